This design comes from an exercise in tuning for small area and a short achievable clock period on the open sky130 flow, not from production work. Function was checked by simulation only, so behaviour that the tests miss may differ from the original. The runs stand in the order in which they began. Some may have run side by side, so a run need not build on the results above it, and the first need not be the original design. Some runs may be left out. An edit can pass the tests and still lose a function that they never use. The clock port is modelled as an ideal driver; clocking choices that lean on that would not hold on a real chip.

$ cat design.v
module lisnoc_fifo #(
   parameter W = 34
)(
   input              clk,
   input              rst,
   input  [W-1:0]     in_flit,
   input              push,       
   output             in_ready,
   output [W-1:0]     out_flit,
   output             out_valid,
   input              pop         
);
   reg [2:0]   wr, rd;
   reg [W-1:0] mem0, mem1, mem2, mem3;
   wire empty = (wr == rd);
   wire full  = (wr[1:0] == rd[1:0]) & (wr[2] != rd[2]);
   assign in_ready  = !full;
   assign out_valid = !empty;
   always @(posedge clk) begin
      if (rst) begin
         wr <= 3'd0;
         rd <= 3'd0;
      end else begin
         if (push) wr <= wr + 3'd1;
         if (pop)  rd <= rd + 3'd1;
      end
   end
   always @(posedge clk) begin
      if (!full && wr[1:0] == 2'd0) mem0 <= in_flit;
      if (!full && wr[1:0] == 2'd1) mem1 <= in_flit;
      if (!full && wr[1:0] == 2'd2) mem2 <= in_flit;
      if (!full && wr[1:0] == 2'd3) mem3 <= in_flit;
   end
   assign out_flit = rd[1] ? (rd[0] ? mem3 : mem2) : (rd[0] ? mem1 : mem0);
endmodule
module lisnoc_router_input_route (
   input             clk,
   input             rst,
   input      [33:0] fifo_flit,
   input             fifo_valid,
   output            fifo_pop,
   input             read,          
   output reg        active,
   output reg [4:0]  sel,
   output reg [33:0] switch_flit
);
   wire load = !active | read;
   wire hdr  = fifo_flit[32];       
   assign fifo_pop = fifo_valid & load;
   always @(posedge clk) begin
      if (rst) begin
         active <= 1'b0;
         sel    <= 5'd0;
      end else begin
         active <= fifo_valid | (active & !read);
         if (fifo_pop & hdr) sel <= fifo_flit[4:0];
      end
   end
   always @(posedge clk) begin
      if (load)
         switch_flit <= {fifo_flit[33:28],
                         hdr ? {5'd0, fifo_flit[27:5]} : fifo_flit[27:0]};
   end
endmodule
module lisnoc_router_arbiter_prio #(
   parameter [4:0] PRESENT = 5'b11111    
)(
   input              clk,
   input              rst,
   input  [4:0]       req,           
   input  [5*34-1:0]  flits,         
   input              full,          
   output [4:0]       grant,         
   output             push,          
   output [33:0]      flit_o
);
   reg  [4:0] mst;                  
   reg  [3:0] mem [0:4];            
   reg  [4:0] hi;                   
   reg  [4:0] lock;                 
   wire [4:0] r = req & PRESENT;
   wire [33:0] f [0:4];
   wire [3:0]  q [0:4];             
   wire [3:0]  c [0:4];             
   genvar p, k;
   generate
      for (p = 0; p < 5; p = p + 1) begin : g_in
         assign f[p] = PRESENT[p] ? flits[p*34 +: 34] : 34'd0;
         assign q[p] = f[p][31] ? f[p][31:28] : 4'd0;
         assign c[p] = mst[p] ? mem[p] : q[p];
      end
   endgenerate
   wire [24:0] gt;
   wire [24:0] ahead;
   generate
      for (p = 0; p < 5; p = p + 1) begin : g_p
         for (k = 0; k < 5; k = k + 1) begin : g_q
            assign gt[k*5+p] = |(c[k] & ~c[p]);
            if (k < p)
               assign ahead[k*5+p] = hi[k] | !hi[p];
            else
               assign ahead[k*5+p] = hi[k] & !hi[p];
         end
      end
   endgenerate
   wire [4:0] wun;                  
   generate
      for (p = 0; p < 5; p = p + 1) begin : g_w
         wire [4:0] beaten;
         for (k = 0; k < 5; k = k + 1) begin : g_b
            if (k == p || !PRESENT[k] || !PRESENT[p])
               assign beaten[k] = 1'b0;
            else
               assign beaten[k] = r[k] & (gt[k*5+p] | (!gt[p*5+k] & ahead[k*5+p]));
         end
         assign wun[p] = r[p] & ~|beaten;
      end
   endgenerate
   wire locked = |lock;
   wire [4:0] w = locked ? lock : wun;
   assign grant = w;
   wire [4:0] take = w & r;
   assign push = !full & |take;
   wire [4:0] is_last, is_hdr;
   generate
      for (p = 0; p < 5; p = p + 1) begin : g_t
         assign is_last[p] = f[p][33];
         assign is_hdr[p]  = !f[p][33] & f[p][32];
      end
   endgenerate
   wire done  = !full & |(take & is_last);
   wire hxfer = !full & |(take & is_hdr);
   assign flit_o = ({34{w[0]}} & f[0]) | ({34{w[1]}} & f[1]) | ({34{w[2]}} & f[2]) |
                   ({34{w[3]}} & f[3]) | ({34{w[4]}} & f[4]);
   integer i;
   always @(posedge clk) begin
      if (rst) begin
         mst  <= 5'd0;
         hi   <= 5'd0;
         lock <= 5'd0;
         for (i = 0; i < 5; i = i + 1) mem[i] <= 4'd0;
      end else if (done) begin
         for (i = 0; i < 5; i = i + 1) begin
            if (r[i] & !w[i]) begin
               mst[i] <= 1'b1;
               mem[i] <= mst[i] ? {1'b1, mem[i][3:1]} : q[i];
            end else begin
               mst[i] <= 1'b0;
               mem[i] <= 4'd0;
            end
         end
         hi   <= {w[3] | w[2] | w[1] | w[0], w[2] | w[1] | w[0], w[1] | w[0], w[0], 1'b0};
         lock <= 5'd0;
      end else if (hxfer) begin
         lock <= w;
      end
   end
endmodule
module lisnoc_router #(
   parameter [4:0] PRESENT = 5'b11111
)(
   input              clk,
   input              rst,
   input  [5*34-1:0]  in_flit,
   input  [4:0]       in_valid,
   output [4:0]       in_ready,
   output [5*34-1:0]  out_flit,
   output [4:0]       out_valid,      
   input  [4:0]       out_ready       
);
   wire [5*34-1:0] sw_flit;
   wire [4:0]      sw_active;
   wire [4:0]      sw_sel [0:4];
   wire [4:0]      read;
   wire [4:0]      grant [0:4];      
   wire [4:0]      ofull;
   genvar p, o;
   generate
      for (p = 0; p < 5; p = p + 1) begin : inputs
         if (PRESENT[p]) begin : g
            wire [33:0] fflit;
            wire        fvalid, fpop, fready;
            lisnoc_fifo fifo (
               .clk(clk), .rst(rst),
               .in_flit(in_flit[p*34 +: 34]),
               .push(in_valid[p] & fready),
               .in_ready(fready),
               .out_flit(fflit), .out_valid(fvalid), .pop(fpop));
            assign in_ready[p] = fready;
            lisnoc_router_input_route route (
               .clk(clk), .rst(rst),
               .fifo_flit(fflit), .fifo_valid(fvalid), .fifo_pop(fpop),
               .read(read[p]),
               .active(sw_active[p]), .sel(sw_sel[p]),
               .switch_flit(sw_flit[p*34 +: 34]));
            assign read[p] = (grant[0][p] & !ofull[0]) | (grant[1][p] & !ofull[1]) |
                             (grant[2][p] & !ofull[2]) | (grant[3][p] & !ofull[3]) |
                             (grant[4][p] & !ofull[4]);
         end else begin : g
            assign in_ready[p]  = 1'b0;
            assign sw_active[p] = 1'b0;
            assign sw_sel[p]    = 5'd0;
            assign sw_flit[p*34 +: 34] = 34'd0;
            assign read[p] = 1'b0;
         end
      end
      for (o = 0; o < 5; o = o + 1) begin : outputs
         if (PRESENT[o]) begin : g
            wire [4:0]  req;
            for (p = 0; p < 5; p = p + 1) begin : r
               assign req[p] = sw_active[p] & sw_sel[p][o];
            end
            wire [33:0] aflit;
            wire        apush, aready;
            lisnoc_router_arbiter_prio #(.PRESENT(PRESENT)) arbiter (
               .clk(clk), .rst(rst),
               .req(req), .flits(sw_flit), .full(!aready),
               .grant(grant[o]), .push(apush), .flit_o(aflit));
            assign ofull[o] = !aready;
            lisnoc_fifo fifo (
               .clk(clk), .rst(rst),
               .in_flit(aflit), .push(apush), .in_ready(aready),
               .out_flit(out_flit[o*34 +: 34]), .out_valid(out_valid[o]),
               .pop(out_valid[o] & out_ready[o]));
         end else begin : g
            assign grant[o] = 5'd0;
            assign ofull[o] = 1'b1;
            assign out_flit[o*34 +: 34] = 34'd0;
            assign out_valid[o] = 1'b0;
         end
      end
   endgenerate
endmodule
module reset (
   input      clk,
   input      rst_n,
   output reg reset_globle
);
   always @(posedge clk or negedge rst_n) begin
      if (!rst_n) reset_globle <= 1'b1;
      else        reset_globle <= 1'b0;
   end
endmodule
module torus_mesh #(
   parameter flit_type_width = 2,
   parameter flit_data_width = 32,
   parameter vchannels = 1,
   parameter xdim = 3,
   parameter ydim = 3,
   parameter ph_prio_offset = 0,
   parameter ph_prio_width = 4,
   parameter nodes = xdim*ydim,
   parameter flit_width = flit_data_width + flit_type_width
)(
   input                          rst_n,
   input                          clk,
   input  [nodes*flit_width-1:0]  local_in_flit_i,
   input  [nodes*vchannels-1:0]   local_in_valid_i,
   output [nodes*vchannels-1:0]   local_in_ready_o,
   output [nodes*flit_width-1:0]  local_out_flit_o,
   output [nodes*vchannels-1:0]   local_out_valid_o,
   input  [nodes*vchannels-1:0]   local_out_ready_i
);
   wire rst;
   reset rs (.clk(clk), .rst_n(rst_n), .reset_globle(rst));
   wire [5*34-1:0] in_flit   [0:8];
   wire [4:0]      in_valid  [0:8];
   wire [4:0]      in_ready  [0:8];
   wire [5*34-1:0] out_flit  [0:8];
   wire [4:0]      out_valid [0:8];
   wire [4:0]      out_ready [0:8];
   genvar x, y;
   generate
      for (y = 0; y < 3; y = y + 1) begin : row
         for (x = 0; x < 3; x = x + 1) begin : col
            localparam integer n = x + 3*y;
            localparam [4:0] PRESENT = {1'b1, x > 0, y > 0, x < 2, y < 2};
            lisnoc_router #(.PRESENT(PRESENT)) u_router (
               .clk(clk), .rst(rst),
               .in_flit(in_flit[n]), .in_valid(in_valid[n]), .in_ready(in_ready[n]),
               .out_flit(out_flit[n]), .out_valid(out_valid[n]), .out_ready(out_ready[n]));
            if (y < 2) begin : gn
               assign in_flit[n][0*34 +: 34] = out_flit[n+3][2*34 +: 34];
               assign in_valid[n][0]         = out_valid[n+3][2];
               assign out_ready[n][0]        = in_ready[n+3][2];
            end else begin : gn
               assign in_flit[n][0*34 +: 34] = 34'd0;
               assign in_valid[n][0]         = 1'b0;
               assign out_ready[n][0]        = 1'b0;
            end
            if (x < 2) begin : ge
               assign in_flit[n][1*34 +: 34] = out_flit[n+1][3*34 +: 34];
               assign in_valid[n][1]         = out_valid[n+1][3];
               assign out_ready[n][1]        = in_ready[n+1][3];
            end else begin : ge
               assign in_flit[n][1*34 +: 34] = 34'd0;
               assign in_valid[n][1]         = 1'b0;
               assign out_ready[n][1]        = 1'b0;
            end
            if (y > 0) begin : gs
               assign in_flit[n][2*34 +: 34] = out_flit[n-3][0*34 +: 34];
               assign in_valid[n][2]         = out_valid[n-3][0];
               assign out_ready[n][2]        = in_ready[n-3][0];
            end else begin : gs
               assign in_flit[n][2*34 +: 34] = 34'd0;
               assign in_valid[n][2]         = 1'b0;
               assign out_ready[n][2]        = 1'b0;
            end
            if (x > 0) begin : gw
               assign in_flit[n][3*34 +: 34] = out_flit[n-1][1*34 +: 34];
               assign in_valid[n][3]         = out_valid[n-1][1];
               assign out_ready[n][3]        = in_ready[n-1][1];
            end else begin : gw
               assign in_flit[n][3*34 +: 34] = 34'd0;
               assign in_valid[n][3]         = 1'b0;
               assign out_ready[n][3]        = 1'b0;
            end
            assign in_flit[n][4*34 +: 34] = local_in_flit_i[n*34 +: 34];
            assign in_valid[n][4]         = local_in_valid_i[n];
            assign local_in_ready_o[n]    = in_ready[n][4];
            assign local_out_flit_o[n*34 +: 34] = out_flit[n][4*34 +: 34];
            assign local_out_valid_o[n]   = !rst & out_valid[n][4] & local_out_ready_i[n];
            assign out_ready[n][4]        = local_out_ready_i[n];
         end
      end
   endgenerate
endmodule
$ cat run.sh
#!/bin/bash
# synth_recipe.tcl (not shown) runs the flow's synth.tcl, then flattens the netlist and writes it again
# the make line also repeats each setting of config.mk as NAME=value (left out here)
make -C /OpenROAD-flow-scripts/flow DESIGN_CONFIG=/design/flow/config.mk WORK_HOME=/design/flow/orfs CLKGATE_MAP_FILE= SYNTH_SCRIPT=/design/flow/synth_recipe.tcl finish
$ cat config.mk
export PLATFORM = sky130hd
export DESIGN_NAME = torus_mesh
export DESIGN_NICKNAME = torus_mesh
export VERILOG_FILES = /design/flow/design.v
export SDC_FILE = /design/flow/constraint.sdc
export NUM_CORES = 8
export LEC_CHECK = 0
export CAP_MARGIN = 20
export CORE_MARGIN = 2
export CORE_UTILIZATION = 40
export SLEW_MARGIN = 20
$ cat constraint.sdc
create_clock -name core_clock -period 8.0 [get_ports {clk}]
set_input_delay 1.6000 -clock core_clock [delete_from_list [all_inputs] [get_ports {clk}]]
set_output_delay 1.6000 -clock core_clock [all_outputs]
set_load 0.01 [all_outputs]
==> results.yml, run 1 <==
worst_hold_path:
  hold_path_depth: 2
  hold_class: "reg -> reg"
drt:
  viasPerCell: 6.05
  drt_iter0_markers: 41298
  antenna_left: 0
  vias: 288572
  drc_errors: 0
  first_pass_iters: 20
  wire_per_inst_um: 32.3
  wirelength_mm: 1540
synth:
  ys_ff_latch: 11545
  ys_async_sr_fraction: 0.0000866
  syn-num-nets: 30505
  synth_ff_type: "edfxtp_1"
  synthCells: 29849
  synth-edff-count: 10098
  synth_top_area_share: 0.626
  synth_common_cells: "edfxtp_1 (10098), nand2_1 (2655), mux4_2 (2244)"
  seq_area_frac_synth: 0.685
  yosysMostFrequentCell: "edfxtp_1"
  synth_warnings: 31
  syn_area_per_cell_um2: 16.2
  ys_top_cells_by_area: "edfxtp_1 (63%), mux4_2 (10%), dfxtp_1 (6.0%)"
  ys_types: 118
  syn-cell-area_mm2: 0.485
  synth_top_area_cell: "edfxtp_1"
worst_setup_path:
  path_class: "reg -> reg"
  crit_arrival_ps: 6410
  ff2ff_setup_slack_ps: 2460
  cp_slowest_stage_delay_ps: 970
  critPathTopFamily: "compound AO/OA/AOI/OAI gates"
  path_max_fanout: 37
  crit_required_ps: 8870
  worstSetupStartpointType: "register"
  cp_slowest_cell: "edfxtp_1"
  cpMostUsedCell: "buf_4"
  path_buf_inv: 2
  cp-end-kind: "register"
  crit_path_cell_trace: "buf_4, and3b_1, a211oi_1, o41ai_1, o2111ai_1, o41ai_4, buf_4, a22o_1, a21o_1, or2_2"
  r2r_cells: 10
die:
  start_util: 0.401
  io_pins: 650
  num_rows: 404
  die_x_mm: 1.10
  die_h_mm: 1.10
  die_area_mm2: 1.22
  coreArea_mm2: 1.21
placement:
  portBuffers: 649
  place_area_mm2: 0.509
  hpwl_mm: 1050
  gp_congestion: 0.997
timing:
  rsz0062_at_grt: "no"
  fmax_mhz: 180
  min_period_over_period: 0.693
  finalHoldViolCount: 0
  setup-violations-final: 0
  setup_tns_ps: 0
  slew_headroom: 0.154
  tightest_slew_ps: 1270
  fin_worst_skew_ps: 103
  maxSlewViolCount: 0
  min_period_ps: 5540
status:
  outcome: "complete, no violations"
grt:
  met3_usage: 0.0520
  use_met2: 0.374
  grt.total_usage: 0.243
  grt_overflow_total: 0
  grt_pass1_vias: 278839
  grt_max_degree: 103
  grt.busiest_layer: "met2"
  antenna_found_initial: 121
  grt_pass1_wl_mm: 2140
  met1_usage: 0.336
clock_tree:
  cts_setup_buffers: 0
  clk_pin_slew_worst_paths_ps: 70
  ctsHtreeMaxLevel: 7
  clkLatencyLatePin_ps: 1330
  cts_root_buf: "clkbuf_16"
  cts-resized-gates: 0
  hold_buffers: 0
  clockBufferDepth: 6
  cts_tree: "built"
  cts-buffers-inserted: 1310
  numClockSinks: 11545
layout:
  fin_area_mm2: 0.551
  final_nets: 31239
  syn_to_final_growth_pct: 13.7
  layout-drive-gt1-share: 0.191
job:
  maxCapViolations: 0
-- worst max-delay path by stage --
stage                                                                  to  slack [ps]  depth (start not counted)
after floorplan           row[1].col[2].u_router.inputs[3].g.route.sel[4]        3860                         12
after global placement                               local_out_valid_o[4]        2300                          4
after detailed placement    row[1].col[1].u_router.inputs[1].g.fifo.rd[0]        2770                         11
after CTS                                           local_out_flit_o[146]        2340                          3
after global routing                                 local_out_valid_o[0]        2160                          6
final                                                            register        2460                         10
-- layout make-up --
type / instances / area, um^2
Timing Repair Buffer: 1332 / 11900
Multi-Input combinational cell: 15700 / 143000
Antenna cell: 61 / 153
Inverter: 694 / 2610
Sequential cell: 11545 / 332000
Clock buffer: 1668 / 35300
Fill cell: 103430 / 658000
Tap cell: 16037 / 20100
Clock inverter: 641 / 6360
-- metal layers --
layer / part of all wire / wire, um
met1: 0.41 / 636000
met2: 0.45 / 697000
met3: 0.084 / 129000
met4: 0.049 / 75500
met5: 0.00037 / 573
-- flip-flops by register name, indices dropped and copies added (netlist names), 102 cells and up --
name	cells
row.col.u_router.inputs.g.fifo.mem0	1122
row.col.u_router.inputs.g.fifo.mem1	1122
row.col.u_router.inputs.g.fifo.mem2	1122
row.col.u_router.inputs.g.fifo.mem3	1122
row.col.u_router.inputs.g.route.switch_flit	1122
row.col.u_router.outputs.g.fifo.mem0	1122
row.col.u_router.outputs.g.fifo.mem1	1122
row.col.u_router.outputs.g.fifo.mem2	1122
row.col.u_router.outputs.g.fifo.mem3	1122
row.col.u_router.outputs.g.arbiter.mem	500
row.col.u_router.outputs.g.arbiter.lock	165
row.col.u_router.inputs.g.route.sel	125
row.col.u_router.outputs.g.arbiter.mst	125
row.col.u_router.outputs.g.arbiter.hi	102
-- stage by stage --
stage	instances	worst slack [ps]	hold slack (ps)	utilization
6_report	47678	2460	445	0.456
5_1_grt	47619	2160	461	0.456
4_1_cts	47607	2340	443	0.456
3_5_place_dp	45298	2770	435	0.421
3_3_place_gp	45290	2300	427	0.421
2_1_floorplan	29849	3860	417	-
-- logic make-up after synthesis --
logic type               count (synthesis)  share of synthesized area
AO/OA/AOI/OAI                         4782                     0.0774
XOR/XNOR                               432                    0.00780
adder cells (fa/ha/maj)                330                    0.00852
buffers and inverters                 2604                     0.0212
flip-flops                           11545                      0.685
multiplexers                          3514                      0.133
other                                    1                 0.00000774
AND/OR/NAND/NOR                       6641                     0.0671
-- worst min-delay path, cell delays in order (launching register included) --
cell	delay, ps
dfxtp_1	320
inv_1	50
nor2_1	30
-- layout by cell type, fill, tap and decap left out, types with 132 or more instances in the layout --
| master | Yosys | final |
|---|---|---|
| clkinv_2 | 0 | 210 |
| a22o_1 | 134 | 134 |
| o211ai_1 | 458 | 458 |
| clkdlybuf4s50_1 | 0 | 649 |
| mux4_2 | 2244 | 2244 |
| clkbuf_16 | 0 | 1325 |
| o2111ai_1 | 144 | 144 |
| nor3_1 | 179 | 178 |
| ha_1 | 330 | 330 |
| mux2i_1 | 416 | 416 |
| mux2_2 | 851 | 851 |
| buf_4 | 38 | 654 |
| nand2_1 | 2655 | 2653 |
| clkinv_1 | 0 | 192 |
| a22oi_1 | 474 | 474 |
| and3b_1 | 262 | 262 |
| a211oi_1 | 415 | 415 |
| dfxtp_1 | 1446 | 1369 |
| a222oi_1 | 973 | 973 |
| o21ai_0 | 387 | 384 |
| nand3_1 | 381 | 374 |
| nand3b_1 | 286 | 286 |
| xnor2_1 | 258 | 258 |
| clkbuf_1 | 1346 | 260 |
| a21oi_1 | 594 | 593 |
| and2_1 | 628 | 612 |
| nor2b_1 | 306 | 303 |
| inv_1 | 694 | 689 |
| nand2b_1 | 133 | 132 |
| edfxtp_1 | 10098 | 10098 |
| xor2_1 | 174 | 174 |
| nor2_1 | 1211 | 1208 |
Power of run 1 is not shown: the default activity estimate is doubtful for this run.
==> run 2: changes to the inputs <==
==> design.v (replaced) <==
module lisnoc_fifo #(
   parameter W = 34
)(
   input              clk,
   input              rst,
   input  [W-1:0]     in_flit,
   input              push,       
   output             in_ready,
   output [W-1:0]     out_flit,
   output             out_valid,
   input              pop         
);
   reg [1:0]   wr;
   reg [3:0]   rd;                
   reg         ne, nf;            
   wire        full = !nf;
   reg [W-1:0] mem0, mem1, mem2, mem3;
   wire [1:0] rdb  = {rd[3] | rd[2], rd[3] | rd[1]};
   wire [1:0] diff = wr - rdb;
   wire one   = diff == 2'd1;
   wire three = diff == 2'd3;
   assign in_ready  = nf;
   assign out_valid = ne;
   always @(posedge clk) begin
      if (rst) begin
         wr   <= 2'd0;
         rd   <= 4'b0001;
         ne   <= 1'b0;
         nf   <= 1'b1;
      end else begin
         if (push) wr <= wr + 2'd1;
         if (pop)  rd <= {rd[2:0], rd[3]};
         ne   <= push | (ne & !(pop & one));
         nf   <= !((full & !pop) | (three & push & !pop));
      end
   end
   always @(posedge clk) begin
      if (!full && wr == 2'd0) mem0 <= in_flit;
      if (!full && wr == 2'd1) mem1 <= in_flit;
      if (!full && wr == 2'd2) mem2 <= in_flit;
      if (!full && wr == 2'd3) mem3 <= in_flit;
   end
   assign out_flit = ({W{rd[0]}} & mem0) | ({W{rd[1]}} & mem1) |
                     ({W{rd[2]}} & mem2) | ({W{rd[3]}} & mem3);
endmodule
module lisnoc_fifo_head #(
   parameter W = 34
)(
   input              clk,
   input              rst,
   input              rst_n,      
   input  [W-1:0]     in_flit,
   input              push,       
   output             in_ready,
   output [W-1:0]     out_flit,
   output             out_valid,
   input              out_ready   
);
   wire pop = out_ready & out_valid;
   reg [3:1]   occ_hi;
   reg         occ0;
   wire [3:0]  occ = {occ_hi, occ0};
   reg [W-1:0] e0, m0, m1, m2;
   reg [2:0]   cw, cr;
   assign in_ready  = !occ[3];
   assign out_valid = occ[0];
   assign out_flit  = e0;
   always @(posedge clk or negedge rst_n) begin
      if (!rst_n)             occ0 <= 1'b0;
      else if (rst)           occ0 <= 1'b0;
      else if (push & !pop)   occ0 <= 1'b1;
      else if (pop & !push)   occ0 <= occ[1];
   end
   always @(posedge clk) begin
      if (rst)                occ_hi <= 3'd0;
      else if (push & !pop)   occ_hi <= occ[2:0];
      else if (pop & !push)   occ_hi <= {1'b0, occ[3:2]};
   end
   wire cpush = push & (occ[1] | (occ[0] & !pop));
   wire cpop  = pop & occ[1];
   always @(posedge clk) begin
      if (rst) begin
         cw <= 3'b001;
         cr <= 3'b001;
      end else begin
         if (cpush) cw <= {cw[1:0], cw[2]};
         if (cpop)  cr <= {cr[1:0], cr[2]};
      end
   end
   wire [W-1:0] chead = ({W{cr[0]}} & m0) | ({W{cr[1]}} & m1) | ({W{cr[2]}} & m2);
   wire take_in = out_ready ? !occ[1] : !occ[0];
   wire [W-1:0] other = out_ready ? chead : e0;
   always @(posedge clk) begin
      if (rst)
         e0 <= {W{1'b0}};
      else
         e0 <= take_in ? in_flit : other;
   end
   wire cwe = !occ[3] | pop;
   always @(posedge clk) begin
      if (cwe & cw[0]) m0 <= in_flit;
      if (cwe & cw[1]) m1 <= in_flit;
      if (cwe & cw[2]) m2 <= in_flit;
   end
endmodule
module lisnoc_router #(
   parameter [4:0] PRESENT = 5'b11111
)(
   input              clk,
   input              rst,
   input              rst_n,
   input  [5*34-1:0]  in_flit,
   input  [4:0]       in_valid,
   output [4:0]       in_ready,
   output [5*34-1:0]  out_flit,
   output [4:0]       out_valid,      
   input  [4:0]       out_ready       
);
   wire [33:0] sw   [0:4];           
   wire [4:0]  active;
   wire [4:0]  sel  [0:4];
   wire [4:0]  mst;                  
   wire [4:0]  mid;                  
   wire [3:0]  c    [0:4];           
   wire [3:0]  cn   [0:4];           
   wire [4:0]  seln [0:4];           
   wire [4:0]  read;                 
   wire [4:0]  doneo;                
   wire [4:0]  onf;                  
   genvar p, o, k;
   generate
      for (p = 0; p < 5; p = p + 1) begin : inputs
         if (PRESENT[p]) begin : g
            wire [33:0] fflit;
            wire        fvalid, fready;
            wire        load = !active[p] | read[p];
            wire        hdr  = fflit[32];           
            lisnoc_fifo fifo (
               .clk(clk), .rst(rst),
               .in_flit(in_flit[p*34 +: 34]),
               .push(in_valid[p] & fready),
               .in_ready(fready),
               .out_flit(fflit), .out_valid(fvalid),
               .pop(fvalid & load));
            assign in_ready[p] = fready;
            reg [33:0] swr;
            always @(posedge clk) begin
               if (load)
                  swr <= {fflit[33:28], hdr ? {5'd0, fflit[27:5]} : fflit[27:0]};
            end
            assign sw[p] = swr;
            reg       act_r, mid_r, mst_r;
            reg [4:0] sel_r;
            reg [3:0] c_r;
            assign active[p] = act_r;
            assign sel[p]    = sel_r;
            assign mid[p]    = mid_r;
            assign mst[p]    = mst_r;
            assign c[p]      = c_r;
            wire xfer  = act_r & read[p];
            wire [4:0] sel_nx = (fvalid & load & hdr) ? fflit[4:0] : sel_r;
            assign seln[p] = rst ? 5'd0 : sel_nx;
            wire last  = swr[33];                   
            always @(posedge clk) begin
               if (rst) begin
                  act_r <= 1'b0;
                  sel_r <= 5'd0;
                  mid_r <= 1'b0;
                  mst_r <= 1'b0;
               end else begin
                  act_r <= fvalid | (act_r & !read[p]);
                  sel_r <= sel_nx;
                  if (xfer) mid_r <= !swr[33] & (swr[32] | mid_r);
                  if (xfer & last)
                     mst_r <= 1'b0;
                  else if (doneo[p])
                     mst_r <= 1'b1;
               end
            end
            wire [3:0] qh = fflit[31] ? fflit[31:28] : 4'd0;
            wire [3:0] c_nx = (load & (!mst_r | last)) ? qh :
                              (doneo[p] & mst_r) ? {1'b1, c_r[3:1]} : c_r;
            always @(posedge clk) c_r <= c_nx;
            assign cn[p] = c_nx;
         end else begin : g
            assign in_ready[p] = 1'b0;
            assign sw[p] = 34'd0;
            assign active[p] = 1'b0;
            assign sel[p]    = 5'd0;
            assign mid[p]    = 1'b0;
            assign mst[p]    = 1'b0;
            assign c[p]      = 4'd0;
            assign cn[p]     = 4'd0;
            assign seln[p]   = 5'd0;
         end
      end
      wire [24:0] gt;
      for (p = 0; p < 5; p = p + 1) begin : g_gt
         for (k = 0; k < 5; k = k + 1) begin : g_k
            if (k == p || !PRESENT[k] || !PRESENT[p]) begin : n
               assign gt[k*5+p] = 1'b0;
            end else begin : y
               reg gt_r;
               always @(posedge clk) gt_r <= |(cn[k] & ~cn[p]);
               assign gt[k*5+p] = gt_r;
            end
         end
      end
      wire [4:0]  hin    [0:4];
      wire [24:0] aheadn [0:4];
      for (o = 0; o < 5; o = o + 1) begin : g_hi
         for (p = 0; p < 5; p = p + 1) begin : g_p
            for (k = 0; k < 5; k = k + 1) begin : g_k
               if (k < p)
                  assign aheadn[o][k*5+p] = hin[o][k] | !hin[o][p];
               else
                  assign aheadn[o][k*5+p] = hin[o][k] & !hin[o][p];
            end
         end
      end
      wire [24:0] same, ahs;
      for (p = 0; p < 5; p = p + 1) begin : g_pair
         for (k = 0; k < 5; k = k + 1) begin : g_k
            if (k == p || !PRESENT[k] || !PRESENT[p]) begin : n
               assign same[k*5+p] = 1'b0;
               assign ahs[k*5+p]  = 1'b0;
            end else begin : y
               reg same_r, ahs_r;
               always @(posedge clk) begin
                  same_r <= |(seln[k] & seln[p]);
                  ahs_r  <= |(seln[p] & {aheadn[4][k*5+p], aheadn[3][k*5+p], aheadn[2][k*5+p],
                                         aheadn[1][k*5+p], aheadn[0][k*5+p]});
               end
               assign same[k*5+p] = same_r;
               assign ahs[k*5+p]  = ahs_r;
            end
         end
      end
      for (p = 0; p < 5; p = p + 1) begin : g_read
         if (PRESENT[p]) begin : g
            wire [4:0] beat, lockd, fin;
            for (k = 0; k < 5; k = k + 1) begin : g_k
               if (k == p || !PRESENT[k]) begin : n
                  assign beat[k]  = 1'b0;
                  assign lockd[k] = 1'b0;
                  assign fin[k]   = 1'b0;
               end else begin : y
                  wire sm = same[k*5+p];
                  assign beat[k]  = active[k] & sm & (gt[k*5+p] | (!gt[p*5+k] & ahs[k*5+p]));
                  assign lockd[k] = mid[k] & sm;
                  assign fin[k]   = active[k] & sm & read[k] & sw[k][33];
               end
            end
            wire nfsel = |(sel[p] & onf);
            assign read[p]  = nfsel & (mid[p] | (active[p] & ~|lockd & ~|beat));
            assign doneo[p] = active[p] & |fin;
         end else begin : g
            assign read[p]  = 1'b0;
            assign doneo[p] = 1'b0;
         end
      end
      for (o = 0; o < 5; o = o + 1) begin : outputs
         if (PRESENT[o]) begin : g
            wire [4:0] w, take;
            for (p = 0; p < 5; p = p + 1) begin : g_w
               assign w[p]    = read[p] & sel[p][o];
               assign take[p] = w[p] & active[p];
            end
            wire push = |take;
            wire done = |(take & {sw[4][33], sw[3][33], sw[2][33], sw[1][33], sw[0][33]});
            reg [4:0] hi_r;
            assign hin[o] = rst ? 5'd0 :
                            done ? {w[3] | w[2] | w[1] | w[0], w[2] | w[1] | w[0], w[1] | w[0], w[0], 1'b0} :
                            hi_r;
            always @(posedge clk) hi_r <= hin[o];
            wire [33:0] xbar = ({34{w[0]}} & sw[0]) | ({34{w[1]}} & sw[1]) | ({34{w[2]}} & sw[2]) |
                               ({34{w[3]}} & sw[3]) | ({34{w[4]}} & sw[4]);
            wire aready;
            assign onf[o] = aready;
            if (o == 4) begin : local_fifo
               lisnoc_fifo_head fifo (
                  .clk(clk), .rst(rst), .rst_n(rst_n),
                  .in_flit(xbar), .push(push), .in_ready(aready),
                  .out_flit(out_flit[o*34 +: 34]), .out_valid(out_valid[o]),
                  .out_ready(out_ready[o]));
            end else begin : link_fifo
               lisnoc_fifo fifo (
                  .clk(clk), .rst(rst),
                  .in_flit(xbar), .push(push), .in_ready(aready),
                  .out_flit(out_flit[o*34 +: 34]), .out_valid(out_valid[o]),
                  .pop(out_valid[o] & out_ready[o]));
            end
         end else begin : g
            assign hin[o] = 5'd0;
            assign onf[o] = 1'b0;
            assign out_flit[o*34 +: 34] = 34'd0;
            assign out_valid[o] = 1'b0;
         end
      end
   endgenerate
endmodule
module reset (
   input      clk,
   input      rst_n,
   output reg reset_globle
);
   always @(posedge clk or negedge rst_n) begin
      if (!rst_n) reset_globle <= 1'b1;
      else        reset_globle <= 1'b0;
   end
endmodule
module torus_mesh #(
   parameter flit_type_width = 2,
   parameter flit_data_width = 32,
   parameter vchannels = 1,
   parameter xdim = 3,
   parameter ydim = 3,
   parameter ph_prio_offset = 0,
   parameter ph_prio_width = 4,
   parameter nodes = xdim*ydim,
   parameter flit_width = flit_data_width + flit_type_width
)(
   input                          rst_n,
   input                          clk,
   input  [nodes*flit_width-1:0]  local_in_flit_i,
   input  [nodes*vchannels-1:0]   local_in_valid_i,
   output [nodes*vchannels-1:0]   local_in_ready_o,
   output [nodes*flit_width-1:0]  local_out_flit_o,
   output [nodes*vchannels-1:0]   local_out_valid_o,
   input  [nodes*vchannels-1:0]   local_out_ready_i
);
   wire rst;
   reset rs (.clk(clk), .rst_n(rst_n), .reset_globle(rst));
   wire [5*34-1:0] in_flit   [0:8];
   wire [4:0]      in_valid  [0:8];
   wire [4:0]      in_ready  [0:8];
   wire [5*34-1:0] out_flit  [0:8];
   wire [4:0]      out_valid [0:8];
   wire [4:0]      out_ready [0:8];
   genvar x, y;
   generate
      for (y = 0; y < 3; y = y + 1) begin : row
         for (x = 0; x < 3; x = x + 1) begin : col
            localparam integer n = x + 3*y;
            localparam [4:0] PRESENT = {1'b1, x > 0, y > 0, x < 2, y < 2};
            lisnoc_router #(.PRESENT(PRESENT)) u_router (
               .clk(clk), .rst(rst), .rst_n(rst_n),
               .in_flit(in_flit[n]), .in_valid(in_valid[n]), .in_ready(in_ready[n]),
               .out_flit(out_flit[n]), .out_valid(out_valid[n]), .out_ready(out_ready[n]));
            if (y < 2) begin : gn
               assign in_flit[n][0*34 +: 34] = out_flit[n+3][2*34 +: 34];
               assign in_valid[n][0]         = out_valid[n+3][2];
               assign out_ready[n][0]        = in_ready[n+3][2];
            end else begin : gn
               assign in_flit[n][0*34 +: 34] = 34'd0;
               assign in_valid[n][0]         = 1'b0;
               assign out_ready[n][0]        = 1'b0;
            end
            if (x < 2) begin : ge
               assign in_flit[n][1*34 +: 34] = out_flit[n+1][3*34 +: 34];
               assign in_valid[n][1]         = out_valid[n+1][3];
               assign out_ready[n][1]        = in_ready[n+1][3];
            end else begin : ge
               assign in_flit[n][1*34 +: 34] = 34'd0;
               assign in_valid[n][1]         = 1'b0;
               assign out_ready[n][1]        = 1'b0;
            end
            if (y > 0) begin : gs
               assign in_flit[n][2*34 +: 34] = out_flit[n-3][0*34 +: 34];
               assign in_valid[n][2]         = out_valid[n-3][0];
               assign out_ready[n][2]        = in_ready[n-3][0];
            end else begin : gs
               assign in_flit[n][2*34 +: 34] = 34'd0;
               assign in_valid[n][2]         = 1'b0;
               assign out_ready[n][2]        = 1'b0;
            end
            if (x > 0) begin : gw
               assign in_flit[n][3*34 +: 34] = out_flit[n-1][1*34 +: 34];
               assign in_valid[n][3]         = out_valid[n-1][1];
               assign out_ready[n][3]        = in_ready[n-1][1];
            end else begin : gw
               assign in_flit[n][3*34 +: 34] = 34'd0;
               assign in_valid[n][3]         = 1'b0;
               assign out_ready[n][3]        = 1'b0;
            end
            assign in_flit[n][4*34 +: 34] = local_in_flit_i[n*34 +: 34];
            assign in_valid[n][4]         = local_in_valid_i[n];
            assign local_in_ready_o[n]    = in_ready[n][4];
            assign local_out_flit_o[n*34 +: 34] = out_flit[n][4*34 +: 34];
            assign local_out_valid_o[n]   = out_valid[n][4] & local_out_ready_i[n];
            assign out_ready[n][4]        = local_out_ready_i[n];
         end
      end
   endgenerate
endmodule
==> flow/run.sh (new file) <==
#!/bin/bash
set -euo pipefail
cd "$(dirname "${BASH_SOURCE[0]}")/.."
bash standard.sh \
  "PRE_IO_PLACEMENT_TCL=$PWD/flow/io.tcl" \
  "POST_GLOBAL_PLACE_TCL=$PWD/flow/pinpath.tcl" \
  "CTS_ARGS=-sink_clustering_enable -repair_clock_nets -sink_clustering_size 20 -sink_clustering_max_diameter 50 -dont_use_dummy_load" \
  "BUFFER_PORTS_ARGS=-buffer_cell sky130_fd_sc_hd__buf_2" \
  finish > flow_make.log 2>&1
==> flow/io.tcl (new file) <==
# Sourced before place_pins (PRE_IO_PLACEMENT_TCL): keep each node's
# local_out_ready_i and local_out_valid_o pins next to each other, so the
# combinational path between them stays short.
for {set n 0} {$n < 9} {incr n} {
  set_io_pin_constraint -group -order \
    -pin_names [list "local_out_ready_i\[$n\]" "local_out_valid_o\[$n\]"]
}
==> flow/pinpath.tcl (new file) <==
# Sourced after global placement (POST_GLOBAL_PLACE_TCL). For each node n,
# the path local_out_ready_i[n] -> local_out_valid_o[n] is combinational
# (valid = not-empty and ready). io.tcl keeps those two pins together; this
# moves the cells on that path (the two port buffers and the gate joining
# them) next to the pins, and gives the input buffer's other loads (the
# output FIFO's pop logic) a buffer of their own, so that the input buffer
# drives only the joining gate and that buffer. Detailed placement
# legalizes the moved cells afterwards.
proc pinpath_driver {net} {
  foreach it [$net getITerms] {
    if {[$it isOutputSignal]} { return $it }
  }
  return ""
}
proc pinpath_move {inst x y} {
  set m [$inst getMaster]
  $inst setLocation [expr {$x - [$m getWidth] / 2}] [expr {$y - [$m getHeight] / 2}]
  $inst setPlacementStatus PLACED
}
set pinpath_block [ord::get_db_block]
set pinpath_core [$pinpath_block getCoreArea]
set pinpath_buf [[ord::get_db] findMaster sky130_fd_sc_hd__buf_4]
for {set n 0} {$n < 9} {incr n} {
  set po [$pinpath_block findBTerm "local_out_valid_o\[$n\]"]
  set pi [$pinpath_block findBTerm "local_out_ready_i\[$n\]"]
  if {$po eq "NULL" || $pi eq "NULL"} { continue }
  set bb [[lindex [$po getBPins] 0] getBBox]
  set x [expr {([$bb xMin] + [$bb xMax]) / 2}]
  set y [expr {([$bb yMin] + [$bb yMax]) / 2}]
  # a point inside the core, 10 um in from the pin
  set x [expr {max([$pinpath_core xMin] + 10000, min([$pinpath_core xMax] - 10000, $x))}]
  set y [expr {max([$pinpath_core yMin] + 10000, min([$pinpath_core yMax] - 10000, $y))}]
  # the input port buffer: the one cell on local_out_ready_i's net
  set inet [$pi getNet]
  set ibuf ""
  foreach it [$inet getITerms] { set ibuf [$it getInst] }
  if {$ibuf eq "" || [llength [$inet getITerms]] != 1} { continue }
  set ibufnet ""
  foreach it [$ibuf getITerms] { if {[$it isOutputSignal]} { set ibufnet [$it getNet] } }
  if {$ibufnet eq "" || $ibufnet eq "NULL"} { continue }
  # walk back from the output pin through single-input cells to the gate
  # fed by the input buffer
  set path {}
  set net [$po getNet]
  set gate ""
  for {set i 0} {$i < 8 && $gate eq ""} {incr i} {
    set d [pinpath_driver $net]
    if {$d eq ""} { break }
    set inst [$d getInst]
    lappend path $inst
    set ins {}
    foreach it [$inst getITerms] {
      if {[$it isInputSignal] && [$it getNet] ne "NULL"} { lappend ins $it }
    }
    foreach it $ins {
      if {[$it getNet] eq $ibufnet} { set gate $it }
    }
    if {[llength $ins] != 1} { break }
    set net [[lindex $ins 0] getNet]
  }
  if {$gate eq ""} { continue }
  foreach inst [concat $path [list $ibuf]] {
    puts "pinpath: node $n moves [$inst getName] ([[$inst getMaster] getName])"
    pinpath_move $inst $x $y
  }
  # start the port buffers at a useful size; repair may resize them later
  $ibuf swapMaster [[ord::get_db] findMaster sky130_fd_sc_hd__buf_8]
  [lindex $path 0] swapMaster [[ord::get_db] findMaster sky130_fd_sc_hd__buf_6]
  # On each net of the path (input buffer -> gate -> ... -> output buffer),
  # the loads off the path move to a new buffer of their own.
  set keep [list $gate]
  set nets [list $ibufnet]
  # path holds the cells from the output buffer back to the gate
  for {set i [expr {[llength $path] - 1}]} {$i > 0} {incr i -1} {
    set from [lindex $path $i]
    set to [lindex $path [expr {$i - 1}]]
    foreach it [$from getITerms] {
      if {[$it isOutputSignal]} {
        set pn [$it getNet]
        foreach jt [$to getITerms] {
          if {[$jt isInputSignal] && [$jt getNet] eq $pn} { lappend nets $pn; lappend keep $jt }
        }
      }
    }
  }
  set j 0
  foreach pn $nets kt $keep {
    set others {}
    foreach it [$pn getITerms] {
      if {[$it isInputSignal] && $it ne $kt} { lappend others $it }
    }
    if {[llength $others] == 0} { continue }
    set sb [odb::dbInst_create $pinpath_block $pinpath_buf "pinpath_split_${n}_$j"]
    set sn [odb::dbNet_create $pinpath_block "pinpath_split_net_${n}_$j"]
    foreach it $others { $it disconnect; $it connect $sn }
    [$sb findITerm A] connect $pn
    [$sb findITerm X] connect $sn
    pinpath_move $sb $x $y
    puts "pinpath: node $n splits [llength $others] loads of [$pn getName] to [$sb getName]"
    incr j
  }
}
==> standard.sh (new file) <==
#!/bin/bash
# synth_recipe.tcl (not shown) runs the flow's synth.tcl, then flattens the netlist and writes it again
# the make line also repeats each setting of config.mk as NAME=value (left out here)
make -C /OpenROAD-flow-scripts/flow DESIGN_CONFIG=/design/flow/config.mk WORK_HOME=/design/flow/orfs CLKGATE_MAP_FILE= SYNTH_SCRIPT=/design/flow/synth_recipe.tcl "${@:-finish}"
--- a/config.mk
+++ b/config.mk
@@ -7,5 +7,8 @@
 export LEC_CHECK = 0
 export CAP_MARGIN = 20
 export CORE_MARGIN = 2
-export CORE_UTILIZATION = 40
-export SLEW_MARGIN = 20
+export CORE_UTILIZATION = 65
+export CTS_CLUSTER_DIAMETER = 50
+export CTS_CLUSTER_SIZE = 20
+export SETUP_SLACK_MARGIN = 4.6
+export SLEW_MARGIN = 60
removed: run.sh
==> run 2 against run 1 <==
Against the previous run:
- synthesized cell count is 1.0% higher
- synthesized area shrank 8.4%
- routed wire length fell by 12%
- worst hold slack gained 6.9 ps
- register-to-register slack improved by 2100 ps
- clock-buffer cell count is 860 lower
- die area decreased by 44%
- setup slack gained 2000 ps
- via count shrank 0.53%
- highest routed layer unchanged
- clock skew rose by 15 ps
==> results.yml, run 2 <==
worst_setup_path:
  ff2ff_setup_slack_ps: 4560
  crit_arrival_ps: 1990
  cp-end-kind: "output port"
  crit_required_ps: 6400
  path_class: "reg -> out"
  r2r_end: "row[1].col[1].u_router.g_pair[1].g_k[3].y.ahs_r"
  critPathTopFamily: "flip-flops"
  crit_path_cell_trace: "nand2_8, inv_4, buf_6"
  path_max_fanout: 2
  worstSetupStartpointType: "register"
  cp_slowest_stage_delay_ps: 590
  r2r_cells: 12
  cp_slowest_cell: "dfrtp_4"
  path_buf_inv: 2
clock_tree:
  clockBufferDepth: 4
  clk_pin_slew_worst_paths_ps: 80
  cts_tree: "built"
  cts-buffers-inserted: 808
  numClockSinks: 11396
  ctsHtreeMaxLevel: 6
  clkLatencyLatePin_ps: 1230
  cts_root_buf: "clkbuf_16"
layout:
  fillers: 43055
  final_cell_mix: "edfxtp_1 (9792), nand2_1 (3585), a22oi_1 (2860), nor2_1 (1534), dfxtp_1 (1431)"
  fin_area_mm2: 0.488
  multi_input_area_mm2: 0.113
  final_nets: 31657
  final_common_cell: "edfxtp_1"
  seqCellArea_mm2: 0.327
  syn_to_final_growth_pct: 9.91
  layout-drive-gt1-share: 0.123
timing:
  maxSlewViolCount: 0
  rsz0062_at_grt: "yes"
  slew_headroom: 0.513
  holdWs_ps: 452
  setup_tns_ps: 0
  setup-violations-final: 0
  finalHoldViolCount: 0
  layout_setup_ws_ps: 4410
  fmax_mhz: 279
  min_period_ps: 3590
  fin_worst_skew_ps: 118
  min_period_over_period: 0.449
  tightest_slew_ps: 730
grt:
  grt.total_usage: 0.376
  met1_usage: 0.529
  grt_pass1_wl_mm: 1900
  antenna_found_initial: 95
  grt_pass1_vias: 268740
  grt_max_degree: 100
  grt_overflow_total: 0
  met3_usage: 0.0933
  grt.busiest_layer: "met2"
  use_met2: 0.562
synth:
  synth-edff-count: 9792
  synth_ff_type: "edfxtp_1"
  synth_top_area_share: 0.662
  seq_area_frac_synth: 0.735
  synth_top_area_cell: "edfxtp_1"
  ys_types: 113
  ys_async_sr_fraction: 0.000878
  syn-num-nets: 30791
  synthCells: 30162
  ys_ff_latch: 11396
  syn-cell-area_mm2: 0.444
  ys_top_cells_by_area: "edfxtp_1 (66%), dfxtp_1 (7.2%), a22oi_1 (4.9%)"
  synth_warnings: 13
  synth_common_cells: "edfxtp_1 (9792), nand2_1 (3607), a22oi_1 (2870)"
  yosysMostFrequentCell: "edfxtp_1"
  syn_area_per_cell_um2: 14.7
die:
  die_area_mm2: 0.690
  start_util: 0.652
  coreArea_mm2: 0.681
  die_x_um: 830
  die_h_um: 830
  io_pins: 650
  num_rows: 303
drt:
  drc_errors: 0
  antenna_left: 0
  vias: 287047
  wire_per_inst_um: 33.6
  viasPerCell: 7.16
  drt_iter0_markers: 48574
  wirelength_mm: 1350
  first_pass_iters: 29
placement:
  hpwl_mm: 915
  dpl_worst_slack_ps: 4000
  place_area_mm2: 0.463
  portBuffers: 649
status:
  outcome: "complete, no violations"
worst_hold_path:
  hold_class: "reg -> reg"
  hold_path_depth: 2
  min_to: "row[0].col[0].u_router.outputs[1].g.hi_r[0]"
  holdCritStartpoint: "row[0].col[0].u_router.outputs[1].g.hi_r[0]"
job:
  maxCapViolations: 0
[run 2: changes by cell type in the layout (fill, tap and decap cells not counted), moves of 355 or more]
cell             change
and2_1             -355
a22o_1             +744
buf_2              +754
clkdlybuf4s50_1    -649
mux2i_1            +537
clkbuf_16          -516
mux2_2             -818
a221oi_1           +718
mux4_2            -2244
nand2_1            +932
o211ai_1           -367
a22oi_1           +2386
a211oi_1           -376
[run 2: timing repair]
action / in CTS / in global routing
hold buffers: 0 / 0
setup buffers: 39 / 58
resized for setup: 279 / 204
gates cloned: 3 / 8
endpoints found under the setup margin: 302 / 197
endpoints found under the hold margin: 0 / 0
pin swaps: 20 / 47
[run 2: per-stage QoR]
| stage | utilization | std cells |
|---|---|---|
| 2_1_floorplan | - | 30162 |
| 3_3_place_gp | 0.671 | 38456 |
| 3_5_place_dp | 0.681 | 38996 |
| 4_1_cts | 0.713 | 39846 |
| 5_1_grt | 0.717 | 40043 |
| 6_report | 0.717 | 40088 |
[run 2: routing by layer]
layer | up-vias | share of wire
li1 | 121086 | -
met1 | 144092 | 0.38
met2 | 18493 | 0.45
met3 | 3306 | 0.12
met4 | 70 | 0.059
met5 | - | 0.00084
[run 2: final cells by class]
cell class                      count  share of cell area
Timing Repair Buffer             2088              0.0291
Sequential cell                 11396               0.670
Clock buffer                      808              0.0414
Antenna cell                       65            0.000333
Inverter                          603             0.00489
Multi-Input combinational cell  16102               0.231
Timing Repair inverter              2           0.0000231
Buffer                             27            0.000415
Tap cell                         8997              0.0231
[run 2: worst max-delay path by stage]
stage | startpoint | endpoint | cells past startpoint
2_1_floorplan | local_out_ready_i[0] | local_out_valid_o[0] | 3
3_3_place_gp | row[1].col[1].u_router.inputs[0].g.act_r | row[1].col[1].u_router.g_pair[2].g_k[1].y.ahs_r | 9
5_1_grt | register | local_out_valid_o[4] | 3
3_5_place_dp | row[1].col[1].u_router.inputs[4].g.act_r | row[1].col[1].u_router.g_pair[1].g_k[3].y.ahs_r | 11
4_1_cts | register | local_out_valid_o[4] | 3
6_report | register | local_out_valid_o[4] | 3
[run 2: kinds of logic after synthesis]
kind of cell               share of synthesized area
adders and majority gates                    0.00854
AOI/OAI and AO/OA                              0.142
other                                     0.00000845
and+or+nand+nor                               0.0653
xor gates and xnor gates                     0.00337
buffers and inverters                         0.0230
DFF                                            0.735
muxes                                         0.0228
[run 2: worst reg2reg max path, cell delays in order, from the launching register on]
cell       delay [ps]
dfxtp_4           430
a22oi_1           330
o2111ai_4         320
o2111ai_1         240
a21oi_2            90
buf_4             190
a222oi_1          320
buf_2             250
and2_4            260
o21ai_1           180
nor4b_2           440
nand2_1           130
nand4bb_2         160
Power of run 2 is not shown: the default activity estimate is doubtful for this run.
==> run 3: changes to the inputs <==
==> run.sh (new file) <==
#!/bin/bash
# synth_recipe.tcl (not shown) runs the flow's synth.tcl, then flattens the netlist and writes it again
# the make line also repeats each setting of config.mk as NAME=value (left out here)
make -C /OpenROAD-flow-scripts/flow DESIGN_CONFIG=/design/flow/config.mk WORK_HOME=/design/flow/orfs CLKGATE_MAP_FILE= SYNTH_SCRIPT=/design/flow/synth_recipe.tcl finish
removed: flow/run.sh
removed: flow/io.tcl
removed: flow/pinpath.tcl
removed: standard.sh
==> run 3 against run 2 <==
Against the previous run:
- utilization up 1.5 points
- critical endpoint unchanged
- clock skew fell by 72 ps
- critical path depth grew 1
- cell area is 2.1% higher
- largest cell class unchanged
- sequential cell count unchanged
- first-iteration DRC count increased by 2.6%
- clock-buffer cell count up 248
- worst hold slack improved by 0.56 ps
- die area unchanged
- synthesized area unchanged
==> results.yml, run 3 <==
grt:
  grt_pass1_wl_mm: 1900
  grt_pass1_vias: 269817
  grt.total_usage: 0.376
  grt_max_degree: 80
  grt_overflow_total: 0
  antenna_found_initial: 79
clock_tree:
  numClockSinks: 11396
  cts_tree: "built"
  hold_buffers: 0
  clockBufferDepth: 4
  cts_root_buf: "clkbuf_16"
  clkLatencyLatePin_ps: 1200
  ctsHtreeMaxLevel: 6
  clk_pin_slew_worst_paths_ps: 70
  cts-buffers-inserted: 802
worst_setup_path:
  crit_arrival_ps: 1940
  path_class: "in -> out"
  crit_path_start: "local_out_ready_i[4]"
  worstSetupStartpointType: "input port"
  cp-end-kind: "output port"
  r2r-start: "row[1].col[0].u_router.g_pair[1].g_k[4].y.same_r"
  path_max_fanout: 2
  r2r_end: "row[1].col[0].u_router.g_pair[0].g_k[2].y.ahs_r"
  crit_required_ps: 6400
  ff2ff_setup_slack_ps: 4520
  r2r_cells: 10
placement:
  hpwl_mm: 909
  gp_congestion: 1.04
  portBuffers: 649
die:
  io_pins: 650
  coreArea_mm2: 0.681
  die_x_um: 830
  die_area_mm2: 0.690
  start_util: 0.652
  die_h_um: 830
  num_rows: 303
timing:
  setup_tns_ps: 0
  min_period_ps: 3540
  setup-violations-final: 0
  tightest_slew_ps: 735
  slew_headroom: 0.510
  maxSlewViolCount: 0
  min_period_over_period: 0.443
  holdWs_ps: 452
  finalHoldViolCount: 0
  rsz0062_at_grt: "yes"
  fmax_mhz: 282
  fin_worst_skew_ps: 46.5
synth:
  synth_xor_area_frac: 0.00337
  synthMuxAreaShare: 0.0228
  synth_top_area_cell: "edfxtp_1"
  synthCells: 30162
  ys_async_sr_fraction: 0.000878
  synth_fa_ha_area_frac: 0.00854
  synth_simple_gate_area_frac: 0.0653
  ys_types: 113
  synth_top_area_share: 0.662
  synth_ff_type: "edfxtp_1"
  syn-cell-area_mm2: 0.444
  synth_common_cells: "edfxtp_1 (9792), nand2_1 (3607), a22oi_1 (2870)"
  seq_area_frac_synth: 0.735
  syn-num-nets: 30791
  synth_top_family_by_area: "compound AO/OA/AOI/OAI gates"
  yosysMostFrequentCell: "edfxtp_1"
  synth-edff-count: 9792
  synth_compound_area_frac: 0.142
  syn_area_per_cell_um2: 14.7
  ys_ff_latch: 11396
  ys_top_cells_by_area: "edfxtp_1 (66%), dfxtp_1 (7.2%), a22oi_1 (4.9%)"
  synth_warnings: 13
drt:
  wirelength_mm: 1350
  drc_errors: 0
  first_pass_iters: 28
  viasPerCell: 7.09
  drt_iter0_markers: 49835
  antenna_left: 0
  vias: 289307
  wire_per_inst_um: 33.1
layout:
  syn_to_final_growth_pct: 12.2
  layout-drive-gt1-share: 0.133
  final_nets: 31682
  final_cell_mix: "edfxtp_1 (9792), nand2_1 (3578), a22oi_1 (2862), nor2_1 (1542), dfxtp_1 (1223)"
  final_common_cell: "edfxtp_1"
worst_hold_path:
  min_to: "row[0].col[0].u_router.outputs[1].g.hi_r[0]"
  hold_class: "reg -> reg"
  holdCritStartpoint: "row[0].col[0].u_router.outputs[1].g.hi_r[0]"
  hold_path_depth: 2
job:
  maxCapViolations: 0
status:
  outcome: "complete, no violations"
run 3: cell counts after synthesis:
Identical to the previous run, type by type.
run 3: metal layers:
metal  GRT usage  vias to the layer above  share of wire
met5     0.00448                        -        0.00040
met4       0.174                       32          0.058
met3      0.0836                     3063           0.12
met2       0.561                    18744           0.45
met1       0.535                   145569           0.38
li1            -                   121899              -
run 3: layout make-up:
type / instances / area [um^2]
diodes: 70 / 175
multi-input cells: 16102 / 113000
clock inverters: 456 / 5780
clock buffers: 1056 / 21900
repair buffers: 2145 / 16700
repair inverters: 3 / 18.8
flip-flops and latches: 11396 / 327000
well taps: 8997 / 11300
fillers: 41656 / 183000
inverters: 603 / 2430
run 3: timing repair:
action,in CTS,in global routing
buffers inserted,83,67
setup endpoints to repair,553,222
gates resized for setup,1824,173
pin swaps,28,42
gates cloned,4,7
run 3: cells by family after synthesis:
group	Yosys count
buffers and inverters	2671
muxes	1007
and+or+nand+nor	6782
AOI/OAI and AO/OA	7831
other	1
adders and majority gates	303
xor gates and xnor gates	171
DFF	11396
run 3: worst max-delay path, cell delays in order:
cell	delay (ps)
buf_12	110
nand2_8	70
inv_6	30
buf_8	130
run 3: stage by stage:
stage          cell area (um^2)  utilization  cells  setup WS, ps
2_1_floorplan            444000            -  30162          4600
3_3_place_gp             460000        0.676  38487          3130
3_5_place_dp             466000        0.685  38958          3080
4_1_cts                  495000        0.727  40557          4450
5_1_grt                  498000        0.731  40769          4450
6_report                 498000        0.732  40828          4460
run 3: worst max path at each step:
| stage | to | depth (start not counted) |
|---|---|---|
| 3_3_place_gp | local_out_valid_o[4] | 4 |
| 4_1_cts | local_out_valid_o[4] | 4 |
| 3_5_place_dp | local_out_valid_o[4] | 4 |
| 5_1_grt | local_out_valid_o[4] | 4 |
| 6_report | local_out_valid_o[4] | 4 |
| 2_1_floorplan | local_out_valid_o[0] | 3 |
Power of run 3 is not shown: the default activity estimate is doubtful for this run.
==> run 4: changes to the inputs <==
==> flow/run.sh (new file) <==
#!/bin/bash
set -euo pipefail
cd "$(dirname "${BASH_SOURCE[0]}")/.."
bash standard.sh \
  "PRE_IO_PLACEMENT_TCL=$PWD/flow/io.tcl" \
  "POST_GLOBAL_PLACE_TCL=$PWD/flow/pinpath.tcl" \
  "CTS_ARGS=-sink_clustering_enable -repair_clock_nets -sink_clustering_size 20 -sink_clustering_max_diameter 50 -dont_use_dummy_load" \
  "BUFFER_PORTS_ARGS=-buffer_cell sky130_fd_sc_hd__buf_2" \
  finish > flow_make.log 2>&1
==> flow/io.tcl (new file) <==
# Sourced before place_pins (PRE_IO_PLACEMENT_TCL): keep each node's
# local_out_ready_i and local_out_valid_o pins next to each other, so the
# combinational path between them stays short.
for {set n 0} {$n < 9} {incr n} {
  set_io_pin_constraint -group -order \
    -pin_names [list "local_out_ready_i\[$n\]" "local_out_valid_o\[$n\]"]
}
==> flow/pinpath.tcl: back to that of run 2 <==
==> standard.sh (new file) <==
#!/bin/bash
# synth_recipe.tcl (not shown) runs the flow's synth.tcl, then flattens the netlist and writes it again
# the make line also repeats each setting of config.mk as NAME=value (left out here)
make -C /OpenROAD-flow-scripts/flow DESIGN_CONFIG=/design/flow/config.mk WORK_HOME=/design/flow/orfs CLKGATE_MAP_FILE= SYNTH_SCRIPT=/design/flow/synth_recipe.tcl "${@:-finish}"
--- a/config.mk
+++ b/config.mk
@@ -10,5 +10,5 @@
 export CORE_UTILIZATION = 65
 export CTS_CLUSTER_DIAMETER = 50
 export CTS_CLUSTER_SIZE = 20
-export SETUP_SLACK_MARGIN = 4.6
-export SLEW_MARGIN = 60
+export SETUP_SLACK_MARGIN = 4.5
+export SLEW_MARGIN = 40
removed: run.sh
==> run 4 against run 3 <==
Against the previous run:
- sequential share of layout area up 2.1 points
- first-iteration DRC count up 3.3%
- still clean on timing, DRC and antenna
- clock-buffer cell count down 248
- worst hold slack worse by 84 ps
- register-to-register slack worse by 130 ps
==> results.yml, run 4 <==
synth:
  ys_async_sr_fraction: 0.000878
  seq_area_frac_synth: 0.735
  syn_area_per_cell_um2: 14.7
  synth_top_area_cell: "edfxtp_1"
  synth_top_area_share: 0.662
  ys_top_cells_by_area: "edfxtp_1 (66%), dfxtp_1 (7.2%), a22oi_1 (4.9%)"
  syn-cell-area_mm2: 0.444
  yosysMostFrequentCell: "edfxtp_1"
  synth_common_cells: "edfxtp_1 (9792), nand2_1 (3607), a22oi_1 (2870)"
  synth_warnings: 13
  synthCells: 30162
  synth_ff_type: "edfxtp_1"
  synth-edff-count: 9792
  ys_ff_latch: 11396
  syn-num-nets: 30791
  ys_types: 113
worst_setup_path:
  crit_path_cell_trace: "inv_1, a221oi_2, nor2_4, and2_1, buf_4, a222oi_1, nand2_1"
  worstSetupStartpointType: "register"
  r2r_cells: 7
  cp.depth: 7
  path_max_fanout: 35
  path_class: "reg -> reg"
  cp-end-kind: "register"
  crit_arrival_ps: 4430
  cp_slowest_cell: "a222oi_1"
  cp_slowest_stage_delay_ps: 730
  path_buf_inv: 2
  critPathTopFamily: "compound AO/OA/AOI/OAI gates"
  crit_required_ps: 8810
  ff2ff_setup_slack_ps: 4390
timing:
  maxSlewViolCount: 0
  setup_tns_ps: 0
  tightest_slew_ps: 1050
  min_period_ps: 3610
  finalHoldViolCount: 0
  fin_worst_skew_ps: 86.2
  slew_headroom: 0.299
  fmax_mhz: 277
  setup-violations-final: 0
  min_period_over_period: 0.452
  rsz0062_at_grt: "yes"
drt:
  drc_errors: 0
  drt_iter0_markers: 51457
  wirelength_mm: 1340
  wire_per_inst_um: 33.8
  first_pass_iters: 46
  vias: 285897
  viasPerCell: 7.21
  antenna_left: 0
clock_tree:
  cts_root_buf: "clkbuf_16"
  clkLatencyLatePin_ps: 1230
  clockBufferDepth: 4
  cts_tree: "built"
  hold_buffers: 0
  cts-buffers-inserted: 808
  numClockSinks: 11396
  ctsHtreeMaxLevel: 6
  clk_pin_slew_worst_paths_ps: 80
job:
  maxCapViolations: 0
grt:
  grt_overflow_total: 0
  grt.total_usage: 0.373
  antenna_found_initial: 99
  grt_max_degree: 128
  grt_pass1_vias: 266265
  grt_pass1_wl_mm: 1880
layout:
  final_nets: 31216
  syn_to_final_growth_pct: 8.55
  final_cell_mix: "edfxtp_1 (9792), nand2_1 (3590), a22oi_1 (2865), nor2_1 (1568), dfxtp_1 (1462)"
  layout-drive-gt1-share: 0.106
  final_common_cell: "edfxtp_1"
die:
  start_util: 0.652
  die_area_mm2: 0.690
  die_h_um: 830
  io_pins: 650
  die_x_um: 830
  coreArea_mm2: 0.681
  num_rows: 303
placement:
  portBuffers: 649
  hpwl_mm: 905
worst_hold_path:
  hold_class: "in -> async"
status:
  outcome: "complete, no violations"
==> run 4: cell counts after synthesis <==
No cell type changed its count.
==> run 4: what timing repair did <==
action	4_1_cts	5_1_grt
buffers inserted	51	48
resized for setup	251	184
setup endpoints to repair	1250	360
gates cloned	3	3
pin swaps	24	36
==> run 4: how the worst min path moves through the flow <==
stage	startpoint	end	slack, ps	depth (start not counted)
global route	rst_n	asynchronous set/reset pin	350	1
global placement	row[0].col[0].u_router.outputs[1].g.hi_r[0]	row[0].col[0].u_router.outputs[1].g.hi_r[0]	430	2
detailed placement	row[0].col[0].u_router.outputs[1].g.hi_r[0]	row[0].col[0].u_router.outputs[1].g.hi_r[0]	440	2
floorplan	row[0].col[0].u_router.outputs[1].g.hi_r[0]	row[0].col[0].u_router.outputs[1].g.hi_r[0]	420	2
CTS	rst_n	asynchronous set/reset pin	370	1
finish	rst_n	asynchronous set/reset pin	370	1
==> run 4: kinds of logic after synthesis <==
family / after synthesis / synth area share
AO/OA/AOI/OAI: 7831 / 0.142
XOR/XNOR: 171 / 0.00337
adder cells (fa/ha/maj): 303 / 0.00854
buffers and inverters: 2671 / 0.0230
flip-flops: 11396 / 0.735
multiplexers: 1007 / 0.0228
other: 1 / 0.00000845
AND/OR/NAND/NOR: 6782 / 0.0653
==> run 4: cell type report <==
cell class              count  area (um^2)
flip-flops and latches  11396       327000
fillers                 43774       199000
multi-input cells       16100       110000
clock buffers             808        20200
well taps                8997        11300
repair buffers           1650        11100
inverters                 603         2330
plain buffers              27          203
diodes                     63          158
repair inverters            1         5.00
==> run 4: worst register-to-register path, delay by kind of cell, from the launching register on <==
kind	cells	cell delay [ps]
flops	1	580
compound gates	2	1310
buf+inv	2	450
simple gates	3	900
==> run 4: stage by stage <==
stage | hold slack [ps] | setup slack, ps | instances | utilization | instance area, um^2
finish | 369 | 4390 | 39645 | 0.708 | 482000
global route | 346 | 4360 | 39595 | 0.708 | 482000
CTS | 367 | 4370 | 39494 | 0.705 | 480000
detailed placement | 442 | 3690 | 38632 | 0.674 | 459000
global placement | 431 | 3310 | 38447 | 0.671 | 457000
floorplan | 421 | 4520 | 30162 | - | 444000
==> run 4: layer usage <==
| layer | part of all wire | track usage | wire length [um] |
|---|---|---|---|
| met1 | 0.38 | 0.529 | 505000 |
| met2 | 0.45 | 0.558 | 599000 |
| met3 | 0.12 | 0.0898 | 158000 |
| met4 | 0.057 | 0.165 | 76000 |
| met5 | 0.00087 | 0.00420 | 1160 |
Power of run 4 is not shown: the default activity estimate is doubtful for this run.
==> run 5: changes to the inputs <==
==> flow/run.sh (replaced) <==
#!/bin/bash
set -euo pipefail
cd "$(dirname "${BASH_SOURCE[0]}")/.."
bash standard.sh \
  "PRE_IO_PLACEMENT_TCL=$PWD/flow/io.tcl" \
  "POST_GLOBAL_PLACE_TCL=$PWD/flow/pinpath.tcl" \
  "CTS_ARGS=-sink_clustering_enable -repair_clock_nets -sink_clustering_size 25 -sink_clustering_max_diameter 80 -dont_use_dummy_load" \
  "BUFFER_PORTS_ARGS=-buffer_cell sky130_fd_sc_hd__buf_2" \
  finish > flow_make.log 2>&1
--- a/config.mk
+++ b/config.mk
@@ -8,7 +8,7 @@
 export CAP_MARGIN = 20
 export CORE_MARGIN = 2
 export CORE_UTILIZATION = 65
-export CTS_CLUSTER_DIAMETER = 50
-export CTS_CLUSTER_SIZE = 20
-export SETUP_SLACK_MARGIN = 4.5
-export SLEW_MARGIN = 40
+export CTS_CLUSTER_DIAMETER = 80
+export CTS_CLUSTER_SIZE = 25
+export SETUP_SLACK_MARGIN = 4.6
+export SLEW_MARGIN = 60
==> run 5 against run 4 <==
Against the previous run:
- non-clock buffer count is 434 higher
- setup slack better by 68 ps
- worst hold slack better by 83 ps
- die area stayed put
- sequential share of layout area is 0.062 points higher
- critical path depth is 4 lower
- critical path type is now reg -> out
- highest routed layer unchanged
==> results.yml, run 5 <==
placement:
  hpwl_mm: 915
  portBuffers: 649
  placed_cells: 38996
die:
  num_rows: 303
  coreArea_mm2: 0.681
  die_h_um: 830
  die_x_um: 830
  io_pins: 650
  die_area_mm2: 0.690
  start_util: 0.652
synth:
  synth_top_area_cell: "edfxtp_1"
  synth-edff-count: 9792
  seq_area_frac_synth: 0.735
  yosysMostFrequentCell: "edfxtp_1"
  synth_warnings: 13
  ys_types: 113
  ys_ff_latch: 11396
  syn_area_per_cell_um2: 14.7
  synth_common_cells: "edfxtp_1 (9792), nand2_1 (3607), a22oi_1 (2870)"
  ys_async_sr_fraction: 0.000878
  syn-cell-area_mm2: 0.444
  syn-num-nets: 30791
  synth_top_area_share: 0.662
  ys_top_cells_by_area: "edfxtp_1 (66%), dfxtp_1 (7.2%), a22oi_1 (4.9%)"
  synth_ff_type: "edfxtp_1"
  synthCells: 30162
layout:
  syn_to_final_growth_pct: 8.50
  layout-drive-gt1-share: 0.116
  final_nets: 31411
  final_cell_mix: "edfxtp_1 (9792), nand2_1 (3584), a22oi_1 (2860), nor2_1 (1536), dfxtp_1 (1426)"
  fin_cells: 39836
  final_common_cell: "edfxtp_1"
clock_tree:
  numClockSinks: 11396
  clk_pin_slew_worst_paths_ps: 90
  cts_root_buf: "clkbuf_16"
  hold_buffers: 0
  ctsHtreeMaxLevel: 6
  cts_tree: "built"
  clockBufferDepth: 4
  clkLatencyLatePin_ps: 1170
  cts-buffers-inserted: 565
timing:
  setup-violations-final: 0
  setup_tns_ps: 0
  slew_headroom: 0.485
  maxSlewViolCount: 0
  fin_worst_skew_ps: 125
  tightest_slew_ps: 773
  finalHoldViolCount: 0
  fmax_mhz: 282
  min_period_over_period: 0.443
  min_period_ps: 3550
  rsz0062_at_grt: "yes"
drt:
  drt_iter0_markers: 48434
  first_pass_iters: 28
  drc_errors: 0
  viasPerCell: 7.17
  vias: 285775
  antenna_left: 0
  wirelength_mm: 1340
  wire_per_inst_um: 33.7
worst_hold_path:
  holdCritStartpoint: "row[0].col[0].u_router.outputs[1].g.hi_r[0]"
  hold_class: "reg -> reg"
worst_setup_path:
  r2r-start: "row[1].col[1].u_router.inputs[1].g.mid_r"
  path_max_fanout: 2
  crit_arrival_ps: 1950
  path_class: "reg -> out"
  cp-end-kind: "output port"
  worstSetupStartpointType: "register"
  crit_required_ps: 6400
grt:
  grt_pass1_vias: 265874
  grt_max_degree: 100
  grt.total_usage: 0.374
  antenna_found_initial: 85
  grt_pass1_wl_mm: 1890
  grt_overflow_total: 0
job:
  maxCapViolations: 0
status:
  outcome: "complete, no violations"
## run 5: changes by cell type in the layout (fill, tap and decap cells not counted), sizes merged, moves of 2 or more
cell | before | now
and2 | 328 | 326
and3 | 113 | 115
buf | 1652 | 2015
clkbuf | 833 | 590
clkdlybuf4s15 | 0 | 16
clkdlybuf4s18 | 0 | 3
diode | 63 | 59
dlymetal6s2s | 0 | 52
inv | 595 | 593
## run 5: area by class of cell
type / instances / area, um^2
flip-flops and latches: 11396 / 327000
fillers: 43762 / 199000
multi-input cells: 16103 / 113000
clock buffers: 565 / 14100
repair buffers: 2084 / 14100
well taps: 8997 / 11300
inverters: 603 / 2390
plain buffers: 27 / 203
diodes: 59 / 148
repair inverters: 2 / 11.3
## run 5: timing repair
action,CTS,global route
setup endpoints to repair,294,203
resized for setup,269,192
pin swaps,17,46
setup buffers,33,55
gates cloned,3,9
## run 5: per-stage QoR
step,hold slack [ps],instance area (um^2),setup slack [ps],util
2_1_floorplan,421,444000,4600,-
3_3_place_gp,435,457000,3220,0.671
3_5_place_dp,439,463000,4000,0.681
4_1_cts,454,479000,4400,0.704
5_1_grt,480,482000,4430,0.708
6_report,452,482000,4450,0.708
## run 5: worst max-delay path, stage by stage (launching register included)
cell and delay, ps:
dfrtp_4 590, nand2_8 100, inv_4 40, buf_6 110
## run 5: path summary, 6_finish.rpt
check | to | slack [ps] | depth (start not counted)
max | local_out_valid_o[4] | 4450 | 3
min | row[0].col[0].u_router.outputs[1].g.hi_r[0] | 450 | 2
max reg2reg | row[1].col[1].u_router.g_pair[1].g_k[3].y.ahs_r | 4480 | 11
min reg2reg | row[0].col[0].u_router.outputs[1].g.hi_r[0] | 450 | 2
max in group asynchronous | asynchronous set/reset pin | 6820 | 2
min in group asynchronous | asynchronous set/reset pin | 630 | 2
## run 5: metal layers
| metal | vias up | GRT usage | share of wire |
|---|---|---|---|
| met5 | - | 0.00661 | 0.00090 |
| met4 | 70 | 0.169 | 0.058 |
| met3 | 3125 | 0.0905 | 0.12 |
| met2 | 18074 | 0.558 | 0.45 |
| met1 | 144028 | 0.529 | 0.38 |
| li1 | 120478 | - | - |
## run 5: cell families after synthesis
kind of cell,count (synthesis),share of synthesized area
xor+xnor,171,0.00337
compound gates,7831,0.142
other cells,1,0.00000845
mux,1007,0.0228
flops,11396,0.735
buf+inv,2671,0.0230
simple gates,6782,0.0653
fa+ha+maj,303,0.00854
Power of run 5 is not shown: the default activity estimate is doubtful for this run.

## what the ideal ports hide
No port has a modelled driver above. Below, the same layouts with a new extraction and two added sets of constraints.
Step 1, drivers: a clkbuf_16 drives clk and a buf_2 each remaining input, both assumed.
Step 2, shift: input delay + t, output delay - t, t = (earliest + latest rising clock arrival at the registers) / 2. This alone moves slack from input paths to output paths.
Three values: ideal ports, drivers, drivers and shift; two values: the first two.
| run | t, ns | slack for setup (ns) | worst setup path after step 2 | pins driven straight from the clock port |
|---|---|---|---|---|
| run 1 | 1.464 | 2.458 / 2.303 / 2.458 | register to register | 1 |
| run 2 | 1.315 | 4.410 / 4.248 / 4.438 | input to output | 1 |
| run 3 | 1.323 | 4.458 / 4.239 / 4.239 | input to output | 1 |
| run 4 | 1.309 | 4.386 / 4.289 / 4.386 | register to register | 1 |
| run 5 | 1.256 | 4.455 / 4.303 / 4.437 | input to output | 1 |
After both steps every run listed still meets setup and hold. For run 3, which loses most, drivers alone change the setup slack by -0.219 ns; drivers and shift together by -0.219 ns.
